What follows belongs to an exercise in optimizing a design on an open flow for small area, a short achievable clock period and few clock cycles; a production flow would make more cautious choices. Only simulation tests tie the RTL to the original design; equivalence was not proved. Runs are listed by start time; runs that overlapped did not see each other's results, and the first one shown may already differ from the original design. The series may have gaps, and a smaller design here may also do less where the tests do not look. Power figures rest on the tool's default switching activity, not on a simulated workload.

==> flow/design.v <==
`timescale 1ns / 1ps
module mux_2_1(out, select, in1, in2);
parameter width = 5;
	output [width-1:0] out;
	input select;
	input [width-1:0] in1;
	input [width-1:0] in2;
	assign out = select ? in2:in1;
endmodule
`timescale 1ns / 1ps
module mux_3_1(out, select, in1, in2, in3);
parameter width = 5;
	output reg [width-1:0] out;
	input [1:0] select;
	input [width-1:0] in1;
	input [width-1:0] in2;
	input [width-1:0] in3;
	always@(select or in1 or in2 or in3)
	begin
		if(select == 2'b00)
			out <= in1;
		else if(select == 2'b01)
			out <= in2;
		else if(select == 2'b10)
			out <= in3;
		else
			out <= 1'b0;
	end
endmodule
`timescale 1ns / 1ps
module Ideal_ALU(R1, Zero, R2, R3, ALUOp);
	parameter	word_size = 32;		 
	input  [word_size-1:0] R2, R3;
	input	 [2:0]			  ALUOp;
	output reg [word_size-1:0] R1;	 
	output reg Zero;											 
 always @ (R2, R3, ALUOp)				 
	begin
		case (ALUOp)
			3'h0: R1 = R2;
			3'h1: R1 = ~R2;
			3'h2: R1 = (R2 + R3);
			3'h3: R1 = (R2 - R3);
			3'h4: R1 = (R2 | R3);
			3'h5: R1 = (R2 & R3);
			3'h6: R1 = (R2 ^ R3);
			3'h7: R1 = (($signed(R2) < $signed(R3))? 1:0);	
		endcase
		if(R1 == 32'b0)
			Zero = 1'b1;
		else
			Zero = 1'b0;
	end
endmodule
module nbit_register_file(write_data, 
                          read_data_1, read_data_2, 
                          read_sel_1, read_sel_2, 
                          write_address, RegWrite, WordPosition, clk);
    parameter data_width = 32;
    parameter select_width = 5; 
    input                                       clk, RegWrite;
	 input			  [1:0]								WordPosition;				
    input           [data_width-1:0]            write_data;
    input           [4:0]                       read_sel_1, read_sel_2, write_address;
    output		     [data_width-1:0]            read_data_1, read_data_2;
    reg             [data_width-1:0]            register_file [0:data_width-1];
	 assign		read_data_1 = register_file[read_sel_1];
	 assign		read_data_2 = register_file[read_sel_2];
    always @ (posedge clk) begin
        if (RegWrite) 
		  begin
				if(WordPosition == 2'b1)
					register_file[write_address] <= {register_file[write_address][31:16], write_data[15:0]};
				else if(WordPosition == 2'b10)
					register_file[write_address] <= {write_data[15:0], register_file[write_address][15:0]};
				else
					register_file[write_address] <= write_data;
			end
    end
endmodule
`timescale 1ns / 1ps
module FSM(
			input [5:0] opcode,
			input clk,
			input rst,
			output reg PCWrite,
			output reg PCWriteCond,
			output reg InstMemRead,
			output reg MemRead,
			output reg MemWrite,
			output reg MemtoReg,
			output reg InstrRegWrite,
			output reg [1:0] PCSource,
			output reg [2:0] ALUop,
			output reg [1:0] ALUSrcB,
			output reg [1:0] ALUSrcA,
			output reg RegRead1,
			output reg RegRead2,
			output reg RegWrite,
			output reg ImmExtend,
			output reg BranchType,
			output reg [1:0] RegWordPos
			);
			parameter	LW = 6'b100011, SW = 6'b101011, J = 6'b000001, BEQ = 6'b000100, R_type = 6'b010000;
			reg [3:0] state;
			reg [3:0] next_state;
			always@(*)
			begin
				next_state = state;
				InstMemRead = 0;
				PCWrite = 0;
				PCWriteCond = 0;
				MemRead = 0;
				MemWrite = 0;
				MemtoReg = 0;
				InstrRegWrite = 0;
				PCSource = 2'b0;
				ALUop = 3'b0;
				ALUSrcB = 2'b0;
				ALUSrcA = 2'b0;
				RegRead1 = 0;
				RegRead2 = 0;
				RegWrite = 0;
				ImmExtend = 0;
				BranchType = 0;
				RegWordPos = 0;
				case(state)
					4'd0: 
					begin
						ALUSrcB = 2'b1;
						ALUSrcA = 2'b0;
						ALUop = 3'b010;
						InstrRegWrite = 1;
						PCWrite = 1;
						PCSource = 2'b00;
						next_state = 4'd1;
					end
					4'd1:
					begin
						ALUSrcB = 2'b10;
						ALUSrcA = 2'b0;
						ALUop = 3'b010;
						ImmExtend = 0;
						if(opcode[5:3] == 3'b010 || opcode[5:3] == 3'b110)
						begin
							RegRead1 = 1'b1;
							RegRead2 = 1'b1;
						end
						else if(opcode[5:3] == 3'b100)
						begin
							RegRead1 = 1'b1;
						end
						if(opcode == J)  
							next_state = 4'd2;
						else if(opcode[5:4] == 2'b10)  
							next_state = 4'd3;
						else if(opcode == 6'b111011 || opcode == 6'b111100)  
							next_state = 4'd6;
						else if(opcode[5:4] == 2'b01 || opcode[5:4] == 2'b11)  
							next_state = 4'd4;
						else
							next_state = 4'd0;
					end
					4'd2:
					begin
						PCWrite = 1;
						PCSource = 2'b10;
						next_state = 4'd0;
					end	
					4'd3:
					begin
						ALUSrcB = 2'b0;
						ALUSrcA = 2'b10;
						ALUop = 3'b011;
						PCWriteCond = 1;
						PCSource = 2'b1;
						BranchType = opcode[0];
						next_state = 4'd0;
					end
					4'd4:
					begin
						ALUSrcB = {opcode[5],1'b0};
						if(opcode == 6'b111001 || opcode == 6'b111010)
							ALUSrcA = 2'b1;
						else
							ALUSrcA = 2'b10;
						if(opcode == 6'b111001 || opcode == 6'b111010)
							ALUop = 3'b010;
						else
							ALUop = opcode[2:0];
						if(ALUop == 3'b010 || ALUop == 3'b011 || ALUop == 3'b111)
							ImmExtend = 0;
						else
							ImmExtend = 1;
						next_state = 4'd5;
					end
					4'd5:
					begin
						RegWrite = 1;
						MemtoReg = 0;
						if(opcode == 6'b111001)
							RegWordPos = 2'b1;
						else if(opcode == 6'b111010)  
							RegWordPos = 2'b10;
						else
							RegWordPos = 2'b0;  
						next_state = 4'd0;
					end
					4'd6:
					begin
						ALUop = 3'b010;
						ALUSrcB = 2'b10;
						ImmExtend = 1;
						if(opcode == 6'b111011 || opcode == 6'b111100)  
							ALUSrcA = 2'b1;
						else
							ALUSrcA = 2'b10;  
						if(opcode == 6'b111100 || opcode == 6'b111110)  
								next_state = 4'd9;
						else if(opcode == 6'b111011 || opcode == 6'b111101) 
								next_state = 4'd7;
					end
					4'd7:
					begin
						MemRead = 1;
						next_state = 4'd8;
					end
					4'd8:
					begin
						MemtoReg = 1;
						RegWrite = 1;
						next_state = 4'd0;
					end
					4'd9:
					begin
						MemWrite = 1;
						next_state = 4'd0;
					end
				endcase
			end
			always@(posedge clk)
			begin
				if(rst)
					state <= 4'b0;
				else
					state <= next_state;
			end
endmodule
`timescale 1ns / 1ps
module CPU( 
	input clk,
	input rst,
	output [31:0] PC_OUT,
	input [31:0] instr,
	output [15:0] dmem_addr,
	output [31:0] dmem_wdata,
	output dmem_we,
	input [31:0] dmem_rdata
	);
	reg [31:0] PC;
	reg [31:0] IR;
	assign PC_OUT = PC;
	wire PCWrite;
	wire PCWriteCond;
	wire MemRead;
	wire MemWrite;
	wire MemtoReg;
	wire InstrRegWrite;
	wire [1:0] PCSource;
	wire [2:0] ALUOp;
	wire [1:0] ALUSrcB;
	wire [1:0] ALUSrcA;
	wire RegRead1;
	wire RegRead2;
	wire RegWrite;
	wire ImmExtend;
	wire BranchType;
	wire [1:0] RegWordPos;
	wire [31:0] IR_in;
	assign IR_in = instr;
	FSM stateMachine (
		.opcode(IR[31:26]), 
		.clk(clk), 
		.rst(rst), 
		.PCWrite(PCWrite), 
		.PCWriteCond(PCWriteCond), 
		.MemRead(MemRead), 
		.MemWrite(MemWrite), 
		.MemtoReg(MemtoReg), 
		.InstrRegWrite(InstrRegWrite), 
		.PCSource(PCSource), 
		.ALUop(ALUOp), 
		.ALUSrcB(ALUSrcB), 
		.ALUSrcA(ALUSrcA), 
		.RegRead1(RegRead1), 
		.RegRead2(RegRead2), 
		.RegWrite(RegWrite), 
		.ImmExtend(ImmExtend), 
		.BranchType(BranchType),
		.RegWordPos(RegWordPos)
	);
	wire [31:0] regFileWriteData;
	wire [31:0] readData1;
	wire [31:0] readData2;
	wire [4:0] readSe1;
	wire [4:0] readSe2;
	mux_2_1 #(.width(5)) regFileSelect1 (
		.out(readSe1),
		.select(RegRead1),
		.in1(IR[25:21]),
		.in2(IR[20:16])
	);
	mux_2_1 #(.width(5)) regFileSelect2 (
		.out(readSe2),
		.select(RegRead2),
		.in1(IR[25:21]),
		.in2(IR[15:11])
	);
	nbit_register_file regFile (
		.write_data(regFileWriteData),
		.read_data_1(readData1),
		.read_data_2(readData2),
		.read_sel_1(readSe1),
		.read_sel_2(readSe2),
		.write_address(IR[25:21]),
		.RegWrite(RegWrite),
		.WordPosition(RegWordPos),
		.clk(clk)
	);
	reg [31:0] A;
	reg [31:0] B;
	wire [31:0] immExtIn1;
	wire [31:0] immExtIn2;
	wire [31:0] immExtendOut;
	assign immExtIn1 = {{16{IR[15]}}, IR[15:0]};
	assign immExtIn2 = {16'b0, IR[15:0]};
	mux_2_1 #(.width(32)) immExtender(
		.out(immExtendOut),
		.select(ImmExtend),
		.in1(immExtIn1),
		.in2(immExtIn2)
	);
	wire [31:0] ALUSrc1;
	wire [31:0] ALUSrc2;
	mux_3_1 #(.width(32)) aluIn1 (
		.out(ALUSrc1),
		.select(ALUSrcA),
		.in1(PC),
		.in2(32'b0),
		.in3(A)
	);
	mux_3_1 #(.width(32)) aluIn2 (
		.out(ALUSrc2),
		.select(ALUSrcB),
		.in1(B),
		.in2(32'b1),
		.in3(immExtendOut)
	);
	wire [31:0] ALUOutWire;
	wire ALUZero;
	Ideal_ALU alu (
		.R1(ALUOutWire),
		.Zero(ALUZero),
		.R2(ALUSrc1),
		.R3(ALUSrc2),
		.ALUOp(ALUOp)
	);
	reg [31:0] ALUOut;
	wire ALUZeroInv;
	not branchInv(ALUZeroInv, ALUZero);
	wire branchCon;
	mux_2_1 #(.width(1)) branchMux(
		.out(branchCon),
		.select(BranchType),
		.in1(ALUZero),
		.in2(ALUZeroInv)
	);
	wire branchCond;
	wire PCEnable;
	and (branchCond, PCWriteCond, branchCon);
	or (PCEnable, branchCond, PCWrite);
	wire [31:0] PCData;
	mux_3_1 #(.width(32)) pcSrc (
		.out(PCData),
		.select(PCSource),
		.in1(ALUOutWire),
		.in2(ALUOut),
		.in3({PC[31:26], IR[25:0]})
	);
	wire [31:0] dataMemOut;
	assign dmem_wdata = B;
	assign dmem_addr = ALUOut[15:0];
	assign dmem_we = MemWrite;
	assign dataMemOut = dmem_rdata;
	reg [31:0] memDataRegister;
	mux_2_1 #(.width(32)) regWriteDataMux(
		.out(regFileWriteData),
		.select(MemtoReg),
		.in1(ALUOut),
		.in2(memDataRegister)
	);
	always@(posedge clk)
	begin
		if(rst)
			PC <= 32'b0;
		else if(PCEnable == 1'b1)
		begin
			PC <= PCData;
		end
	end
	always@(posedge clk)
	begin
		A <= readData1;
		B <= readData2;
		ALUOut <= ALUOutWire;
		memDataRegister <= dataMemOut;
		if(InstrRegWrite)
			IR <= IR_in;
	end
endmodule
==> flow/run.sh <==
#!/bin/bash
# synth_recipe.tcl (not shown) runs the flow's synth.tcl, then flattens the netlist and writes it again
# the make line also repeats each setting of config.mk as NAME=value (left out here)
make -C /OpenROAD-flow-scripts/flow DESIGN_CONFIG=/design/flow/config.mk WORK_HOME=/design/flow/orfs CLKGATE_MAP_FILE= SYNTH_SCRIPT=/design/flow/synth_recipe.tcl finish
==> flow/config.mk <==
export PLATFORM = sky130hd
export DESIGN_NAME = CPU
export DESIGN_NICKNAME = CPU
export VERILOG_FILES = /design/flow/design.v
export SDC_FILE = /design/flow/constraint.sdc
export NUM_CORES = 4
export LEC_CHECK = 0
export CAP_MARGIN = 20
export CORE_MARGIN = 2
export CORE_UTILIZATION = 45
export PLACE_DENSITY = 0.6
export SLEW_MARGIN = 20
==> flow/constraint.sdc <==
create_clock -name core_clock -period 6.5 [get_ports {clk}]
set_input_delay 1.3000 -clock core_clock [delete_from_list [all_inputs] [get_ports {clk}]]
set_output_delay 1.3000 -clock core_clock [all_outputs]
set_load 0.01 [all_outputs]
==> results of run 1 <==
## worst max path at each step
stage	slack (ns)	cells after the start	to
finish	0.28	20	PC[1]
global route	-0.02	22	PC[6]
CTS	0.10	23	PC[25]
detailed placement	0.13	23	PC[6]
global placement	0.15	18	PC[5]
floorplan	0.42	26	PC[19]
## power groups by stage
stage / logic [mW] / registers, mW / clock network (mW)
floorplan: 6.66 / 10.3 / 0
global placement: 11.0 / 10.8 / 0
detailed placement: 11.0 / 10.8 / 0
CTS: 11.1 / 10.6 / 7.78
global route: 12.1 / 10.6 / 8.09
finish: 11.4 / 10.7 / 7.69
## routing by layer
layer	global-route usage [%]	up-vias	wire length, µm
li1	-	23400	-
met3	6.08	520	22700
met1	42.7	26200	95400
met5	0	-	26
met4	13.8	4	10900
met2	49.4	2798	107000
## cell usage after synthesis, drive strengths merged, types with 6 or more instances
| cell type | instances |
|---|---|
| a31oi | 271 |
| a22oi | 39 |
| nor2 | 166 |
| or3 | 12 |
| and3 | 9 |
| o21bai | 6 |
| mux2i | 37 |
| a32oi | 14 |
| nor3 | 50 |
| o221ai | 9 |
| edfxtp | 1056 |
| nand2 | 1209 |
| o21a | 26 |
| nor4 | 11 |
| or2 | 8 |
| o21ai | 99 |
| a21oi | 332 |
| and2 | 517 |
| mux2 | 22 |
| o31ai | 19 |
| or4 | 7 |
| ha | 98 |
| a311oi | 262 |
| nand2b | 24 |
| nor3b | 9 |
| a221oi | 13 |
| clkbuf | 476 |
| a22o | 12 |
| a21o | 93 |
| dfxtp | 164 |
| xnor2 | 25 |
| nand3 | 29 |
| nand3b | 7 |
| a211oi | 744 |
| nand4 | 14 |
| inv | 104 |
| nor2b | 18 |
| a222oi | 19 |
| buf | 97 |
| o211ai | 16 |
## sequential cells by signal (all words and copies together) (netlist names)
signal                 count
stateMachine.state         4
ALUOut                    32
A                         32
B                         32
PC                        32
memDataRegister           32
IR                        32
regFile.register_file   1024
## metrics by stage
step	power, mW	hold WS, ns
after floorplan	17.0	0.498
after global placement	21.7	0.529
after detailed placement	21.8	0.533
after CTS	29.4	0.545
after global routing	30.8	0.556
final	29.7	0.536
## cells in the final DEF, fill, tap and decap left out, drive strengths merged, types with 9 or more instances in the layout
master / n
a211oi: 744
a21o: 93
a21oi: 332
a221oi: 13
a222oi: 19
a22o: 12
a22oi: 39
a311oi: 262
a31oi: 271
a32oi: 14
and2: 517
and3: 9
buf: 264
bufinv: 12
clkbuf: 176
clkdlybuf4s50: 145
clkinv: 41
dfxtp: 164
edfxtp: 1056
ha: 98
inv: 113
mux2: 22
mux2i: 37
nand2: 1209
nand2b: 24
nand3: 29
nand4: 14
nor2: 166
nor2b: 18
nor3: 50
nor3b: 9
nor4: 11
o211ai: 16
o21a: 26
o21ai: 99
o221ai: 9
o31ai: 19
or3: 12
xnor2: 25
## cell families after synthesis
group / synth area share [%]
mux: 0.977
simple gates: 15.2
fa+ha+maj: 1.98
buf+inv: 4.19
xor+xnor: 0.397
compound gates: 22.6
flops: 54.6
## worst max-delay path, delay by kind of cell, from the launching register on
kind            cells  cell delay [ns]
simple gates        8             2.64
fa+ha+maj           1             0.49
xor+xnor            1             0.11
compound gates      7             1.47
flops               1             0.48
buf+inv             2             0.50
mux                 1             0.33
## repair_timing
action | 4_1_cts | 5_1_grt
endpoints found under the setup margin | 0 | 32
gates resized for setup | 0 | 21
buffers inserted | 0 | 1
## final cells by class
type	instances	area (µm²)
clock inverter	65	764
clock buffer	176	3620
sequential	1220	35000
tap	1890	2360
inverter	104	390
timing repair buffer	409	3920
antenna	2	5.00
multi-input combinational	4325	26900
fill	12400	68400
==> impl_metrics.toml, run 1 <==
[critical_path]
ff2ff_path_depth = 20
max_stage_delay_ns = 0.66
end_kind = "register"
worstSetupPathType = "reg2reg"
cp_common_cell = "nor2_1"
critPathLaunchType = "register"
cp.required_ns = 7.11
crit_fanout = 26
r2r-end = "PC[1]"
worstPathArrival_ns = 6.84
crit_path_top_delay_cell = "or4_1"
r2r_setup_slack_ns = 0.28
r2r-start = "stateMachine.state[0]"
startpoint = "stateMachine.state[0]"
crit_chain = "buf_4 > nor2_1 > o21ai_0 > a21oi_2 > nor2_1 > a21oi_1 > ha_1 > or4_1 > nor3_2 > o211ai_1 > nand3_1 > xnor2_1 > a221oi_1 > a22oi_1 > nor4_1 > nand4_2 > mux2i_4 > or2_1 > buf_6 > a211oi_1"

[cells_and_area]
drive_above_1_share_pct = 9.87
final_core_util_pct = 51.6
final_cells = 8191
syn2layout_area_growth_pct = 14.0
nets = 6362
finalInstanceArea_mm2 = 0.0730

[timing]
fin_crit_sh_pct = 95.8
fin_crit_ns = 6.22
final_hold_viol_count = 0
drv_slew = 0
slew_headroom_pct = 24.2
skew_ns = 0.0323
tightest_slew_ns = 1.11
timing.fmax_mhz = 161
setup_viol = 0
fin_ws_ns = 0.276
tns_ns = 0

[pwr]
p_sw_mw = 11.6
power_frac_seq_pct = 35.8
vdd_ir_drop_max_mv = 0.252
p_clk_share_pct = 25.9
swShare_pct = 39.2
p_leak_nw = 24.8
pwr-share-comb_pct = 38.3
p_per_area_mw_per_mm2 = 407
p_int_mw = 18.1

[floorplan]
row_count = 138
initial_utilization_pct = 45.3
pin_count = 147
fp.dieH_um = 381
die-area_mm2 = 0.145
design.core.area_mm2 = 0.141
die-width_um = 381

[placement]
place.gp.congestion = 1.01
place_ws_ns = 0.128
dpl_cell_area_mm2 = 0.0685
dp.cells = 7947
dp_hpwl_um = 147000
io_buffers = 146

[synthesis]
synth_nets = 6388
syn_avg_cell_area_um2 = 10.3
synth_flop_cell = "edfxtp_1"
netlist_area_mm2 = 0.0640
synth.distinct_cells = 93
synth.largest_area_cell = "edfxtp_1"
syn_inst = 6222
async_flop_share_pct = 0
synth_top_area_share_pct = 49.5
synthTopCellsByArea = "edfxtp_1 (50%), a211oi_1 (8.6%), nand2_1 (7.1%), dfxtp_1 (5.1%), and2_1 (5.1%)"
synth-seq-cells = 1220
ys.warnings.count = 5
seq_area_frac_synth_pct = 54.6
synth_edf_count = 1056

[global_routing]
grt_overflow = 0
track_usage_pct = 31.6
grt_pass1_vias = 49700
grt_max_degree = 149
antenna_found_initial = 9
grt_first_pass_wirelength_um = 340000

[clock_tree]
cts_inserted_buffers = 136
clk_latency_ns = 0.79
postCtsHoldBufs = 0
cts.clk_slew.worst_paths_ns = 0.06
clock_sinks = 1220
root_buffer = "clkbuf_16"
cts_tree = "done"
htreeDepth = 4
cts_max_path_buffers = 3

[detailed_routing]
drt-pass1-iter-count = 7
drc = 0
wire_per_inst_um = 28.8
ant_nets = 0
vias = 53000
drt_wl_total_um = 236000
first_iter_violations = 6717
vias_per_cell = 6.47

[min_path]
min_to = "PC[10]"
whs_path_depth = 2
hold_class = "reg2reg"
min_from = "PC[10]"

[status]
status = "timing/DRC/antenna clean"

[flow_run]
drv_cap = 0
Testbench counts, summed over its fixed seeds: cycles 117,794.
==> inputs of run 2 (changes only) <==
==> flow/design.v (replaced) <==
`timescale 1ns / 1ps
module mux_2_1(out, select, in1, in2);
parameter width = 5;
	output [width-1:0] out;
	input select;
	input [width-1:0] in1;
	input [width-1:0] in2;
	assign out = select ? in2:in1;
endmodule
`timescale 1ns / 1ps
module mux_3_1(out, select, in1, in2, in3);
parameter width = 5;
	output reg [width-1:0] out;
	input [1:0] select;
	input [width-1:0] in1;
	input [width-1:0] in2;
	input [width-1:0] in3;
	always@(select or in1 or in2 or in3)
	begin
		if(select == 2'b00)
			out <= in1;
		else if(select == 2'b01)
			out <= in2;
		else if(select == 2'b10)
			out <= in3;
		else
			out <= 1'b0;
	end
endmodule
`timescale 1ns / 1ps
module Ideal_ALU(A, Y, rdata, add, sub, slt, ld, tl, th, R, eq);
	input  [31:0] A, Y, rdata;
	input  add, sub, slt, ld;
	input  [3:0] tl, th;
	output [31:0] R;
	output eq;
	wire [31:0] sum = A + (Y ^ {32{sub}}) + {31'b0, sub};
	wire lt = (A[31] ^ Y[31]) ? A[31] : sum[31];
	wire [31:0] na = ~A, ny = ~Y;
	wire [31:0] lg_lo = ({32{tl[3]}} & A & Y) | ({32{tl[2]}} & A & ny) | ({32{tl[1]}} & na & Y) | ({32{tl[0]}} & na & ny);
	wire [31:0] lg_hi = ({32{th[3]}} & A & Y) | ({32{th[2]}} & A & ny) | ({32{th[1]}} & na & Y) | ({32{th[0]}} & na & ny);
	wire [31:0] lg = {lg_hi[31:16], lg_lo[15:0]};
	assign R = ({32{(add | sub) & ~slt}} & sum) | {31'b0, slt & lt} | ({32{ld}} & rdata) | lg;
	assign eq = (A == Y);
endmodule
module nbit_register_file(clk, we, waddr, wdata, raddr1, rdata1, raddr2, rdata2);
	input clk, we;
	input [4:0] waddr, raddr1, raddr2;
	input [31:0] wdata;
	output [31:0] rdata1, rdata2;
	reg [31:0] register_file [0:31];
	assign rdata1 = register_file[raddr1];
	assign rdata2 = register_file[raddr2];
	always @(posedge clk)
		if (we)
			register_file[waddr] <= wdata;
endmodule
`timescale 1ns / 1ps
module FSM(
	input [31:0] instr,
	output j,         
	output wr,        
	output swi,       
	output br,        
	output bne,       
	output add,       
	output sub,       
	output slt,       
	output ld,        
	output [3:0] tl,  
	output [3:0] th,  
	output yimm,      
	output [31:0] yval,
	output rr1,       
	output rr2        
	);
	wire [5:0] op = instr[31:26];
	wire [15:0] imm = instr[15:0];
	wire [2:0] f = op[2:0];
	assign rr1 = (op[5:3] == 3'b010) | (op[5:3] == 3'b110) | (op[5:3] == 3'b100);
	assign rr2 = (op[5:3] == 3'b010) | (op[5:3] == 3'b110);
	assign j   = (op == 6'b000001);
	assign br  = (op[5:4] == 2'b10);
	assign bne = op[0];
	wire lwi = (op == 6'b111011);
	assign swi = (op == 6'b111100);
	wire li  = (op == 6'b111001);
	wire lui = (op == 6'b111010);
	wire alu = op[4] & ~lwi & ~swi & ~li & ~lui;    
	assign wr = op[4] & ~swi;
	assign ld  = lwi;
	assign add = alu & (f == 3'd2);
	assign sub = alu & ((f == 3'd3) | (f == 3'd7));
	assign slt = alu & (f == 3'd7);
	reg [3:0] t;
	always @(*) begin
		case (f)
			3'd0: t = 4'b1100;     
			3'd1: t = 4'b0011;     
			3'd4: t = 4'b1110;     
			3'd5: t = 4'b1000;     
			3'd6: t = 4'b0110;     
			default: t = 4'b0000;
		endcase
	end
	assign tl = li ? 4'b1010 : lui ? 4'b1100 : alu ? t : 4'b0000;
	assign th = li ? 4'b1100 : lui ? 4'b1010 : alu ? t : 4'b0000;
	wire sx = (f == 3'd2) | (f == 3'd3) | (f == 3'd7);
	assign yimm = (alu & op[5]) | li | lui;
	assign yval = li  ? {16'b0, imm} :
	              lui ? {imm, 16'b0} :
	              {{16{sx & imm[15]}}, imm};
endmodule
`timescale 1ns / 1ps
module CPU(
	input clk,
	input rst,
	output [31:0] PC_OUT,
	input [31:0] instr,
	output [15:0] dmem_addr,
	output [31:0] dmem_wdata,
	output dmem_we,
	input [31:0] dmem_rdata
	);
	reg [31:0] PC;
	assign PC_OUT = PC;
	reg [31:0] A2;        
	reg [31:0] Y2;        
	reg [15:0] imm2;      
	reg [4:0]  dest2;     
	reg        wr2;       
	reg        swi2;      
	reg        br2;       
	reg        bne2;      
	reg        add2;      
	reg        sub2;      
	reg        slt2;      
	reg        ld2;       
	reg [3:0]  tl2;       
	reg [3:0]  th2;       
	wire [4:0] rs = instr[25:21];
	wire [4:0] rt = instr[20:16];
	wire [4:0] rd = instr[15:11];
	wire [15:0] imm = instr[15:0];
	wire d_j, d_wr, d_swi, d_br, d_bne, d_add, d_sub, d_slt, d_ld, d_yimm, d_rr1, d_rr2;
	wire [3:0] d_tl, d_th;
	wire [31:0] d_yval;
	FSM dec (
		.instr(instr),
		.j(d_j), .wr(d_wr), .swi(d_swi), .br(d_br), .bne(d_bne),
		.add(d_add), .sub(d_sub), .slt(d_slt), .ld(d_ld),
		.tl(d_tl), .th(d_th),
		.yimm(d_yimm), .yval(d_yval),
		.rr1(d_rr1), .rr2(d_rr2)
	);
	wire [4:0] selA = d_rr1 ? rt : rs;
	wire [4:0] selB = d_rr2 ? rd : rs;
	wire [31:0] res;
	wire eq;
	Ideal_ALU alu (
		.A(A2), .Y(Y2), .rdata(dmem_rdata),
		.add(add2), .sub(sub2), .slt(slt2), .ld(ld2), .tl(tl2), .th(th2),
		.R(res), .eq(eq)
	);
	wire taken = br2 & (eq ^ bne2);
	wire wen = wr2;
	wire [31:0] rfA, rfB;
	nbit_register_file regFile (
		.clk(clk),
		.we(wen), .waddr(dest2), .wdata(res),
		.raddr1(selA), .rdata1(rfA),
		.raddr2(selB), .rdata2(rfB)
	);
	wire fwdA = wen & (dest2 == selA);
	wire fwdB = wen & (dest2 == selB) & ~d_yimm;
	wire [31:0] A_next = fwdA ? res : rfA;
	wire [31:0] Y_next = fwdB ? res : (d_yimm ? d_yval : rfB);
	wire [31:0] PCp1 = PC + 32'd1;
	wire [31:0] target = PC + {{16{imm2[15]}}, imm2};
	always @(posedge clk) begin
		if (rst)
			PC <= 32'b0;
		else if (taken)
			PC <= target;
		else if (d_j)
			PC <= {PCp1[31:26], instr[25:0]};
		else
			PC <= PCp1;
	end
	wire kill = rst | taken;
	always @(posedge clk) begin
		A2    <= A_next;
		Y2    <= Y_next;
		imm2  <= imm;
		dest2 <= rs;
		bne2  <= d_bne;
		add2  <= d_add;
		sub2  <= d_sub;
		slt2  <= d_slt;
		ld2   <= d_ld;
		tl2   <= d_tl;
		th2   <= d_th;
		wr2   <= d_wr  & ~kill;
		swi2  <= d_swi & ~kill;
		br2   <= d_br  & ~kill;
	end
	assign dmem_addr = imm2;
	assign dmem_wdata = Y2;
	assign dmem_we = swi2;
endmodule
==> run 2 against run 1 <==
Sequential share of layout area is 1.8 points higher. Count of clock-buffer cells in the layout decreased by 48. Highest routed layer unchanged. Critical endpoint is now regFile.register_file[30][31]. Sequential power fell by 19%. Clock power down 11%. First-iteration DRC count shrank 8.1%. Wire length shrank 16%. Still clean on timing, DRC and antenna. Synthesized area is 11% lower. Combinational power is 66% lower. Critical path type unchanged. Largest power group is now sequential cells.
==> impl_metrics.toml, run 2 <==
[clock_tree]
cts_resized = 0
postCtsHoldBufs = 0
cts_tree = "done"
cts.clk_slew.worst_paths_ns = 0.07
root_buffer = "clkbuf_16"
cts_setup_buffers = 0
cts_max_path_buffers = 3
clock_sinks = 1128
cts_inserted_buffers = 117
htreeDepth = 3
clk_latency_ns = 0.77

[timing]
timing.fmax_mhz = 160
fin_crit_sh_pct = 96.1
rsz0062_at_grt = "no"
setup_viol = 0
tns_ns = 0
fin_crit_ns = 6.24
slew_headroom_pct = 20.4
drv_slew = 0
final_hold_viol_count = 0
skew_ns = 0.0396
tightest_slew_ns = 1.19

[cells_and_area]
final_common_cell = "edfxtp_1"
largest_reg_flops = 1024
syn2layout_area_growth_pct = 15.8
nets = 4101
finalInstanceArea_mm2 = 0.0661
nFillCells = 10200
multi_input_area_mm2 = 0.0232
final_cell_mix = "edfxtp_1 (1,024), mux4_2 (507), nand2_1 (360)"
drive_above_1_share_pct = 26.3
reg.largest.list = "regFile.register_file: 1024 flops, PC: 32 flops, Y2: 32 flops"
regMostFlops = "regFile.register_file"
final_cells = 5725
regArea_mm2 = 0.0328

[critical_path]
max_stage_delay_ns = 0.78
worstPathArrival_ns = 6.74
crit_path_top_delay_cell = "dfxtp_4"
r2r-end = "regFile.register_file[30][31]"
ff2ff_path_depth = 17
crit_family = "compound AO/OA/AOI/OAI gates"
cp.required_ns = 7.00
end_kind = "register"
r2r_setup_slack_ns = 0.26
crit_chain = "buf_12 > buf_4 > mux4_2 > a22o_1 > a221o_1 > nor2_2 > inv_1 > ha_1 > and4_1 > nand2_1 > a2111oi_0 > buf_4 > o21a_1 > nor2_1 > xnor2_1 > o21ai_2 > buf_12"
worstSetupPathType = "reg2reg"
critPathLaunchType = "register"
crit_buf_inv = 5
crit_fanout = 42

[placement]
dp_hpwl_um = 128000
io_buffers = 146
place.gp.congestion = 0.955
dpl_cell_area_mm2 = 0.0621
dp.cells = 5501

[pwr]
p_per_area_mw_per_mm2 = 294
swShare_pct = 28.8
vdd_ir_drop_max_mv = 0.227
power_frac_seq_pct = 44.7
p_clk_share_pct = 35.2
pwr-share-comb_pct = 20.0
p_sw_mw = 5.59
p_int_mw = 13.8
p_leak_nw = 22.5

[synthesis]
synth_nets = 3845
seq_area_frac_synth_pct = 57.6
yosys.cell_count.top_type = "edfxtp_1"
syn_avg_cell_area_um2 = 15.4
synth.distinct_cells = 78
synth_common_cells = "edfxtp_1 (1,024), mux4_2 (507), nand2_1 (360)"
synth_flop_cell = "edfxtp_1"
netlist_area_mm2 = 0.0570
async_flop_share_pct = 0
synth_top_area_share_pct = 53.9
ys.warnings.count = 3
synth_edf_count = 1024
syn_inst = 3715
synthTopCellsByArea = "edfxtp_1 (54%), mux4_2 (20%), dfxtp_1 (3.7%), mux2i_1 (2.4%), nand2_1 (2.4%)"
synth.largest_area_cell = "edfxtp_1"
synth-seq-cells = 1128

[global_routing]
grt_max_degree = 67
grt_pass1_vias = 37300
track_usage_pct = 30.3
antenna_found_initial = 14
grt_first_pass_wirelength_um = 280000
grt_overflow = 0

[min_path]
whs_path_depth = 3
hold_class = "reg2reg"
min_from = "PC[31]"
min_to = "PC[31]"

[detailed_routing]
drc = 0
drt_wl_total_um = 199000
vias_per_cell = 6.79
first_iter_violations = 6174
wire_per_inst_um = 34.8
vias = 38900
ant_nets = 0
drt-pass1-iter-count = 8

[floorplan]
die-area_mm2 = 0.130
die-width_um = 360
fp.dieH_um = 360
initial_utilization_pct = 45.4
pin_count = 147
row_count = 130
design.core.area_mm2 = 0.126

[status]
status = "timing/DRC/antenna clean"

[flow_run]
drv_cap = 0
-- run 2: kinds of logic after synthesis --
logic type / after synthesis / share of synthesized area (%)
AOI/OAI and AO/OA: 534 / 6.46
xor gates and xnor gates: 136 / 2.09
adders and majority gates: 64 / 1.43
buffers and inverters: 319 / 2.54
DFF: 1128 / 57.6
muxes: 673 / 23.0
and+or+nand+nor: 861 / 6.92
-- run 2: worst max-delay path by stage --
| stage | slack (ns) | cells past startpoint | end |
|---|---|---|---|
| floorplan | 0.29 | 20 | regFile.register_file[0][28] |
| global placement | 0.35 | 17 | regFile.register_file[24][31] |
| detailed placement | 0.28 | 17 | regFile.register_file[24][31] |
| CTS | 0.23 | 17 | regFile.register_file[30][31] |
| global route | 0.007 | 17 | regFile.register_file[2][0] |
| finish | 0.26 | 17 | regFile.register_file[30][31] |
-- run 2: power groups by stage --
stage          Sequential, mW  Clock [mW]  Combinational [mW]
2_1_floorplan            8.78           0                2.29
3_5_place_dp             8.82           0                3.82
3_3_place_gp             8.82           0                3.80
5_1_grt                  8.68        7.19                4.13
4_1_cts                  8.67        6.90                3.83
6_report                 8.67        6.83                3.89
-- run 2: tightest hold or removal path: cells and delay by family (launching register included) --
family          cells  cell delay [ns]
flops               1             0.37
simple gates        2             0.12
compound gates      1             0.11
-- run 2: per-layer routing --
| metal | track usage (%) | routed length (µm) | up-vias |
|---|---|---|---|
| met5 | 0 | 52 | - |
| met4 | 12.3 | 8600 | 8 |
| met3 | 6.71 | 24100 | 452 |
| met2 | 46.3 | 89900 | 2653 |
| met1 | 42.4 | 76400 | 20200 |
| li1 | - | - | 15600 |
-- run 2: cell type report --
class	instances	share of cell area (%)
multi-input combinational	2268	35.2
clock buffer	128	4.49
inverter	62	0.354
tap	1650	3.12
antenna	3	0.0114
clock inverter	92	1.41
sequential	1128	49.7
timing repair buffer	394	5.70
-- run 2: stage by stage --
| step | hold WS, ns | util, % | power (mW) | setup WS (ns) |
|---|---|---|---|---|
| 5_1_grt | 0.703 | 52.5 | 20.0 | 0.00736 |
| 4_1_cts | 0.642 | 52.5 | 19.4 | 0.230 |
| 3_5_place_dp | 0.632 | 49.4 | 12.6 | 0.283 |
| 6_report | 0.637 | 52.5 | 19.4 | 0.255 |
| 3_3_place_gp | 0.613 | 49.3 | 12.6 | 0.348 |
| 2_1_floorplan | 0.640 | - | 11.1 | 0.294 |
Testbench counts for the RTL of run 2, summed over its fixed seeds: cycles 33,423.
==> inputs of run 3 (changes only) <==
--- a/flow/design.v
+++ b/flow/design.v
@@ -49,6 +49,15 @@
 	input [31:0] wdata;
-	output [31:0] rdata1, rdata2;
+	output reg [31:0] rdata1, rdata2;
 	reg [31:0] register_file [0:31];
-	assign rdata1 = register_file[raddr1];
-	assign rdata2 = register_file[raddr2];
+	wire [31:0] dec1 = 32'b1 << raddr1;
+	wire [31:0] dec2 = 32'b1 << raddr2;
+	integer i;
+	always @(*) begin
+		rdata1 = 32'b0;
+		rdata2 = 32'b0;
+		for (i = 0; i < 32; i = i + 1) begin
+			rdata1 = rdata1 | ({32{dec1[i]}} & register_file[i]);
+			rdata2 = rdata2 | ({32{dec2[i]}} & register_file[i]);
+		end
+	end
 	always @(posedge clk)
--- a/flow/config.mk
+++ b/flow/config.mk
@@ -11,2 +11,3 @@
 export PLACE_DENSITY = 0.6
+export SETUP_SLACK_MARGIN = 3.0
 export SLEW_MARGIN = 20
==> run 3 against run 2 <==
Count of clock-buffer cells in the layout up 18. Sequential power grew 5.8%. Global-route usage rose by 17 points. Die area down 7.1%. Register-to-register slack better by 2.4 ns. Combinational power grew 42%. Synthesized cell count increased by 10%. Design area increased by 4.1%. Non-clock buffer count grew 382. Worst hold slack worse by 0.067 ns. Largest cell class unchanged.
==> impl_metrics.toml, run 3 <==
[status]
status = "timing/DRC/antenna clean"

[global_routing]
grt_pass1_vias = 45600
track_usage_pct = 47.8
grt_first_pass_wirelength_um = 392000
grt_max_degree = 35
antenna_found_initial = 20
grt_overflow = 0

[synthesis]
synth_common_cells = "edfxtp_1 (1,024), a22oi_1 (826), nor2_1 (246)"
yosys.area_share.simple_pct = 8.53
synth_top_family_by_area = "compound AO/OA/AOI/OAI gates"
synthMuxAreaShare_pct = 2.11
synth_xor_area_share_pct = 2.51
syn_inst = 4097
synth_edf_count = 1024
async_flop_share_pct = 0
seq_area_frac_synth_pct = 63.0
netlist_area_mm2 = 0.0529
synth_nets = 4227
synth_flop_cell = "edfxtp_1"
synth-seq-cells = 1155
synth_top_area_share_pct = 58.1
ys.warnings.count = 3
synth.distinct_cells = 74
synth_compound_area_share_pct = 19.8
syn_avg_cell_area_um2 = 12.9
synth.largest_area_cell = "edfxtp_1"
synthTopCellsByArea = "edfxtp_1 (58%), a22oi_1 (12%), dfxtp_1 (5.0%), nor2_1 (1.7%), nand4_1 (1.6%)"
yosys.cell_count.top_type = "edfxtp_1"
synth_fa_ha_area_share_pct = 1.54

[floorplan]
die-width_um = 347
row_count = 125
fp.dieH_um = 347
die-area_mm2 = 0.120
design.core.area_mm2 = 0.116
initial_utilization_pct = 45.5
pin_count = 147

[detailed_routing]
vias = 50600
first_iter_violations = 13000
wire_per_inst_um = 47.0
ant_nets = 0
drt-pass1-iter-count = 17
vias_per_cell = 7.93
drt_wl_total_um = 300000
drc = 0

[placement]
dpl_cell_area_mm2 = 0.0586
place.gp.congestion = 1.04
io_buffers = 146
dp_hpwl_um = 168000

[clock_tree]
cts_max_path_buffers = 3
root_buffer = "clkbuf_16"
cts_tree = "done"
cts.clk_slew.worst_paths_ns = 0.07
htreeDepth = 3
clk_latency_ns = 0.79
clock_sinks = 1155
postCtsHoldBufs = 0
cts_inserted_buffers = 119

[timing]
skew_ns = 0.0411
tns_ns = 0
tightest_slew_ns = 1.26
timing.hold.ws_ns = 0.570
drv_slew = 0
setup_viol = 0
final_hold_viol_count = 0
fin_crit_ns = 3.83
fin_crit_sh_pct = 59.0
rsz0062_at_grt = "yes"
slew_headroom_pct = 15.7
timing.fmax_mhz = 261

[critical_path]
crit_path_top_delay_cell = "dfxtp_4"
crit_chain = "mux2i_4 > fa_2 > nor2b_4 > o31a_1 > o31ai_2 > o211ai_1 > a41oi_2 > buf_4 > a21oi_4 > xnor2_2 > a221oi_4 > buf_12 > clkinvlp_4 > clkbuf_16"
max_stage_delay_ns = 0.46
critPathLaunchType = "register"
startpoint = "Y2[0]"
worstPathArrival_ns = 4.35
crit_family = "compound AO/OA/AOI/OAI gates"
ff2ff_path_depth = 14
end_kind = "register"
crit_buf_inv = 4
r2r_setup_slack_ns = 2.67
r2r-end = "regFile.register_file[11][20]"
worstSetupPathType = "reg2reg"
r2r-start = "Y2[0]"
crit_fanout = 8
crit_cells = 14
cp.required_ns = 7.02
cp-endpoint = "regFile.register_file[11][20]"

[cells_and_area]
final_common_cell = "edfxtp_1"
drive_above_1_share_pct = 25.3
final_cell_mix = "edfxtp_1 (1,024), a22oi_1 (824), buf_4 (413)"
final_core_util_pct = 59.1
syn2layout_area_growth_pct = 30.0
regMostFlops = "regFile.register_file"
largest_reg_flops = 1024
finalInstanceArea_mm2 = 0.0688
nets = 4868

[min_path]
min_from = "PC[31]"
hold_class = "reg2reg"

[flow_run]
drv_cap = 0

[pwr]
vdd_ir_drop_max_mv = 0.264
p_per_area_mw_per_mm2 = 319
p_leak_nw = 24.1
power_mw = 22.0
run 3: worst reg2reg max path, cell delays in order (launching register included):
cell and delay (ns):
dfxtp_4 0.46, mux2i_4 0.38, fa_2 0.32, nor2b_4 0.05, o31a_1 0.27, o31ai_2 0.23
o211ai_1 0.20, a41oi_2 0.31, buf_4 0.17, a21oi_4 0.07, xnor2_2 0.19, a221oi_4 0.31
buf_12 0.20, clkinvlp_4 0.21, clkbuf_16 0.20
run 3: cell type report:
class / count / area, µm²
clock buffer: 146 / 3170
fill: 9028 / 47600
multi-input combinational: 2642 / 20800
timing repair buffer: 776 / 8340
antenna: 17 / 42.5
tap: 1524 / 1910
clock inverter: 80 / 902
inverter: 32 / 166
timing repair inverter: 12 / 100
sequential: 1155 / 33400
run 3: stage by stage:
stage	worst slack (ns)	std cells
floorplan	2.95	4097
global placement	0.648	5751
detailed placement	0.528	5753
CTS	2.75	6248
global route	2.67	6377
finish	2.67	6384
run 3: repair_timing:
item	in CTS	in global routing
resized for setup	338	163
gates cloned	30	12
endpoints found under the setup margin	790	849
pin swaps	97	81
buffers inserted	239	104
run 3: layer usage:
layer | vias up | GRT usage [%] | part of all wire, %
li1 | 18100 | - | -
met1 | 24100 | 56.8 | 32
met2 | 6251 | 64.5 | 38
met3 | 2093 | 25.9 | 19
met4 | 40 | 35.4 | 10
met5 | - | 2.60 | 0.27
run 3: power by group:
part / switching [mW] / internal (mW)
Combinational: 3.32 / 2.20
Sequential: 0.356 / 8.81
Clock: 3.17 / 4.09
run 3: worst min path at each step:
stage          slack (ns)  depth (start not counted)      to
6_report             0.57                          2  PC[31]
5_1_grt              0.59                          2  PC[31]
4_1_cts              0.58                          2  PC[31]
3_5_place_dp         0.55                          2  PC[31]
3_3_place_gp         0.53                          2  PC[31]
2_1_floorplan        0.53                          2   Y2[0]
run 3: kinds of logic after synthesis:
kind of cell               count (synthesis)
DFF                                     1155
AOI/OAI and AO/OA                       1419
xor gates and xnor gates                 152
muxes                                     70
buffers and inverters                    311
and+or+nand+nor                          926
adders and majority gates                 64
Testbench counts for the RTL of run 3, summed over its fixed seeds: cycles 33,423.
==> inputs of run 4 (changes only) <==
--- a/flow/design.v
+++ b/flow/design.v
@@ -45,5 +45,6 @@
 endmodule
-module nbit_register_file(clk, we, waddr, wdata, raddr1, rdata1, raddr2, rdata2);
-	input clk, we;
-	input [4:0] waddr, raddr1, raddr2;
+module nbit_register_file(clk, we, wdata, raddr1, rdata1, raddr2, rdata2);
+	input clk;
+	input [31:0] we;       
+	input [31:0] raddr1, raddr2;    
 	input [31:0] wdata;
@@ -51,4 +52,4 @@
 	reg [31:0] register_file [0:31];
-	wire [31:0] dec1 = 32'b1 << raddr1;
-	wire [31:0] dec2 = 32'b1 << raddr2;
+	wire [31:0] dec1 = raddr1;
+	wire [31:0] dec2 = raddr2;
 	integer i;
@@ -63,4 +64,5 @@
 	always @(posedge clk)
-		if (we)
-			register_file[waddr] <= wdata;
+		for (i = 0; i < 32; i = i + 1)
+			if (we[i])
+				register_file[i] <= wdata;
 endmodule
@@ -138,4 +140,3 @@
 	reg [15:0] imm2;      
-	reg [4:0]  dest2;     
-	reg        wr2;       
+	reg [31:0] we2;       
 	reg        swi2;      
@@ -143,2 +144,3 @@
 	reg        bne2;      
+	reg        pred2;     
 	reg        add2;      
@@ -164,4 +166,7 @@
 	);
-	wire [4:0] selA = d_rr1 ? rt : rs;
-	wire [4:0] selB = d_rr2 ? rd : rs;
+	wire [31:0] dec_rs = 32'b1 << rs;
+	wire [31:0] dec_rt = 32'b1 << rt;
+	wire [31:0] dec_rd = 32'b1 << rd;
+	wire [31:0] selA = d_rr1 ? dec_rt : dec_rs;
+	wire [31:0] selB = d_rr2 ? dec_rd : dec_rs;
 	wire [31:0] res;
@@ -173,4 +178,5 @@
 	);
-	wire taken = br2 & (eq ^ bne2);
-	wire wen = wr2;
+	wire taken = br2 & (eq ^ bne2 ^ pred2);
+	wire kill = rst | taken;
+	wire [31:0] d_we = {32{d_wr & ~kill}} & dec_rs;
 	wire [31:0] rfA, rfB;
@@ -178,3 +184,3 @@
 		.clk(clk),
-		.we(wen), .waddr(dest2), .wdata(res),
+		.we(we2), .wdata(res),
 		.raddr1(selA), .rdata1(rfA),
@@ -182,4 +188,4 @@
 	);
-	wire fwdA = wen & (dest2 == selA);
-	wire fwdB = wen & (dest2 == selB) & ~d_yimm;
+	wire fwdA = |(we2 & selA);
+	wire fwdB = |(we2 & selB) & ~d_yimm;
 	wire [31:0] A_next = fwdA ? res : rfA;
@@ -187,3 +193,8 @@
 	wire [31:0] PCp1 = PC + 32'd1;
-	wire [31:0] target = PC + {{16{imm2[15]}}, imm2};
+	wire d_pred = d_br & imm[15];
+	wire [32:0] ptarget_c = {PC, 1'b1} + {{16{imm[15]}}, imm, 1'b1};
+	wire [31:0] ptarget = ptarget_c[32:1];
+	wire [31:0] offs = {{16{imm2[15]}}, imm2} ^ {32{pred2}};
+	wire [32:0] target_c = {PC, pred2} + {offs, pred2};
+	wire [31:0] target = target_c[32:1];
 	always @(posedge clk) begin
@@ -195,2 +206,4 @@
 			PC <= {PCp1[31:26], instr[25:0]};
+		else if (d_pred)
+			PC <= ptarget;
 		else
@@ -198,3 +211,2 @@
 	end
-	wire kill = rst | taken;
 	always @(posedge clk) begin
@@ -203,4 +215,4 @@
 		imm2  <= imm;
-		dest2 <= rs;
 		bne2  <= d_bne;
+		pred2 <= d_pred;
 		add2  <= d_add;
@@ -211,3 +223,3 @@
 		th2   <= d_th;
-		wr2   <= d_wr  & ~kill;
+		we2   <= d_we;
 		swi2  <= d_swi & ~kill;
==> run 4 against run 3 <==
Now fails the layout checks on capacitance limit, slew limit. Worst hold slack got worse by 0.099 ns. Critical path depth fell by 1. Die area up 5.5%. Critical path type is now in2reg. Largest cell class unchanged. Highest routed layer unchanged.
==> impl_metrics.toml, run 4 <==
[clock_tree]
clk_latency_ns = 0.76
root_buffer = "clkbuf_16"
cts_inserted_buffers = 119
cts_max_path_buffers = 3
htreeDepth = 3
cts.clk_slew.worst_paths_ns = 0.06
postCtsHoldBufs = 0
cts_tree = "done"
clock_sinks = 1182

[detailed_routing]
vias_per_cell = 7.88
ant_nets = 0
wire_per_inst_um = 44.4
vias = 50800
drc = 0
drt-pass1-iter-count = 14
first_iter_violations = 12000
drt_wl_total_um = 286000

[synthesis]
synth.largest_area_cell = "edfxtp_1"
synthTopCellsByArea = "edfxtp_1 (55%), a22oi_1 (7.1%), dfxtp_1 (5.7%), a221oi_1 (3.4%), a22o_1 (3.3%)"
synth_flop_cell = "edfxtp_1"
async_flop_share_pct = 0
yosys.cell_count.top_type = "edfxtp_1"
synth.distinct_cells = 90
seq_area_frac_synth_pct = 60.7
synth_edf_count = 1024
synth_common_cells = "edfxtp_1 (1,024), a22oi_1 (525), clkbuf_1 (234)"
synth-seq-cells = 1182
syn_inst = 4276
syn_avg_cell_area_um2 = 13.1
netlist_area_mm2 = 0.0559
synth_top_area_share_pct = 55.0
ys.warnings.count = 4
synth_nets = 4437

[timing]
setup_viol = 0
rsz0062_at_grt = "yes"
final_hold_viol_count = 0
tightest_slew_ns = 1.52
fin_crit_sh_pct = 58.6
fin_ws_ns = 2.69
tns_ns = 0
drv_slew = 3
timing.fmax_mhz = 262
skew_ns = 0.0413
slew_headroom_pct = -1.45
fin_crit_ns = 3.81

[flow_run]
drv_cap = 1

[min_path]
hold_class = "reg2reg"

[cells_and_area]
final_cells = 6437
final_common_cell = "edfxtp_1"
final_cell_mix = "edfxtp_1 (1,024), a22oi_1 (520), buf_4 (279)"
drive_above_1_share_pct = 22.6
final_core_util_pct = 56.6
largest_reg_flops = 1024
regMostFlops = "regFile.register_file"
finalInstanceArea_mm2 = 0.0699
syn2layout_area_growth_pct = 25.2
nFillCells = 9918
nets = 4850

[placement]
dp_hpwl_um = 157000
dpl_cell_area_mm2 = 0.0614
place.gp.congestion = 0.958
place_ws_ns = 0.936
io_buffers = 146
dp.cells = 5965

[global_routing]
grt_pass1_vias = 46600
grt_max_degree = 40
track_usage_pct = 43.0
grt_overflow = 0
grt_first_pass_wirelength_um = 378000
antenna_found_initial = 13

[floorplan]
pin_count = 147
initial_utilization_pct = 45.2
die-area_mm2 = 0.127
design.core.area_mm2 = 0.123
fp.dieH_um = 356
die-width_um = 356
row_count = 129

[critical_path]
end_kind = "register"
critPathLaunchType = "input port"
r2r_setup_slack_ns = 2.92
worstPathArrival_ns = 4.40
worstSetupPathType = "in2reg"
crit_fanout = 7
cp.required_ns = 7.08

[pwr]
p_leak_nw = 23.6
p_per_area_mw_per_mm2 = 300
vdd_ir_drop_max_mv = 0.290

[status]
status = "failed layout checks"
so_faults = "capacitance limit, slew limit"
==> run 4: cell types whose count changed after synthesis, sizes merged, moves of 60 or more <==
cell	before	now
a221oi	42	220
a222oi	8	70
a22o	86	210
a22oi	826	525
buf	126	66
clkbuf	153	235
nand2	219	110
nand3	67	170
nor2	246	133
nor3	102	33
==> run 4: layer usage <==
| metal | routed length, µm | track usage, % | vias up |
|---|---|---|---|
| met3 | 54300 | 23.2 | 1819 |
| met1 | 93000 | 51.7 | 24300 |
| li1 | - | - | 18800 |
| met4 | 26600 | 28.7 | 28 |
| met5 | 935 | 0.333 | - |
| met2 | 111000 | 59.1 | 5729 |
==> run 4: where the power goes <==
part,switching (mW),leakage [nW],total [mW],internal [mW]
clock network,3.06,1.97,7.22,4.16
logic,2.81,10.9,4.54,1.73
registers,0.355,10.7,9.23,8.88
==> run 4: per-stage QoR <==
step           power [mW]  hold WS (ns)
2_1_floorplan        11.1         0.444
3_3_place_gp         12.6         0.456
3_5_place_dp         12.7         0.464
4_1_cts              20.4         0.474
5_1_grt              21.4         0.495
6_report             21.0         0.471
==> run 4: area by class of cell <==
cell class / instances / area, µm² / area share, %
sequential: 1182 / 34000 / 48.6
multi-input combinational: 2765 / 23300 / 33.3
timing repair buffer: 584 / 6390 / 9.13
clock buffer: 166 / 3440 / 4.93
tap: 1637 / 2050 / 2.93
clock inverter: 59 / 623 / 0.891
inverter: 37 / 139 / 0.199
antenna: 7 / 17.5 / 0.0251
==> run 4: worst paths after layout <==
path                  start                           end  depth (start not counted)
hold reg to reg         br2                        PC[11]                          2
setup / recovery  instr[14]                         Y2[1]                         13
hold / removal          br2                        PC[11]                          2
setup reg to reg       sub2  regFile.register_file[6][29]                         15
==> run 4: cells by family (layout without fill, tap and decap cells) <==
kind of cell	Yosys count	after routing	share of synthesized area, %
AOI/OAI and AO/OA	1582	1590	21.6
muxes	78	78	2.37
other	0	7	0
and+or+nand+nor	813	814	7.86
adders and majority gates	95	95	2.15
buffers and inverters	338	846	2.40
DFF	1182	1182	60.7
xor gates and xnor gates	188	188	2.95
==> run 4: timing repair <==
item	4_1_cts	5_1_grt
cloned	19	7
endpoints found under the setup margin	822	501
setup buffers	141	72
gates resized for setup	325	207
pin swaps	78	97
==> run 4: critical path, cell delays in order <==
cell and delay [ns]:
buf_2 0.18, buf_4 0.19, nand3b_1 0.19, buf_4 0.18
or4_4 0.16, a21boi_2 0.06, a2111o_1 0.42, nor4_4 0.43
nand3_4 0.22, buf_12 0.20, buf_8 0.12, nor4_4 0.56
o31ai_2 0.15
Testbench counts for the RTL of run 4, summed over its fixed seeds: cycles 32,316.
==> inputs of run 5 (changes only) <==
--- a/flow/config.mk
+++ b/flow/config.mk
@@ -7,3 +7,3 @@
 export LEC_CHECK = 0
-export CAP_MARGIN = 20
+export CAP_MARGIN = 30
 export CORE_MARGIN = 2
@@ -12,2 +12,2 @@
 export SETUP_SLACK_MARGIN = 3.0
-export SLEW_MARGIN = 20
+export SLEW_MARGIN = 30
==> run 5 against run 4 <==
Fmax up 3.2%. Largest cell class unchanged. Count of clock-buffer cells in the layout down 14. Critical path type unchanged. Now clean on timing, DRC and antenna. Highest routed layer unchanged. Flip-flop and latch count unchanged. Wire length down 1.1%. Via count down 0.25%.
==> impl_metrics.toml, run 5 <==
[clock_tree]
htreeDepth = 3
clock_sinks = 1182
clk_latency_ns = 0.78
root_buffer = "clkbuf_16"
cts_max_path_buffers = 3
postCtsHoldBufs = 0
cts.clk_slew.worst_paths_ns = 0.06
cts_inserted_buffers = 120
cts_tree = "done"

[synthesis]
seq_area_frac_synth_pct = 60.7
synth_flop_cell = "edfxtp_1"
ys.warnings.count = 4
synth_top_area_share_pct = 55.0
synth_common_cells = "edfxtp_1 (1,024), a22oi_1 (525), clkbuf_1 (234)"
yosys.cell_count.top_type = "edfxtp_1"
synthTopCellsByArea = "edfxtp_1 (55%), a22oi_1 (7.1%), dfxtp_1 (5.7%), a221oi_1 (3.4%), a22o_1 (3.3%)"
async_flop_share_pct = 0
netlist_area_mm2 = 0.0559
synth-seq-cells = 1182
synth_edf_count = 1024
synth.largest_area_cell = "edfxtp_1"
synth.distinct_cells = 90
synth_nets = 4437
syn_inst = 4276
syn_avg_cell_area_um2 = 13.1

[timing]
drv_slew = 0
fin_ws_ns = 2.81
fin_crit_sh_pct = 56.8
timing.fmax_mhz = 271
slew_headroom_pct = 19.0
tns_ns = 0
rsz0062_at_grt = "yes"
skew_ns = 0.0574
fin_crit_ns = 3.69
setup_viol = 0
final_hold_viol_count = 0
tightest_slew_ns = 1.22
timing.hold.ws_ns = 0.485

[status]
status = "timing/DRC/antenna clean"

[critical_path]
critPathLaunchType = "input port"
r2r-start = "sub2"
cp_common_cell = "buf_4"
ff2ff_path_depth = 9
r2r_setup_slack_ns = 2.98
worstSetupPathType = "in2reg"
cp.required_ns = 7.11
worstPathArrival_ns = 4.30
startpoint = "instr[29]"
r2r-end = "A2[23]"
crit_cells = 15
max_stage_delay_ns = 0.41
end_kind = "register"
crit_path_top_delay_cell = "nor4_4"
crit_family = "simple AND/OR/NAND/NOR gates"
crit_buf_inv = 6
crit_chain = "buf_8 > buf_6 > and2b_4 > buf_6 > o32ai_4 > and2_4 > a2111o_1 > nor4_4 > nand3_4 > buf_4 > buf_4 > buf_4 > nor3_4 > a31oi_4 > o2bb2ai_1"
cp-endpoint = "Y2[23]"
crit_fanout = 5

[detailed_routing]
wire_per_inst_um = 44.1
first_iter_violations = 12200
vias_per_cell = 7.90
drt_wl_total_um = 283000
vias = 50600
drt-pass1-iter-count = 15
ant_nets = 0
drc = 0

[global_routing]
grt_pass1_vias = 46300
track_usage_pct = 42.6
grt_max_degree = 40
grt_overflow = 0
grt_first_pass_wirelength_um = 375000
antenna_found_initial = 11

[min_path]
hold_class = "reg2reg"
whs_path_depth = 2

[cells_and_area]
regArea_mm2 = 0.0340
largest_reg_flops = 1024
nets = 4823
drive_above_1_share_pct = 21.8
regMostFlops = "regFile.register_file"
multi_input_area_mm2 = 0.0231
final_core_util_pct = 56.2
finalInstanceArea_mm2 = 0.0693
nFillCells = 9932
final_cell_mix = "edfxtp_1 (1,024), a22oi_1 (519), buf_4 (254)"
syn2layout_area_growth_pct = 24.1
final_common_cell = "edfxtp_1"

[placement]
place.gp.congestion = 0.958
dpl_cell_area_mm2 = 0.0615
dp_hpwl_um = 157000
io_buffers = 146
place_ws_ns = 0.995

[floorplan]
pin_count = 147
design.core.area_mm2 = 0.123
initial_utilization_pct = 45.2
die-width_um = 356
die-area_mm2 = 0.127
row_count = 129
fp.dieH_um = 356

[pwr]
vdd_ir_drop_max_mv = 0.294
p_per_area_mw_per_mm2 = 294
p_leak_nw = 23.4

[flow_run]
drv_cap = 0
-- run 5: cell count changes in the layout (fill, tap and decap cells not counted), sizes merged, moves of 2 or more --
cell           delta
bufinv            -5
dlygate4sd2       +2
clkdlybuf4s15     +2
clkbuf           -14
o21ai             -4
buf              -28
clkinv           +21
-- run 5: worst min-delay path by stage --
stage / slack, ns / startpoint / end
after global routing: 0.52 / br2 / PC[11]
after floorplan: 0.44 / br2 / PC[11]
after CTS: 0.49 / br2 / PC[11]
after detailed placement: 0.46 / br2 / PC[11]
after global placement: 0.46 / br2 / PC[11]
final: 0.49 / br2 / PC[11]
-- run 5: worst min-delay path, cell delays in order (launching register included) --
cell     delay [ns]
dfxtp_1        0.31
nand3_1        0.06
a21oi_1        0.06
-- run 5: kinds of logic after synthesis --
family	Yosys count	synth area share [%]
multiplexers	78	2.37
AND/OR/NAND/NOR	813	7.86
adder cells (fa/ha/maj)	95	2.15
AO/OA/AOI/OAI	1582	21.6
flip-flops	1182	60.7
buffers and inverters	338	2.40
XOR/XNOR	188	2.95
-- run 5: metal layers --
metal	GRT usage, %	vias to the layer above	routed length (µm)
met4	27.6	20	25900
li1	-	18800	-
met3	21.5	1787	52200
met2	59.6	5717	112000
met1	51.8	24300	92700
met5	0.519	-	385
-- run 5: what timing repair did --
item | 4_1_cts | 5_1_grt
gates resized for setup | 307 | 181
gates cloned | 13 | 10
setup endpoints to repair | 822 | 458
setup buffers | 136 | 44
pin swaps | 75 | 95
endpoints found under the hold margin | 0 | 0
-- run 5: where the power goes --
part | switching (mW) | internal [mW] | total, mW
Sequential | 0.349 | 8.88 | 9.23
Clock | 3.15 | 3.85 | 7.00
Combinational | 2.60 | 1.59 | 4.20
Total | 6.10 | 14.3 | 20.4
-- run 5: area by class of cell --
type                    instances  area share [%]
multi-input cells            2762            33.4
clock inverters                75           0.911
diodes                          8          0.0289
flip-flops and latches       1182            49.0
clock buffers                 152            4.73
repair buffers                559            8.82
inverters                      37           0.200
well taps                    1637            2.95
-- run 5: per-stage QoR --
step | power, mW | std cells
3_3_place_gp | 12.6 | 5964
2_1_floorplan | 11.1 | 4276
4_1_cts | 19.9 | 6347
5_1_grt | 20.8 | 6404
6_report | 20.4 | 6412
3_5_place_dp | 12.7 | 5971
==> inputs of run 6 (changes only) <==
--- a/flow/config.mk
+++ b/flow/config.mk
@@ -10,2 +10,4 @@
 export CORE_UTILIZATION = 45
+export CTS_CLUSTER_DIAMETER = 60
+export CTS_CLUSTER_SIZE = 15
 export PLACE_DENSITY = 0.6
==> run 6 against run 5 <==
Critical path type unchanged. Design area is 0.67% higher. Final cell count is 0.59% higher. Synthesized cell count stayed put. Non-clock buffer count is 71 higher. Setup slack worse by 0.12 ns. Synthesized area stayed put.
==> impl_metrics.toml, run 6 <==
[status]
status = "timing/DRC/antenna clean"

[synthesis]
seq_area_frac_synth_pct = 60.7
synth.distinct_cells = 90
synth.largest_area_cell = "edfxtp_1"
netlist_area_mm2 = 0.0559
synth_top_area_share_pct = 55.0
synth_nets = 4437
synth-seq-cells = 1182
ys.warnings.count = 4
synth_common_cells = "edfxtp_1 (1,024), a22oi_1 (525), clkbuf_1 (234)"
yosys.cell_count.top_type = "edfxtp_1"
syn_avg_cell_area_um2 = 13.1
synth_edf_count = 1024
synth_flop_cell = "edfxtp_1"
synthTopCellsByArea = "edfxtp_1 (55%), a22oi_1 (7.1%), dfxtp_1 (5.7%), a221oi_1 (3.4%), a22o_1 (3.3%)"
syn_inst = 4276
async_flop_share_pct = 0

[timing]
timing.hold.ws_ns = 0.476
slew_headroom_pct = 20.0
fin_crit_ns = 3.82
rsz0062_at_grt = "yes"
final_hold_viol_count = 0
timing.fmax_mhz = 262
tightest_slew_ns = 1.20
fin_ws_ns = 2.68
skew_ns = 0.0657
setup_viol = 0
fin_crit_sh_pct = 58.7
drv_slew = 0
tns_ns = 0

[critical_path]
end_kind = "register"
cp_common_cell = "buf_6"
critPathLaunchType = "input port"
cp.required_ns = 7.08
worstPathArrival_ns = 4.40
crit_chain = "buf_8 > buf_6 > and2b_4 > or2_4 > o22ai_4 > buf_6 > buf_6 > a22o_1 > a221oi_1 > nand4_1 > nor4_4 > o31ai_1"
crit_path_top_delay_cell = "nor4_4"
crit_cells = 12
max_stage_delay_ns = 0.72
crit_buf_inv = 4
crit_fanout = 18
worstSetupPathType = "in2reg"
crit_family = "simple AND/OR/NAND/NOR gates"
ff2ff_path_depth = 16

[detailed_routing]
ant_nets = 0
drc = 0
drt-pass1-iter-count = 13
vias_per_cell = 7.97
wire_per_inst_um = 44.9
vias = 51400
drt_wl_total_um = 289000
first_iter_violations = 12400

[pwr]
p_per_area_mw_per_mm2 = 285
p_leak_nw = 23.6
power_mw = 19.9
vdd_ir_drop_max_mv = 0.221

[placement]
dpl_cell_area_mm2 = 0.0615
place.gp.congestion = 0.958
place_ws_ns = 0.995
io_buffers = 146
dp_hpwl_um = 157000

[clock_tree]
clock_sinks = 1182
htreeDepth = 3
cts_tree = "done"
cts_inserted_buffers = 104
root_buffer = "clkbuf_16"
cts.clk_slew.worst_paths_ns = 0.07
cts_max_path_buffers = 3
clk_latency_ns = 0.74

[cells_and_area]
syn2layout_area_growth_pct = 25.0
finalInstanceArea_mm2 = 0.0698
largest_reg_flops = 1024
regMostFlops = "regFile.register_file"
nets = 4878
final_common_cell = "edfxtp_1"
nFillCells = 9837
final_cell_mix = "edfxtp_1 (1,024), a22oi_1 (521), buf_4 (298)"
drive_above_1_share_pct = 22.8

[global_routing]
track_usage_pct = 42.6
grt_overflow = 0
grt_pass1_vias = 46200
grt_max_degree = 40
antenna_found_initial = 11
grt_first_pass_wirelength_um = 375000

[floorplan]
design.core.area_mm2 = 0.123
row_count = 129
die-width_um = 356
pin_count = 147
initial_utilization_pct = 45.2
fp.dieH_um = 356
die-area_mm2 = 0.127

[min_path]
whs_path_depth = 2
hold_class = "reg2reg"

[flow_run]
drv_cap = 0
[run 6: cell counts after synthesis]
Identical to the previous run, type by type.
[run 6: area by class of cell]
cell class                      count  area (µm²)  share of cell area, %
Antenna cell                       15        37.5                 0.0538
Clock buffer                      145        2850                   4.08
Clock inverter                     42         483                  0.692
Inverter                           37         139                  0.199
Multi-Input combinational cell   2762       23200                   33.2
Sequential cell                  1182       34000                   48.7
Tap cell                         1637        2050                   2.93
Timing Repair Buffer              630        7090                   10.2
[run 6: what timing repair did]
item / 4_1_cts / 5_1_grt
cloned: 17 / 15
pin swaps: 81 / 94
hold buffers: 0 / 0
hold endpoints to repair: 0 / 0
gates resized for setup: 298 / 229
setup endpoints to repair: 822 / 480
setup buffers: 146 / 96
[run 6: tightest hold or removal path: cells and delay by family, from the launching register on]
family	cells	cell delay (ns)
flops	1	0.31
simple gates	1	0.06
compound gates	1	0.05
[run 6: logic make-up (layout without fill, tap and decap cells)]
kind of cell | after synthesis | after routing | synth area share (%)
flops | 1182 | 1182 | 60.7
buf+inv | 338 | 854 | 2.40
other cells | 0 | 15 | 0
mux | 78 | 78 | 2.37
fa+ha+maj | 95 | 95 | 2.15
compound gates | 1582 | 1586 | 21.6
simple gates | 813 | 815 | 7.86
xor+xnor | 188 | 188 | 2.95
[run 6: final timing paths]
kind,from,endpoint,slack [ns]
min,br2,PC[11],0.48
max reg2reg,sub2,A2[31],2.90
max,instr[29],Y2[1],2.68
min reg2reg,br2,PC[11],0.48
[run 6: per-layer routing]
metal  GRT usage (%)  up-vias  share of wire, %
met5           0.370        -              0.19
met4            28.4       22               9.5
met3            21.3     1806                19
met2            59.5     5907                39
met1            51.5    24800                32
li1                -    18900                 -
[run 6: report_power, final]
| part | leakage, nW | internal (mW) | switching, mW | total (mW) |
|---|---|---|---|---|
| sequential | 10.7 | 8.87 | 0.351 | 9.22 |
| clock | 1.62 | 3.28 | 3.03 | 6.30 |
| combinational | 11.3 | 1.71 | 2.69 | 4.40 |
[run 6: stage by stage]
step,util [%],std cells
floorplan,-,4276
global placement,49.7,5964
detailed placement,49.8,5971
CTS,54.7,6321
global route,56.5,6439
finish,56.5,6450
==> inputs of run 7 (changes only) <==
--- a/flow/config.mk
+++ b/flow/config.mk
@@ -11,3 +11,3 @@
 export CTS_CLUSTER_DIAMETER = 60
-export CTS_CLUSTER_SIZE = 15
+export CTS_CLUSTER_SIZE = 20
 export PLACE_DENSITY = 0.6
==> run 7 against run 6 <==
Via count down 1.5%. Power up 0.81%. Clock power up 5.1%. Sequential share of layout area up 0.40 points. Worst hold slack better by 0.0049 ns. Wire length down 1.9%. Utilization down 0.46 points. Critical endpoint is now Y2[16]. Setup slack better by 0.089 ns. First-iteration DRC count up 0.71%. Flip-flop and latch count unchanged. Global-route usage about the same.
==> impl_metrics.toml, run 7 <==
[status]
status = "timing/DRC/antenna clean"

[floorplan]
design.core.area_mm2 = 0.123
die-area_mm2 = 0.127
pin_count = 147
row_count = 129
fp.dieH_um = 356
die-width_um = 356
initial_utilization_pct = 45.2

[pwr]
p_per_area_mw_per_mm2 = 290
p_sw_mw = 6.31
p_clk_share_pct = 33.0
power_mw = 20.1
p_int_mw = 13.8
p_leak_nw = 23.3
vdd_ir_drop_max_mv = 0.227
pwr-share-comb_pct = 21.1
power_frac_seq_pct = 45.9
swShare_pct = 31.4

[detailed_routing]
drt-pass1-iter-count = 11
drc = 0
vias_per_cell = 7.93
first_iter_violations = 12500
wire_per_inst_um = 44.5
drt_wl_total_um = 284000
vias = 50600
ant_nets = 0

[global_routing]
grt_pass1_vias = 46200
grt_overflow = 0
antenna_found_initial = 12
grt_first_pass_wirelength_um = 375000
track_usage_pct = 42.7
grt_max_degree = 40

[placement]
dp.cells = 5971
place.gp.congestion = 0.958
io_buffers = 146
dpl_cell_area_mm2 = 0.0615
dp_hpwl_um = 157000

[critical_path]
critPathLaunchType = "input port"
ff2ff_path_depth = 16
cp-endpoint = "Y2[16]"
crit_fanout = 32
cp.required_ns = 7.11
r2r-end = "regFile.register_file[23][31]"
worstSetupPathType = "in2reg"
end_kind = "register"
startpoint = "instr[29]"
r2r-start = "sub2"
r2r_setup_slack_ns = 3.01
worstPathArrival_ns = 4.34

[timing]
skew_ns = 0.0606
tightest_slew_ns = 1.16
drv_slew = 0
fin_crit_sh_pct = 57.4
rsz0062_at_grt = "yes"
timing.hold.ws_ns = 0.481
fin_crit_ns = 3.73
slew_headroom_pct = 22.4
timing.fmax_mhz = 268
setup_viol = 0
final_hold_viol_count = 0
tns_ns = 0

[cells_and_area]
nFillCells = 9931
finalInstanceArea_mm2 = 0.0692
syn2layout_area_growth_pct = 23.9
final_cells = 6384
largest_reg_flops = 1024
final_common_cell = "edfxtp_1"
multi_input_area_mm2 = 0.0232
regMostFlops = "regFile.register_file"
drive_above_1_share_pct = 22.3
nets = 4814
final_cell_mix = "edfxtp_1 (1,024), a22oi_1 (518), buf_4 (265)"
regArea_mm2 = 0.0340

[synthesis]
async_flop_share_pct = 0
synth-seq-cells = 1182
syn_avg_cell_area_um2 = 13.1
synth_edf_count = 1024
syn_inst = 4276
synth.distinct_cells = 90
synth_nets = 4437
netlist_area_mm2 = 0.0559
synth_common_cells = "edfxtp_1 (1,024), a22oi_1 (525), clkbuf_1 (234)"
synth.largest_area_cell = "edfxtp_1"
synthTopCellsByArea = "edfxtp_1 (55%), a22oi_1 (7.1%), dfxtp_1 (5.7%), a221oi_1 (3.4%), a22o_1 (3.3%)"
seq_area_frac_synth_pct = 60.7
synth_top_area_share_pct = 55.0
synth_flop_cell = "edfxtp_1"
ys.warnings.count = 4
yosys.cell_count.top_type = "edfxtp_1"

[clock_tree]
cts_max_path_buffers = 3
htreeDepth = 3
clk_latency_ns = 0.77
clock_sinks = 1182
cts.clk_slew.worst_paths_ns = 0.08
cts_inserted_buffers = 98
root_buffer = "clkbuf_16"
cts_tree = "done"

[flow_run]
drv_cap = 0

[min_path]
whs_path_depth = 2
hold_class = "reg2reg"
==> run 7: repair_timing <==
item	4_1_cts	5_1_grt
resized for setup	285	204
hold buffers	0	0
pin swaps	80	89
setup endpoints to repair	822	512
gates cloned	12	10
buffers inserted	140	54
==> run 7: how the worst min path moves through the flow <==
stage,endpoint,start
4_1_cts,PC[11],br2
3_5_place_dp,PC[11],br2
6_report,PC[11],br2
3_3_place_gp,PC[11],br2
2_1_floorplan,PC[11],br2
5_1_grt,PC[11],br2
==> run 7: cell families (layout without fill, tap and decap cells) <==
group | Yosys count | after routing | share of synthesized area, %
flops | 1182 | 1182 | 60.7
mux | 78 | 78 | 2.37
xor+xnor | 188 | 188 | 2.95
fa+ha+maj | 95 | 95 | 2.15
other cells | 0 | 10 | 0
buf+inv | 338 | 794 | 2.40
simple gates | 813 | 814 | 7.86
compound gates | 1582 | 1586 | 21.6
==> run 7: critical path, stage by stage <==
cell and delay (ns):
buf_8 0.10, buf_6 0.11, and2b_4 0.35, buf_6 0.15, o32ai_4 0.07, buf_4 0.15
buf_12 0.22, a22o_1 0.28, a221oi_1 0.23, nand3_1 0.14, nor3_2 0.19, nand4_1 0.48
mux2i_2 0.42, a21oi_1 0.11
==> run 7: per-stage QoR <==
stage	setup WS (ns)	utilization, %
finish	2.77	56.1
global route	2.85	56.1
CTS	2.91	54.7
detailed placement	0.995	49.8
global placement	1.02	49.7
floorplan	2.84	-
==> run 7: power by group through the flow <==
| stage | logic (mW) | registers [mW] | clock network, mW |
|---|---|---|---|
| 2_1_floorplan | 1.92 | 9.23 | 0 |
| 3_3_place_gp | 3.26 | 9.37 | 0 |
| 3_5_place_dp | 3.32 | 9.36 | 0 |
| 4_1_cts | 3.76 | 9.18 | 6.56 |
| 5_1_grt | 4.39 | 9.22 | 6.83 |
| 6_report | 4.25 | 9.22 | 6.62 |
==> run 7: final cells by class <==
cell class                 count  share of cell area, %
sequential                  1182                   49.1
inverter                      37                  0.201
tap                         1637                   2.96
multi-input combinational   2761                   33.5
antenna                       10                 0.0361
clock buffer                 110                   3.70
clock inverter                74                   1.46
timing repair buffer         573                   9.06
==> run 7: metal layers <==
metal	part of all wire [%]	vias to the layer above	global-route usage (%)	wire, µm
met5	0.067	-	1.15	189
met4	9.2	15	28.0	26100
met3	18	1705	21.3	51400
met2	39	5751	59.0	112000
met1	33	24400	52.2	94100
li1	-	18700	-	-

-- separate check: timing with driven ports --
The flow's constraints put no driver on any port. The routed layouts listed below were extracted and timed again, unchanged, in two steps.
Step 1 (the two cells are an assumption about what drives the block):
set clk [get_ports {clk}]
set_driving_cell -lib_cell sky130_fd_sc_hd__clkbuf_16 $clk
set_driving_cell -lib_cell sky130_fd_sc_hd__buf_2 [delete_from_list [all_inputs] $clk]
Step 2 times the ports against the registers' clock, not the clock port: input delays grow and output delays shrink by t, the midpoint of the rising clock arrivals with the driver on.
Three values: ideal, step 1, step 2; two values: the first two.
run	shift t [ns]	setup slack, ns	cell pins on the clock port's net
run 1	0.851	0.276 / 0.276 / 0.276	1
run 2	0.833	0.255 / 0.255 / 0.255	1
run 3	0.858	2.667 / 2.667 / 2.101	1
run 4	0.807	2.688 / 2.724 / 1.917	1
run 5	0.824	2.807 / 2.821 / 1.997	1
run 6	0.780	2.682 / 2.699 / 1.918	1
run 7	0.813	2.771 / 2.782 / 1.969	1
The setup slack of run 5, which loses most, moves by +0.014 ns with the drivers and by -0.810 ns with both steps.
